Context: an optimization exercise on an open-source flow, tuned for small area. The choices shown serve that exercise and are no tape-out recipe.
Function was checked by simulation only, so behaviour that the tests miss may differ from the original.
The runs stand in the order in which they began. Some may have run side by side, so a run need not build on the results above it, and the first need not be the original design.
The series may have gaps, and a smaller design here may also do less where the tests do not look.
Power is estimated from default activity; no workload was simulated.

<file path="design/flow/run.sh">
#!/bin/bash
# synth_recipe.tcl (not shown) runs the flow's synth.tcl, then flattens the netlist and writes it again
# the make line also repeats each setting of config.mk as NAME=value (left out here)
make -C /OpenROAD-flow-scripts/flow DESIGN_CONFIG=/design/flow/config.mk WORK_HOME=/design/flow/orfs CLKGATE_MAP_FILE= SYNTH_SCRIPT=/design/flow/synth_recipe.tcl finish
</file>
<file path="design/flow/config.mk">
export PLATFORM = sky130hd
export DESIGN_NAME = Game
export DESIGN_NICKNAME = Game
export VERILOG_FILES = /design/flow/design.v
export SDC_FILE = /design/flow/constraint.sdc
export NUM_CORES = 4
export LEC_CHECK = 0
export CAP_MARGIN = 20
export CORE_MARGIN = 2
export CORE_UTILIZATION = 40
export SLEW_MARGIN = 20
</file>
<file path="design/flow/constraint.sdc">
create_clock -name core_clock -period 11.0 [get_ports {clk}]
set_input_delay 2.2000 -clock core_clock [delete_from_list [all_inputs] [get_ports {clk}]]
set_output_delay 2.2000 -clock core_clock [all_outputs]
set_load 0.01 [all_outputs]
</file>
<file path="design/flow/design.v">
module IP_PS2_keyboard(clk,rst,ps2_clk,ps2_dat,ps2_code,ps2_done);
	input clk,rst,ps2_clk,ps2_dat;
	output reg[7:0] ps2_code; 
	output reg ps2_done;
	reg[7:0] PS2C_r; 
	wire PS2Cf;
	assign PS2Cf=(!rst)? 1'b1 : &PS2C_r;
	always @(posedge clk) 
		PS2C_r <= {ps2_clk,PS2C_r[7:1]};
	reg PS2Cf_d;
	always @(posedge clk or negedge rst)
		if(!rst) PS2Cf_d <= 1'b1;
		else PS2Cf_d <= PS2Cf;
	wire PS2Cf_fall = PS2Cf_d & ~PS2Cf;
	wire PS2Cf_rise = ~PS2Cf_d & PS2Cf;
	reg[10:0] register;
	always @(posedge clk or negedge rst) begin
		if(!rst) register<=11'h7ff;
		else if(PS2Cf_fall) register<={ps2_dat,register[10:1]};
	end
	reg[3:0] cnt;
	always @(posedge clk or negedge rst) begin
		if(!rst) cnt<=0;
		else if(PS2Cf_fall) begin
			if(cnt==10) cnt<=0; 
			else cnt<=cnt+4'd1;
		end
	end
	always @(posedge clk or negedge rst) begin
		if(!rst) begin 
			ps2_code<=8'h00;
			ps2_done<=0;
		end
		else if(PS2Cf_rise) begin
			if(cnt==10) begin
				if((register[9:2]!=8'hff)&(register[9:2]!=8'he0)&(register[9:2]!=8'hf0)) begin
					ps2_code<=register[9:2];
					ps2_done<=1;
				end				
			end
			else begin
				ps2_done<=0;
			end
		end
	end
endmodule
module ps2_deal_Model(clk,rst,ps2_done,ps2,P_up,P_down,P_left,P_right);
	input clk;
	input rst;
	input ps2_done;
	input [7:0]ps2;
	output reg P_up,P_down,P_left,P_right;
	always @(posedge clk or negedge rst)
		if(!rst)
			begin
				P_up <= 0; 
				P_down <= 0;
				P_left <= 0;
				P_right <= 0;
			end
		else if(ps2_done)
			case(ps2)
				8'h6b : P_left <= 1; 
				8'h72 : P_down <= 1;
				8'h74 : P_right <= 1;
				8'h75 : P_up <= 1;
				default: ;
			endcase
		else 
			begin
				P_up <= 0; 
				P_down <= 0;
				P_left <= 0;
				P_right <= 0;
			end
endmodule
module Game_control(clk,rst,P_up,P_down,P_left,P_right,vga_xpos,vga_ypos,vga_red,vga_green,vga_blue,the_end);
	input clk;
	input rst;
	input P_up,P_down,P_left,P_right;
	input [10:0]vga_xpos;
	input [9:0]vga_ypos;
	output vga_red;
	output vga_blue;
	output vga_green;
	output reg the_end;
	parameter DIV=2045;
	integer i,j;
	reg move,temp;
	always @(posedge clk or negedge rst)
		if(!rst)
			begin i <= 0; j <= 0; move <= 1'b0; temp <= 1'b0; end
		else if(i==DIV)
			begin i <= 1'b0; move <= ~move; end
		else if(j==DIV)
			begin j <= 1'b0; temp <= ~temp; end
		else
			begin i <= i + 1'b1; j <= j + 1'b1; end
	wire tick = (i!=DIV) && (j==DIV) && !temp;
	reg [3:0]state;
	parameter left=4'b0001,right=4'b0010,down=4'b0100,up=4'b1000;
	always @(posedge clk or negedge rst)
		if(!rst)
			state <= 4'b0000;
		else if(P_left)
			state <= left;
		else if(P_right)
			state <= right;
		else if(P_down)
			state <= down;
		else if(P_up)
			state <= up;
	parameter N=4;
	reg [11:0]m[2**N-1:0];
	reg [11:0]n[2**N-1:0];
	reg hit; 
	reg[N-1:0] hit_cnt;
	always @(negedge rst, posedge clk)
		if(!rst) begin 
			hit_cnt <= 1'b1;
			hit <= 1'b0;
		end
		else begin
			if(hit_cnt >= a) hit_cnt <= 1'b1;
			else begin
				hit_cnt <= hit_cnt + 1'b1;
				hit <= hit | ((m[0] == m[hit_cnt]) && (n[0] == n[hit_cnt]));
			end
		end
	wire wrap = (m[0] > 600) || (m[0] < 40) || (n[0] > 420) || (n[0] < 60);
	always @(posedge clk or negedge rst) begin
		if(!rst)
		begin m[0]<=200; n[0]<=200; the_end<=1'b0; end
		else if(tick) begin
			if(m[0] > 600)
				m[0] <= 40;
			else if(m[0] < 40)
				m[0] <= 600;
			else if( n[0] > 420)
				n[0] <= 60;
			else if( n[0] < 60)
				n[0] <= 420;
			else if(hit)
				begin m[0]<=0; n[0]<=0;the_end<=1'b1;end
			else
				begin
					case(state)
						left : m[0] <= m[0] - 12'd10;
						right : m[0] <= m[0] + 12'd10;
						down : n[0] <= n[0] + 12'd10;
						up: n[0] <= n[0] - 12'd10;
						default : m[0] <= m[0]+12'd10 ;
					endcase
				end
		end
	end
	integer long_cnt;
	always @(posedge clk)
		if(tick && !wrap && !hit)
			for(long_cnt=0; long_cnt<(2**N-1); long_cnt=long_cnt+1) begin
				m[long_cnt+1] <= m[long_cnt];
				n[long_cnt+1] <= n[long_cnt];
			end
	integer o,p,o_temp,p_temp;	
	always @(negedge rst,posedge clk)
		if(!rst) begin
				p <= 300; 
				o <= 300; 
				o_temp <= 100;
				p_temp <= 80;
		end
		else if(change)
			begin 
				p <= p_temp;
				o <= o_temp;
			end
		else if(o_temp > 400)
			o_temp <= 100;
		else if(o_temp <100)
			o_temp <= 400;
		else if(p_temp > 400)
			p_temp <= 80;
		else if(p_temp < 80)
			p_temp <= 400;
		else
			begin
				o_temp <= o_temp + 10;
				p_temp <= p_temp + 10;
			end
	reg change;
	always @(negedge rst, posedge clk)
		if(!rst) change <= 1'b0;   
		else 
		if(o==m[0] && p==n[0])
			change <= 1'b1;
		else
			change <= 1'b0;
	integer a;
	always @(negedge rst, posedge clk)
		if(!rst) a<=1'b0;    
		else if(!change && (o==m[0] && p==n[0])) begin
			if(a==2**N-1)    
				a <= 1'b0;
			else
				a <= a + 1'b1;
		end
	reg s_all;   
	integer dsp_cnt;
	always @(*) begin
		s_all = 0;
		for(dsp_cnt=0; dsp_cnt<2**N-1; dsp_cnt=dsp_cnt+1)
			if(dsp_cnt < a)
				s_all = s_all | s[dsp_cnt];
	end
	wire h;
	assign h = ((vga_xpos > m[0] ) && (vga_xpos < m[0] + 10) && (vga_ypos > n[0] ) && (vga_ypos < n[0] + 10) );
	reg s[2**N-2:0];
	integer s_cnt;
	always @(*) begin
		for(s_cnt=0; s_cnt<(2**N-1); s_cnt=s_cnt+1)
			s[s_cnt] = ((vga_xpos > m[s_cnt+1] ) && (vga_xpos < m[s_cnt+1] + 10) && (vga_ypos > n[s_cnt+1] ) && (vga_ypos < n[s_cnt+1] + 10) );
	end
	wire h_vaild = ((vga_xpos > 40 ) && (vga_xpos < 600 ) && (vga_ypos > 60	) && (vga_ypos < 420) ); 
	assign vga_green = h_vaild ? h : 1'b0;
	assign vga_blue = s_all;
	assign vga_red = ((vga_xpos > o ) && (vga_xpos < o + 10) && (vga_ypos > p	) && (vga_ypos < p + 10) );
endmodule
module Game_backgroud(vga_xpos,vga_ypos,vga_green);
	input [10:0]vga_xpos;
	input [9:0]vga_ypos;
	output vga_green;
	wire k1 , k2 , k3 , k4 ,k_all;
	assign k1 = ((vga_xpos > 30 ) && (vga_xpos < 40 ) && (vga_ypos > 50 ) && (vga_ypos < 440 ) );
	assign k2 = ((vga_xpos > 610 ) && (vga_xpos < 620 ) && (vga_ypos > 50 ) && (vga_ypos < 440 ) );
	assign k3 = ((vga_xpos > 30 ) && (vga_xpos <620 ) && (vga_ypos > 50 ) && (vga_ypos < 60 ) );
	assign k4 = ((vga_xpos > 30 ) && (vga_xpos < 620 ) && (vga_ypos > 430 ) && (vga_ypos < 440 ) );
	assign k_all = k1 | k2 | k3 | k4;
	wire d1,d2,d3,d4,d_all;
	assign d1 = ((vga_xpos > 40 ) && (vga_xpos < 50 ) && (vga_ypos > 20 ) && (vga_ypos < 40 ) );
	assign d2 = ((vga_xpos > 70 ) && (vga_xpos < 80 ) && (vga_ypos > 0 ) && (vga_ypos < 40 ) );
	assign d3 = ((vga_xpos > 40 ) && (vga_xpos <80 ) && (vga_ypos > 20 ) && (vga_ypos < 25 ) );
	assign d4 = ((vga_xpos > 40 ) && (vga_xpos < 80 ) && (vga_ypos > 35 ) && (vga_ypos < 40 ) );
	assign d_all = d1 | d2 | d3 | d4;
	wire l1,l2,l_all;
	assign l1 = ((vga_xpos > 200 ) && (vga_xpos < 210 ) && (vga_ypos > 0 ) && (vga_ypos < 40 ) );
	assign l2 = ((vga_xpos >200) && (vga_xpos < 230 ) && (vga_ypos > 35 ) && (vga_ypos < 40 ) );
	assign l_all = l1 | l2 ; 	
	wire h1,h2,h3,h_all;
	assign h1 = ((vga_xpos > 350 ) && (vga_xpos <360 ) && (vga_ypos > 0 ) && (vga_ypos < 40 ) );
	assign h2 = ((vga_xpos > 380 ) && (vga_xpos < 390 ) && (vga_ypos > 0 ) && (vga_ypos < 40 ) );
	assign h3 = ((vga_xpos > 350 ) && (vga_xpos < 390 ) && (vga_ypos > 18 ) && (vga_ypos < 23 ) );	
	assign h_all = h1 | h2 | h3 ;
	assign vga_green = k_all | d_all | l_all | h_all ;
endmodule
module merge(the_end,vga_b_green,vga_c_red,vga_c_green,vga_c_blue,vga_t_green,vga_red,vga_blue,vga_green);	
	input the_end;
	input vga_b_green;
	input vga_c_red;
	input vga_c_blue;
	input vga_c_green;
	input vga_t_green;
	output vga_red;
	output vga_blue;
	output vga_green;
	assign vga_red =  the_end ? 1'b0 : vga_c_red ;
	assign vga_blue = the_end ? 1'b0 : vga_c_blue;
	assign vga_green = the_end ? vga_t_green : (vga_b_green | vga_c_green);
endmodule
module The_End(vga_xpos,vga_ypos,vga_green);
	input [10:0] vga_xpos;
	input [9:0] vga_ypos;
	output vga_green;
	wire letter_t_1, letter_t_2,letter_t_all;
	assign letter_t_1  = ((vga_xpos > 60 ) && (vga_xpos < 120 ) && (vga_ypos > 200 ) && (vga_ypos < 205 ) );
	assign letter_t_2  = ((vga_xpos > 90 ) && (vga_xpos < 95 ) && (vga_ypos > 200 ) && (vga_ypos < 300 ) );
	assign letter_t_all = letter_t_1 | letter_t_2 ;
	wire letter_h_1, letter_h_2, letter_h_3,letter_h_all;
	assign letter_h_1  = ((vga_xpos > 160 ) && (vga_xpos < 165 ) && (vga_ypos > 200 ) && (vga_ypos < 300 ) );
	assign letter_h_2  = ((vga_xpos > 160 ) && (vga_xpos < 220 ) && (vga_ypos > 250 ) && (vga_ypos < 255 ) );
	assign letter_h_3  = ((vga_xpos > 215 ) && (vga_xpos < 220 ) && (vga_ypos > 250 ) && (vga_ypos < 300 ) );
	assign letter_h_all = letter_h_1 | letter_h_2 | letter_h_3;
	wire letter_e1_1, letter_e1_2,letter_e1_3, letter_e1_4, letter_e1_5 ,letter_e1_all;
	assign letter_e1_1  = ((vga_xpos > 260 ) && (vga_xpos < 320 ) && (vga_ypos > 220 ) && (vga_ypos < 225 ) );
	assign letter_e1_2  = ((vga_xpos > 260 ) && (vga_xpos < 265 ) && (vga_ypos > 220 ) && (vga_ypos < 300 ) );
	assign letter_e1_3  = ((vga_xpos > 260 ) && (vga_xpos < 320 ) && (vga_ypos > 250 ) && (vga_ypos < 255 ) );
	assign letter_e1_4  = ((vga_xpos > 260 ) && (vga_xpos < 320 ) && (vga_ypos > 295 ) && (vga_ypos < 300 ) );
	assign letter_e1_5  = ((vga_xpos > 315 ) && (vga_xpos < 320 ) && (vga_ypos > 220 ) && (vga_ypos < 255 ) );
	assign letter_e1_all = letter_e1_1 | letter_e1_2 | letter_e1_3 | letter_e1_4 | letter_e1_5;
	wire letter_e2_1, letter_e2_2,letter_e2_3, letter_e2_4 ,letter_e2_all;
	assign letter_e2_1  = ((vga_xpos > 360 ) && (vga_xpos < 420 ) && (vga_ypos > 200 ) && (vga_ypos < 205 ) );
	assign letter_e2_2  = ((vga_xpos > 360 ) && (vga_xpos < 365 ) && (vga_ypos > 200 ) && (vga_ypos < 300 ) );
	assign letter_e2_3  = ((vga_xpos > 360 ) && (vga_xpos < 410 ) && (vga_ypos > 250 ) && (vga_ypos < 255 ) );
	assign letter_e2_4  = ((vga_xpos > 360 ) && (vga_xpos < 420 ) && (vga_ypos > 295 ) && (vga_ypos < 300 ) );
	assign letter_e2_all = letter_e2_1 | letter_e2_2 | letter_e2_3 | letter_e2_4;	
	wire letter_n_1, letter_n_2, letter_n_3,letter_n_all;
	assign letter_n_1  = ((vga_xpos > 460 ) && (vga_xpos < 465 ) && (vga_ypos > 230 ) && (vga_ypos < 300 ) );
	assign letter_n_2  = ((vga_xpos > 460 ) && (vga_xpos < 520 ) && (vga_ypos > 230 ) && (vga_ypos < 235 ) );
	assign letter_n_3  = ((vga_xpos > 515 ) && (vga_xpos < 520 ) && (vga_ypos > 230 ) && (vga_ypos < 300 ) );
	assign letter_n_all = letter_n_1 | letter_n_2 | letter_n_3;	
	wire letter_d_1, letter_d_2,letter_d_3,letter_d_4,letter_d_all;
	assign letter_d_1  = ((vga_xpos > 560 ) && (vga_xpos < 565 ) && (vga_ypos > 250 ) && (vga_ypos < 300 ) );
	assign letter_d_2  = ((vga_xpos > 560 ) && (vga_xpos < 620 ) && (vga_ypos > 250 ) && (vga_ypos < 255 ) );
	assign letter_d_3  = ((vga_xpos > 560 ) && (vga_xpos < 620 ) && (vga_ypos > 295 ) && (vga_ypos < 300 ) );
	assign letter_d_4  = ((vga_xpos > 615 ) && (vga_xpos < 620 ) && (vga_ypos > 200 ) && (vga_ypos < 300 ) );
	assign letter_d_all = letter_d_1 | letter_d_2 | letter_d_3 | letter_d_4;
	assign vga_green = letter_t_all | letter_h_all | letter_e1_all | letter_e2_all | letter_n_all | letter_d_all; 
endmodule
module Game_Main_Model(clk,rst,P_up,P_down,P_left,P_right,vga_xpos,vga_ypos,vga_red,vga_blue,vga_green);
	input clk;
	input rst;
	input P_up,P_down,P_left,P_right;
	input [10:0]vga_xpos;
	input [9:0]vga_ypos;
	output vga_red;
	output vga_blue;
	output vga_green;
	wire [10:0]vga_xpos;
	wire [9:0]vga_ypos;
	wire vga_b_red,vga_b_blue,vga_b_green,vga_c_red,vga_c_blue,vga_c_green,vga_t_green,vga_f_blue,vga_red,vga_blue,vga_green;
	wire [200:0]s,m,n;
	wire s_all;
	wire [31:0]a;
	wire the_end;
	Game_control U1
					(.clk(clk),
					.rst(rst),
					.P_up(P_up),					
					.P_down(P_down),
					.P_left(P_left),
					.P_right(P_right),
					.vga_xpos(vga_xpos),
					.vga_ypos(vga_ypos),
					.vga_red(vga_c_red),
					.vga_blue(vga_c_blue),
					.vga_green(vga_c_green),
					.the_end(the_end));
	Game_backgroud U2
					(.vga_xpos(vga_xpos),
					.vga_ypos(vga_ypos),
					.vga_green(vga_b_green));
	merge U3
				(.the_end(the_end),
				.vga_b_green(vga_b_green),
				.vga_c_red(vga_c_red),
				.vga_c_blue(vga_c_blue),
				.vga_c_green(vga_c_green),
				.vga_t_green(vga_t_green),
				.vga_red(vga_red),
				.vga_blue(vga_blue),
				.vga_green(vga_green));	
	The_End U4
				(.vga_xpos(vga_xpos),
				.vga_ypos(vga_ypos),
				.vga_green(vga_t_green));					
endmodule
module IP_VGA_640X480(clk,rst,rgb_sig,vga_rgb,vga_hs,vga_vs,vga_xypos);
	input clk;
	input rst;
	input[2:0] rgb_sig;
	output[2:0] vga_rgb;
	output vga_hs, vga_vs;
	output[20:0] vga_xypos;
	parameter H_CNT_MAX=10'd800; 
	parameter H_HS=10'd96;
	parameter H_BP=10'd48;
	parameter H_DISP=10'd640;
	parameter H_FP=10'd16;
	parameter H_Left=H_HS+H_BP;
	parameter H_Right=H_HS+H_BP+H_DISP;
	parameter V_CNT_MAX=10'd521;
	parameter V_HS=10'd2;
	parameter V_BP=10'd29;
	parameter V_DISP=10'd480;
	parameter V_FP=10'd10;
	parameter V_Left=V_HS+V_BP;
	parameter V_Right=V_HS+V_BP+V_DISP;	
	reg clk_25M;
	always@(posedge clk or negedge rst)
		if(!rst) clk_25M<=0;
		else clk_25M<=~clk_25M;
	reg[9:0] h_cnt,v_cnt;
	always@(posedge clk or negedge rst) begin
		if(!rst) begin
			h_cnt<=0;
			v_cnt<=0;
		end
		else if(!clk_25M) begin
			if(h_cnt==(H_CNT_MAX-1)) begin
				h_cnt<=0;
				if(v_cnt==(V_CNT_MAX-1)) v_cnt<=0;
				else v_cnt<=v_cnt+10'd1;
			end
			else h_cnt<=h_cnt+10'd1;
		end
	end
	wire[10:0]vga_xpos;
	wire[9:0]vga_ypos;
	assign vga_xypos={vga_xpos,vga_ypos};
	assign vga_xpos = h_cnt - H_Left;
	assign vga_ypos = v_cnt - V_Left;
	assign vga_hs=(h_cnt<H_HS)? 1'b0: 1'b1;
	assign vga_vs=(v_cnt<V_HS)? 1'b0: 1'b1;
	wire disp_valid;
	assign disp_valid=((h_cnt>=H_Left)&&(h_cnt<H_Right)&& (v_cnt>=V_Left)&&(v_cnt<V_Right)) ? 1'b1:1'b0;
	assign vga_rgb = disp_valid ? rgb_sig : 3'b000;
endmodule
module Game
	(
		input clk,
		input rst,
		input ps2_clk,
		input ps2_dat,
        output vga_hs,
        output vga_vs,
		output[2:0] vga_rgb
	);
	wire P_up,P_down,P_left,P_right,ps2_done,vga_red,vga_blue,vga_green;
	wire[2:0] vga_color;
	wire [7:0]ps2;
	wire [7:0]ps2_code;
	wire [10:0]vga_xpos;
	wire [9:0]vga_ypos;
	wire [20:0]vga_zuobiao;
	assign vga_color={vga_red,vga_green,vga_blue};
	assign {vga_xpos,vga_ypos}=vga_zuobiao;
	IP_PS2_keyboard U0(.clk(clk),
	                .rst(rst),
	                .ps2_clk(ps2_clk),
	                .ps2_dat(ps2_dat),
	                .ps2_done(ps2_done),
	                .ps2_code(ps2));
	ps2_deal_Model U1
				(.clk(clk),
				.rst(rst),
				.ps2_done(ps2_done),
				.ps2(ps2),
				.P_up(P_up),
				.P_down(P_down),
				.P_left(P_left),
				.P_right(P_right));
	Game_Main_Model U2
				(.clk(clk),
				.rst(rst),
				.P_up(P_up),
				.P_down(P_down),
				.P_left(P_left),
				.P_right(P_right),
				.vga_xpos(vga_xpos),
                .vga_ypos(vga_ypos),
				.vga_red(vga_red),
				.vga_blue(vga_blue),
				.vga_green(vga_green));
	IP_VGA_640X480 U3(.clk(clk),
	                   .rst(rst),
	                   .rgb_sig(vga_color), 
	                   .vga_rgb(vga_rgb),														
	                   .vga_hs(vga_hs),
	                   .vga_vs(vga_vs),
	                   .vga_xypos(vga_zuobiao));
endmodule
</file>
==> impl_metrics.env, run 1 <==
export IMPL_hold_ws_ns=0.350
export IMPL_synth_edf_count=330
export IMPL_ys_types=85
export IMPL_ant_nets=0
export IMPL_synth_ff_type="edfxtp_1"
export IMPL_die_area_um2=128000
export IMPL_nets=6065
export IMPL_synth_area_um2=50200
export IMPL_worst_pin_slew_ns=1.11
export IMPL_fp_dieW_um=358
export IMPL_area_growth_pct=9.38
export IMPL_yosys_area_share_adder=0.185
export IMPL_layout_min_cycle_time_ns=9.14
export IMPL_skew_ns=0.0261
export IMPL_drive_above_1_share=0.0617
export IMPL_core_um2=125000
export IMPL_drv_slew=0
export IMPL_crit_fanout=40
export IMPL_avgSynthCellArea_um2=9.45
export IMPL_grt_usage=0.258
export IMPL_overflow=0
export IMPL_yosys_area_share_simple=0.162
export IMPL_clk_pin_slew_ns=0.06
export IMPL_start_util=0.402
export IMPL_worst_slack_ns=1.86
export IMPL_clk_latency_ns=0.70
export IMPL_holdBufCountCts=0
export IMPL_clockRootBuffer="clkbuf_16"
export IMPL_syn_nets=6063
export IMPL_yosys_area_top_type="edfxtp_1"
export IMPL_h_tree_depth=3
export IMPL_period_share=0.831
export IMPL_rsz0062_at_grt="false"
export IMPL_wl_per_cell_um=23.9
export IMPL_synth_area_leaders="edfxtp_1, ha_1, dfrtp_1"
export IMPL_drtIter0Drc=4347
export IMPL_cts_tree="built"
export IMPL_cts_resized_gates=0
export IMPL_ys_top_cells_by_count="ha_1, inv_1, xnor2_1"
export IMPL_cts_sinks=640
export IMPL_synthArstFlopShare=0.472
export IMPL_synth_top_family_by_area="adder cells"
export IMPL_drc=0
export IMPL_port_buffers=8
export IMPL_post_place_ws_ns=2.70
export IMPL_grt_pass1_vias=41500
export IMPL_dp_hpwl_um=124000
export IMPL_fmax_mhz=109
export IMPL_clockBufferDepth=3
export IMPL_grt_pass1_wl_um=253000
export IMPL_yosysSeqAreaShare=0.352
export IMPL_final_core_util=0.439
export IMPL_status="complete, no violations"
export IMPL_syn_inst=5316
export IMPL_cap_violations=0
export IMPL_cp_data_arrival_time_ns=6.94
export IMPL_antenna_found_initial=3
export IMPL_crit_required_ns=8.80
export IMPL_wirelength_um=168000
export IMPL_min_path_type="reg2reg"
export IMPL_via_count=42700
export IMPL_yosysMostFrequentCell="ha_1"
export IMPL_setup_tns_ns=0
export IMPL_nFillCells=12000
export IMPL_synth_compound_area_frac=0.161
export IMPL_post_cts_buffers=0
export IMPL_path_class="reg2out"
export IMPL_crit_path_start_kind="register"
export IMPL_io_pins=9
export IMPL_synth_xor_area_frac=0.0762
export IMPL_place_congestion=1.00
export IMPL_final_hold_viol_count=0
export IMPL_synth_mux_area_frac=0.0209
export IMPL_grt_max_degree=150
export IMPL_first_pass_iters=9
export IMPL_setup_violations=0
export IMPL_synth_top_cell_area_share=0.197
export IMPL_slew_limit_headroom=0.253
export IMPL_via_per_inst=6.08
export IMPL_end_kind="output port"
export IMPL_cts_made_buffers=75
export IMPL_dieHeight_um=358
export IMPL_ys_warn_count=7
export IMPL_fp_row_count=130
export IMPL_ys_ff_latch=640
per-stage QoR:
stage | std cells | cell area (µm²)
after CTS | 7027 | 54900
final | 7028 | 54900
after detailed placement | 6891 | 52400
after global placement | 6891 | 52400
after global routing | 7027 | 54900
after floorplan | 5316 | 50200
area by class of cell:
cell class / count / area, µm² / share of cell area
diodes: 1 / 2.50 / 0.0000455
clock buffers: 93 / 1980 / 0.0361
clock inverters: 43 / 591 / 0.0107
inverters: 438 / 1640 / 0.0299
multi-input cells: 4095 / 30400 / 0.554
flip-flops and latches: 640 / 17700 / 0.322
well taps: 1650 / 2060 / 0.0376
repair buffers: 68 / 548 / 0.00997
state kept, by name (all words and copies together) (netlist names), 4 cells and up:
signal / flops
U2.U1.m: 176
U2.U1.n: 176
U2.U1.a: 32
U2.U1.i: 32
U2.U1.j: 32
U2.U1.o: 31
U2.U1.o_temp: 31
U2.U1.p: 31
U2.U1.p_temp: 31
U3.h_cnt: 10
U3.v_cnt: 10
U0.register: 9
U0.PS2C_r: 8
U0.ps2_code: 8
U0.cnt: 4
U2.U1.hit_cnt: 4
U2.U1.state: 4
cell usage in the layout (no fill, tap or decap), drive strengths merged, types with 98 or more instances in the layout:
master / n
o21ai: 341
nand3: 159
nor4: 98
edfxtp: 330
xnor2: 347
nand2: 313
dfrtp: 272
inv: 440
nand4: 171
nor2: 344
a21oi: 245
nor3: 156
ha: 741
worst paths after layout:
check / from / to / slack (ns) / cells past startpoint
setup / recovery: U3.h_cnt[4]$_DFFE_PN0N_ / vga_rgb[1] / 1.86 / 15
hold / removal: U0.PS2C_r[2]$_DFF_P_ / U0.PS2C_r[1]$_DFF_P_ / 0.35 / 0
setup reg to reg: U2.U1.n[0][1]$_DFFE_PN0P_ / U2.U1.n[13][5]$_DFFE_PP_ / 6.43 / 8
hold reg to reg: U0.PS2C_r[2]$_DFF_P_ / U0.PS2C_r[1]$_DFF_P_ / 0.35 / 0
max in group asynchronous: rst / U2.U1.o[22]$_DFFE_PN0P_ / 7.26 / 3
min in group asynchronous: rst / U0.cnt[2]$_DFFE_PN0P_ / 1.53 / 1
kinds of logic (layout without fill, tap and decap cells):
| family | after synthesis | after routing |
|---|---|---|
| muxes | 96 | 96 |
| adders and majority gates | 743 | 743 |
| buffers and inverters | 581 | 642 |
| other | 0 | 1 |
| and+or+nand+nor | 1586 | 1586 |
| xor gates and xnor gates | 437 | 437 |
| DFF | 640 | 640 |
| AOI/OAI and AO/OA | 1233 | 1233 |
worst max-delay path, stage by stage (launching register included):
cell and delay, ns:
dfrtp_1 0.91, inv_2 0.07, buf_4 0.39, ha_1 0.80, inv_2 0.51, ha_1 0.47
nand4_1 0.12, a211oi_1 0.22, o221ai_1 0.17, a2111o_1 0.43, a2111oi_0 0.54, nand4_1 0.15
o32ai_1 0.33, o41ai_1 0.15, a41oi_1 0.35, clkdlybuf4s50_1 0.62
per-layer routing:
| layer | vias to the layer above | global-route usage | routed length [µm] |
|---|---|---|---|
| met1 | 20900 | 0.337 | 70900 |
| met4 | 4 | 0.117 | 8190 |
| met3 | 416 | 0.0539 | 13400 |
| li1 | 19700 | - | - |
| met2 | 1690 | 0.409 | 75800 |
| met5 | - | 0 | 22 |
Power of run 1 is not shown: the default activity estimate is doubtful for this run.
==> run 2: changes to the inputs <==
==> design/flow/design.v (replaced) <==
module IP_PS2_keyboard(clk,rst,ps2_clk,ps2_dat,key,key_stb);
	input clk,rst,ps2_clk,ps2_dat;
	output reg [1:0] key;
	output key_stb;
	reg [3:0] fc;
	always @(posedge clk or negedge rst)
		if(!rst) fc <= 4'd9;
		else if(ps2_clk) begin
			if(fc==4'd10) fc <= 4'd1;
			else if(fc[3]) fc <= 4'd9;
			else fc <= fc + 4'd1;
		end
		else begin
			if(fc==4'd8 || fc==4'd9) fc <= 4'd10;
			else fc <= 4'd0;
		end
	wire rise = (fc==4'd8);
	wire fall = (fc==4'd10);
	reg [3:0] bc;
	always @(posedge clk or negedge rst)
		if(!rst) bc <= 4'd0;
		else if(fall) bc <= (bc==4'd10) ? 4'd0 : bc + 4'd1;
	reg ok;
	reg e;
	always @(*)
		case(bc)
			4'd3: e = ~key[0];
			4'd4: e = key[1] & key[0];
			4'd5: e = ~(key[1] & key[0]);
			4'd6: e = 1'b1;
			4'd7: e = 1'b1;
			default: e = 1'b0;
		endcase
	always @(posedge clk)
		if(fall) begin
			if(bc==4'd1) begin key[1] <= ps2_dat; ok <= 1'b1; end
			if(bc==4'd2) key[0] <= ps2_dat;
			if(bc>=4'd3 && bc<=4'd8) ok <= ok & (ps2_dat == e);
		end
	reg d1,d2;
	always @(posedge clk or negedge rst)
		if(!rst) begin d1 <= 1'b0; d2 <= 1'b0; end
		else begin d1 <= rise && (bc==4'd10); d2 <= d1; end
	assign key_stb = d2 & ok;
endmodule
module ps2_deal_Model(clk,rst,key,key_stb,dir);
	input clk;
	input rst;
	input [1:0] key;
	input key_stb;
	output reg [1:0] dir;
	always @(posedge clk or negedge rst)
		if(!rst) dir <= 2'b00;
		else if(key_stb) dir <= key;
endmodule
module Game_control(clk,rst,dir,cx,sx,cy,sy,vis,vga_red,vga_green,vga_blue,the_end);
	input clk;
	input rst;
	input [1:0] dir;
	input [6:0] cx;
	input [3:0] sx;
	input [5:0] cy;
	input [3:0] sy;
	input vis;
	output vga_red;
	output vga_blue;
	output vga_green;
	output reg the_end;
	reg [10:0] lfsr;
	reg temp;
	wire lfsr_top = &lfsr;
	always @(posedge clk or negedge rst)
		if(!rst) begin lfsr <= 11'h7fe; temp <= 1'b0; end
		else begin
			lfsr <= {lfsr[9:0], lfsr[10]^lfsr[8]};
			if(lfsr_top) temp <= ~temp;
		end
	wire tick = lfsr_top & ~temp;
	reg [5:0] hx, hy;
	reg hit;
	wire wx_hi = (hx==6'd51);    
	wire wx_lo = (hx==6'd57);    
	wire wy_hi = (hy==6'd43);
	wire wy_lo = (hy==6'd5);
	wire wrap = wx_hi | wx_lo | wy_hi | wy_lo;
	always @(posedge clk or negedge rst)
		if(!rst) begin hx <= 6'd10; hy <= 6'd20; the_end <= 1'b0; end
		else if(tick) begin
			if(wx_hi) hx <= 6'd58;
			else if(wx_lo) hx <= 6'd50;
			else if(wy_hi) hy <= 6'd6;
			else if(wy_lo) hy <= 6'd42;
			else if(hit) the_end <= 1'b1;
			else case(dir)
				2'b11: hx <= hx - 6'd1;
				2'b01: hy <= hy + 6'd1;
				2'b10: hy <= hy - 6'd1;
				default: hx <= hx + 6'd1;
			endcase
		end
	reg [5:0] bx[1:15];
	reg [5:0] by[1:15];
	integer k;
	always @(posedge clk)
		if(tick && !wrap && !hit) begin
			bx[1] <= hx; by[1] <= hy;
			for(k=2; k<=15; k=k+1) begin
				bx[k] <= bx[k-1]; by[k] <= by[k-1];
			end
		end
	reg [4:0] fx, ot;
	reg [5:0] fy, pt;
	reg change;
	reg [3:0] a;
	wire eat = (hx=={1'b0,fx}) && (hy==fy);
	always @(posedge clk or negedge rst)
		if(!rst) begin
			fx <= 5'd20; fy <= 6'd30; ot <= 5'd0; pt <= 6'd8;
			change <= 1'b0; a <= 4'd0;
		end
		else begin
			change <= eat;
			if(eat && !change) a <= a + 4'd1;
			if(change) begin fx <= ot; fy <= pt; end
			else if(ot==5'd31) ot <= 5'd0;
			else if(pt==6'd41) pt <= 6'd8;
			else begin ot <= ot + 5'd1; pt <= pt + 6'd1; end
		end
	wire [5:0] qx = vis ? cx[5:0] : hx;
	wire [5:0] qy = vis ? cy : hy;
	reg [15:1] e;
	reg any, pe;
	reg [3:0] hc;
	always @(*) begin
		any = 1'b0;
		pe = 1'b0;
		for(k=1; k<=15; k=k+1) begin
			e[k] = (qx==bx[k]) && (qy==by[k]);
			if(vis ? (k <= a) : (k < a)) any = any | e[k];
			if(hc == k) pe = pe | e[k];
		end
	end
	reg pend;
	wire wrapinc = eat && !change && (a==4'd15);
	always @(posedge clk or negedge rst)
		if(!rst) begin hc <= 4'd1; pend <= 1'b0; hit <= 1'b0; end
		else begin
			if(!vis) begin
				if((any && !wrapinc) || (pend && pe)) hit <= 1'b1;
			end
			if(wrapinc) pend <= (hc!=4'd15);
			else if(!vis) pend <= 1'b0;
			if(!(wrapinc && hc!=4'd15) && !pend)
				hc <= (hc >= a) ? 4'd1 : hc + 4'd1;
		end
	wire sub_ok = (sx!=4'd0) && (sy!=4'd0);
	wire hin = !(hx==6'd50 || hx==6'd51 || hx==6'd57) && !(hy==6'd5 || hy==6'd42 || hy==6'd43);
	assign vga_green = sub_ok && hin && (cx[5:0]==hx) && (cy==hy);
	assign vga_blue = sub_ok && any;
	assign vga_red = sub_ok && (cx[5:0]=={1'b0,fx}) && (cy==fy);
endmodule
module Game_backgroud(cx,sx,cy,sy,vga_green);
	input [6:0] cx;
	input [3:0] sx;
	input [5:0] cy;
	input [3:0] sy;
	output vga_green;
	assign vga_green =
		(((cx > 7'd57) || ((cx == 7'd57) && (sx > 4'd0))) && (cx < 7'd58) && ((cy > 7'd5) || ((cy == 7'd5) && (sy > 4'd0))) && (cy < 7'd44)) |
		(((cx > 7'd115) || ((cx == 7'd115) && (sx > 4'd0))) && (cx < 7'd116) && ((cy > 7'd5) || ((cy == 7'd5) && (sy > 4'd0))) && (cy < 7'd44)) |
		(((cx > 7'd57) || ((cx == 7'd57) && (sx > 4'd0))) && (cx < 7'd116) && ((cy > 7'd5) || ((cy == 7'd5) && (sy > 4'd0))) && (cy < 7'd6)) |
		(((cx > 7'd57) || ((cx == 7'd57) && (sx > 4'd0))) && (cx < 7'd116) && ((cy > 7'd43) || ((cy == 7'd43) && (sy > 4'd0))) && (cy < 7'd44)) |
		(((cx > 7'd58) || ((cx == 7'd58) && (sx > 4'd0))) && (cx < 7'd59) && ((cy > 7'd2) || ((cy == 7'd2) && (sy > 4'd0))) && (cy < 7'd4)) |
		(((cx > 7'd61) || ((cx == 7'd61) && (sx > 4'd0))) && (cx < 7'd62) && ((cy > 7'd0) || ((cy == 7'd0) && (sy > 4'd0))) && (cy < 7'd4)) |
		(((cx > 7'd58) || ((cx == 7'd58) && (sx > 4'd0))) && (cx < 7'd62) && ((cy > 7'd2) || ((cy == 7'd2) && (sy > 4'd0))) && ((cy < 7'd2) || ((cy == 7'd2) && (sy < 4'd5)))) |
		(((cx > 7'd58) || ((cx == 7'd58) && (sx > 4'd0))) && (cx < 7'd62) && ((cy > 7'd3) || ((cy == 7'd3) && (sy > 4'd5))) && (cy < 7'd4)) |
		(((cx > 7'd74) || ((cx == 7'd74) && (sx > 4'd0))) && (cx < 7'd75) && ((cy > 7'd0) || ((cy == 7'd0) && (sy > 4'd0))) && (cy < 7'd4)) |
		(((cx > 7'd74) || ((cx == 7'd74) && (sx > 4'd0))) && (cx < 7'd77) && ((cy > 7'd3) || ((cy == 7'd3) && (sy > 4'd5))) && (cy < 7'd4)) |
		(((cx > 7'd89) || ((cx == 7'd89) && (sx > 4'd0))) && (cx < 7'd90) && ((cy > 7'd0) || ((cy == 7'd0) && (sy > 4'd0))) && (cy < 7'd4)) |
		(((cx > 7'd92) || ((cx == 7'd92) && (sx > 4'd0))) && (cx < 7'd93) && ((cy > 7'd0) || ((cy == 7'd0) && (sy > 4'd0))) && (cy < 7'd4)) |
		(((cx > 7'd89) || ((cx == 7'd89) && (sx > 4'd0))) && (cx < 7'd93) && ((cy > 7'd1) || ((cy == 7'd1) && (sy > 4'd8))) && ((cy < 7'd2) || ((cy == 7'd2) && (sy < 4'd3))));
endmodule
module merge(the_end,vga_b_green,vga_c_red,vga_c_green,vga_c_blue,vga_t_green,vga_red,vga_blue,vga_green);
	input the_end;
	input vga_b_green;
	input vga_c_red;
	input vga_c_blue;
	input vga_c_green;
	input vga_t_green;
	output vga_red;
	output vga_blue;
	output vga_green;
	assign vga_red =  the_end ? 1'b0 : vga_c_red ;
	assign vga_blue = the_end ? 1'b0 : vga_c_blue;
	assign vga_green = the_end ? vga_t_green : (vga_b_green | vga_c_green);
endmodule
module The_End(cx,sx,cy,sy,vga_green);
	input [6:0] cx;
	input [3:0] sx;
	input [5:0] cy;
	input [3:0] sy;
	output vga_green;
	assign vga_green =
		(((cx > 7'd60) || ((cx == 7'd60) && (sx > 4'd0))) && (cx < 7'd66) && ((cy > 7'd20) || ((cy == 7'd20) && (sy > 4'd0))) && ((cy < 7'd20) || ((cy == 7'd20) && (sy < 4'd5)))) |
		(((cx > 7'd63) || ((cx == 7'd63) && (sx > 4'd0))) && ((cx < 7'd63) || ((cx == 7'd63) && (sx < 4'd5))) && ((cy > 7'd20) || ((cy == 7'd20) && (sy > 4'd0))) && (cy < 7'd30)) |
		(((cx > 7'd70) || ((cx == 7'd70) && (sx > 4'd0))) && ((cx < 7'd70) || ((cx == 7'd70) && (sx < 4'd5))) && ((cy > 7'd20) || ((cy == 7'd20) && (sy > 4'd0))) && (cy < 7'd30)) |
		(((cx > 7'd70) || ((cx == 7'd70) && (sx > 4'd0))) && (cx < 7'd76) && ((cy > 7'd25) || ((cy == 7'd25) && (sy > 4'd0))) && ((cy < 7'd25) || ((cy == 7'd25) && (sy < 4'd5)))) |
		(((cx > 7'd75) || ((cx == 7'd75) && (sx > 4'd5))) && (cx < 7'd76) && ((cy > 7'd25) || ((cy == 7'd25) && (sy > 4'd0))) && (cy < 7'd30)) |
		(((cx > 7'd80) || ((cx == 7'd80) && (sx > 4'd0))) && (cx < 7'd86) && ((cy > 7'd22) || ((cy == 7'd22) && (sy > 4'd0))) && ((cy < 7'd22) || ((cy == 7'd22) && (sy < 4'd5)))) |
		(((cx > 7'd80) || ((cx == 7'd80) && (sx > 4'd0))) && ((cx < 7'd80) || ((cx == 7'd80) && (sx < 4'd5))) && ((cy > 7'd22) || ((cy == 7'd22) && (sy > 4'd0))) && (cy < 7'd30)) |
		(((cx > 7'd80) || ((cx == 7'd80) && (sx > 4'd0))) && (cx < 7'd86) && ((cy > 7'd25) || ((cy == 7'd25) && (sy > 4'd0))) && ((cy < 7'd25) || ((cy == 7'd25) && (sy < 4'd5)))) |
		(((cx > 7'd80) || ((cx == 7'd80) && (sx > 4'd0))) && (cx < 7'd86) && ((cy > 7'd29) || ((cy == 7'd29) && (sy > 4'd5))) && (cy < 7'd30)) |
		(((cx > 7'd85) || ((cx == 7'd85) && (sx > 4'd5))) && (cx < 7'd86) && ((cy > 7'd22) || ((cy == 7'd22) && (sy > 4'd0))) && ((cy < 7'd25) || ((cy == 7'd25) && (sy < 4'd5)))) |
		(((cx > 7'd90) || ((cx == 7'd90) && (sx > 4'd0))) && (cx < 7'd96) && ((cy > 7'd20) || ((cy == 7'd20) && (sy > 4'd0))) && ((cy < 7'd20) || ((cy == 7'd20) && (sy < 4'd5)))) |
		(((cx > 7'd90) || ((cx == 7'd90) && (sx > 4'd0))) && ((cx < 7'd90) || ((cx == 7'd90) && (sx < 4'd5))) && ((cy > 7'd20) || ((cy == 7'd20) && (sy > 4'd0))) && (cy < 7'd30)) |
		(((cx > 7'd90) || ((cx == 7'd90) && (sx > 4'd0))) && (cx < 7'd95) && ((cy > 7'd25) || ((cy == 7'd25) && (sy > 4'd0))) && ((cy < 7'd25) || ((cy == 7'd25) && (sy < 4'd5)))) |
		(((cx > 7'd90) || ((cx == 7'd90) && (sx > 4'd0))) && (cx < 7'd96) && ((cy > 7'd29) || ((cy == 7'd29) && (sy > 4'd5))) && (cy < 7'd30)) |
		(((cx > 7'd100) || ((cx == 7'd100) && (sx > 4'd0))) && ((cx < 7'd100) || ((cx == 7'd100) && (sx < 4'd5))) && ((cy > 7'd23) || ((cy == 7'd23) && (sy > 4'd0))) && (cy < 7'd30)) |
		(((cx > 7'd100) || ((cx == 7'd100) && (sx > 4'd0))) && (cx < 7'd106) && ((cy > 7'd23) || ((cy == 7'd23) && (sy > 4'd0))) && ((cy < 7'd23) || ((cy == 7'd23) && (sy < 4'd5)))) |
		(((cx > 7'd105) || ((cx == 7'd105) && (sx > 4'd5))) && (cx < 7'd106) && ((cy > 7'd23) || ((cy == 7'd23) && (sy > 4'd0))) && (cy < 7'd30)) |
		(((cx > 7'd110) || ((cx == 7'd110) && (sx > 4'd0))) && ((cx < 7'd110) || ((cx == 7'd110) && (sx < 4'd5))) && ((cy > 7'd25) || ((cy == 7'd25) && (sy > 4'd0))) && (cy < 7'd30)) |
		(((cx > 7'd110) || ((cx == 7'd110) && (sx > 4'd0))) && (cx < 7'd116) && ((cy > 7'd25) || ((cy == 7'd25) && (sy > 4'd0))) && ((cy < 7'd25) || ((cy == 7'd25) && (sy < 4'd5)))) |
		(((cx > 7'd110) || ((cx == 7'd110) && (sx > 4'd0))) && (cx < 7'd116) && ((cy > 7'd29) || ((cy == 7'd29) && (sy > 4'd5))) && (cy < 7'd30)) |
		(((cx > 7'd115) || ((cx == 7'd115) && (sx > 4'd5))) && (cx < 7'd116) && ((cy > 7'd20) || ((cy == 7'd20) && (sy > 4'd0))) && (cy < 7'd30));
endmodule
module Game_Main_Model(clk,rst,dir,cx,sx,cy,sy,vis,vga_red,vga_blue,vga_green);
	input clk;
	input rst;
	input [1:0] dir;
	input [6:0] cx;
	input [3:0] sx;
	input [5:0] cy;
	input [3:0] sy;
	input vis;
	output vga_red;
	output vga_blue;
	output vga_green;
	wire vga_b_green,vga_c_red,vga_c_blue,vga_c_green,vga_t_green;
	wire the_end;
	Game_control U1(.clk(clk),.rst(rst),.dir(dir),.cx(cx),.sx(sx),.cy(cy),.sy(sy),.vis(vis),
		.vga_red(vga_c_red),.vga_green(vga_c_green),.vga_blue(vga_c_blue),.the_end(the_end));
	Game_backgroud U2(.cx(cx),.sx(sx),.cy(cy),.sy(sy),.vga_green(vga_b_green));
	merge U3(.the_end(the_end),.vga_b_green(vga_b_green),.vga_c_red(vga_c_red),
		.vga_c_blue(vga_c_blue),.vga_c_green(vga_c_green),.vga_t_green(vga_t_green),
		.vga_red(vga_red),.vga_blue(vga_blue),.vga_green(vga_green));
	The_End U4(.cx(cx),.sx(sx),.cy(cy),.sy(sy),.vga_green(vga_t_green));
endmodule
module IP_VGA_640X480(clk,rst,rgb_sig,vga_rgb,vga_hs,vga_vs,cx,sx,cy,sy,vis);
	input clk;
	input rst;
	input[2:0] rgb_sig;
	output[2:0] vga_rgb;
	output vga_hs, vga_vs;
	output reg [6:0] cx;
	output reg [3:0] sx;
	output reg [5:0] cy;
	output reg [3:0] sy;
	output vis;
	reg clk_25M;
	always@(posedge clk or negedge rst)
		if(!rst) clk_25M<=0;
		else clk_25M<=~clk_25M;
	wire h_end = (cx==7'd119) && (sx==4'd5);
	wire v_end = (cy==6'd48) && (sy==4'd9);
	always@(posedge clk or negedge rst) begin
		if(!rst) begin
			cx<=7'd39; sx<=4'd6;
			cy<=6'd60; sy<=4'd9;
		end
		else if(!clk_25M) begin
			if(h_end) begin
				cx<=7'd39; sx<=4'd6;
				if(v_end) begin cy<=6'd60; sy<=4'd9; end
				else if(sy==4'd9) begin sy<=4'd0; cy<=cy+6'd1; end
				else sy<=sy+4'd1;
			end
			else if(sx==4'd9) begin sx<=4'd0; cx<=cx+7'd1; end
			else sx<=sx+4'd1;
		end
	end
	assign vga_hs = !((cx < 7'd49) || ((cx==7'd49) && (sx < 4'd2)));
	assign vga_vs = !(((cy==6'd60) && (sy==4'd9)) || ((cy==6'd61) && (sy==4'd0)));
	assign vis = (cx >= 7'd54) && (cx <= 7'd117) && (cy < 6'd48);
	assign vga_rgb = vis ? rgb_sig : 3'b000;
endmodule
module Game
	(
		input clk,
		input rst,
		input ps2_clk,
		input ps2_dat,
        output vga_hs,
        output vga_vs,
		output[2:0] vga_rgb
	);
	wire key_stb,vis,vga_red,vga_blue,vga_green;
	wire [1:0] key, dir;
	wire [6:0] cx;
	wire [3:0] sx, sy;
	wire [5:0] cy;
	IP_PS2_keyboard U0(.clk(clk),.rst(rst),.ps2_clk(ps2_clk),.ps2_dat(ps2_dat),
		.key(key),.key_stb(key_stb));
	ps2_deal_Model U1(.clk(clk),.rst(rst),.key(key),.key_stb(key_stb),.dir(dir));
	Game_Main_Model U2(.clk(clk),.rst(rst),.dir(dir),.cx(cx),.sx(sx),.cy(cy),.sy(sy),.vis(vis),
		.vga_red(vga_red),.vga_blue(vga_blue),.vga_green(vga_green));
	IP_VGA_640X480 U3(.clk(clk),.rst(rst),.rgb_sig({vga_red,vga_green,vga_blue}),
		.vga_rgb(vga_rgb),.vga_hs(vga_hs),.vga_vs(vga_vs),.cx(cx),.sx(sx),.cy(cy),.sy(sy),.vis(vis));
endmodule
==> impl_metrics.env, run 2 <==
export IMPL_synth_edf_count=183
export IMPL_grt_usage=0.244
export IMPL_synth_compound_area_frac=0.168
export IMPL_final_cell_mix="edfxtp_1, xor2_1, xnor2_1"
export IMPL_cts_made_buffers=31
export IMPL_yosys_area_top_type="edfxtp_1"
export IMPL_clk_pin_slew_ns=0.06
export IMPL_crit_path_start_kind="register"
export IMPL_clockBufferDepth=3
export IMPL_grt_max_degree=176
export IMPL_area_growth_pct=9.69
export IMPL_fmax_mhz=120
export IMPL_rsz0062_at_grt="false"
export IMPL_setup_violations=0
export IMPL_hold_ws_ns=0.359
export IMPL_h_tree_depth=1
export IMPL_fp_dieW_um=208
export IMPL_yosys_area_share_simple=0.129
export IMPL_end_kind="output port"
export IMPL_core_um2=40800
export IMPL_path_class="reg2out"
export IMPL_dp_hpwl_um=36800
export IMPL_synth_mux_area_frac=0.0258
export IMPL_drive_above_1_share=0.114
export IMPL_fp_row_count=74
export IMPL_dieHeight_um=208
export IMPL_cp_data_arrival_time_ns=6.15
export IMPL_crit_required_ns=8.80
export IMPL_period_share=0.759
export IMPL_drc=0
export IMPL_layout_commonest_cell="edfxtp_1"
export IMPL_cts_tree="built"
export IMPL_avgSynthCellArea_um2=10.7
export IMPL_skew_ns=0.0327
export IMPL_via_count=13100
export IMPL_yosysSeqAreaShare=0.473
export IMPL_crit_fanout=26
export IMPL_synth_xor_area_frac=0.132
export IMPL_min_path_type="reg2reg"
export IMPL_drtIter0Drc=1816
export IMPL_io_pins=9
export IMPL_place_congestion=0.949
export IMPL_final_hold_viol_count=0
export IMPL_wirelength_um=53500
export IMPL_ys_ff_latch=275
export IMPL_worst_pin_slew_ns=1.18
export IMPL_ys_top_cells_by_count="edfxtp_1, xor2_1, xnor2_1"
export IMPL_via_per_inst=6.31
export IMPL_clk_latency_ns=0.60
export IMPL_synth_ff_type="edfxtp_1"
export IMPL_layout_min_cycle_time_ns=8.35
export IMPL_clockRootBuffer="clkbuf_16"
export IMPL_start_util=0.406
export IMPL_synth_area_um2=16600
export IMPL_nets=1566
export IMPL_largestRegisters="U2.U1.bx: 90 flops, U2.U1.by: 90 flops, U2.U1.lfsr: 11 flops"
export IMPL_holdBufCountCts=0
export IMPL_syn_inst=1554
export IMPL_overflow=0
export IMPL_cts_sinks=275
export IMPL_status="complete, no violations"
export IMPL_setup_tns_ns=0
export IMPL_synth_top_cell_area_share=0.331
export IMPL_drv_slew=0
export IMPL_slew_limit_headroom=0.208
export IMPL_syn_nets=1596
export IMPL_yosys_area_share_adder=0.0296
export IMPL_cts_resized_gates=0
export IMPL_yosysMostFrequentCell="edfxtp_1"
export IMPL_ys_types=99
export IMPL_ant_nets=0
export IMPL_grt_pass1_wl_um=81100
export IMPL_synth_top_family_by_area="compound AO/OA/AOI/OAI gates"
export IMPL_port_buffers=8
export IMPL_antenna_found_initial=0
export IMPL_first_pass_iters=6
export IMPL_synthArstFlopShare=0.335
export IMPL_grt_pass1_vias=12700
export IMPL_cap_violations=0
export IMPL_die_area_um2=43100
export IMPL_ys_warn_count=6
export IMPL_synth_area_leaders="edfxtp_1, dfrtp_1, xor2_1"
export IMPL_wl_per_cell_um=25.7
export IMPL_post_cts_buffers=0
[run 2: per-stage QoR]
step / util / setup WS [ns] / instances / instance area, µm²
2_1_floorplan: - / 1.50 / 1554 / 16600
3_3_place_gp: 0.419 / 3.55 / 2023 / 17100
3_5_place_dp: 0.419 / 3.39 / 2023 / 17100
4_1_cts: 0.445 / 2.74 / 2081 / 18200
5_1_grt: 0.445 / 2.41 / 2081 / 18200
6_report: 0.445 / 2.65 / 2082 / 18200
[run 2: area by class of cell]
type | instances | area [µm²]
antenna | 1 | 2.50
clock buffer | 37 | 851
clock inverter | 21 | 224
fill | 3758 | 22600
inverter | 72 | 270
multi-input combinational | 1110 | 8040
sequential | 275 | 7840
tap | 532 | 666
timing repair buffer | 34 | 285
[run 2: logic make-up (layout without fill, tap and decap cells)]
family / Yosys count / in the layout
and+or+nand+nor: 415 / 415
xor gates and xnor gates: 249 / 249
muxes: 40 / 40
DFF: 275 / 275
adders and majority gates: 38 / 38
AOI/OAI and AO/OA: 368 / 368
buffers and inverters: 169 / 164
other: 0 / 1
[run 2: final timing paths]
kind	cells after the start	end	startpoint	slack (ns)
max	13	vga_rgb[0]	U3.cx[5]$_DFFE_PN1P_	2.65
min	0	U0.d2$_DFF_PN0_	U0.d1$_DFF_PN0_	0.36
max reg2reg	12	U2.U1.hit$_DFFE_PN0P_	U3.cx[5]$_DFFE_PN1P_	6.16
min reg2reg	0	U0.d2$_DFF_PN0_	U0.d1$_DFF_PN0_	0.36
max in group asynchronous	2	U2.U1.hc[2]$_DFFE_PN0P_	rst	8.24
min in group asynchronous	1	U2.U1.pt[2]$_DFFE_PN0P_	rst	1.56
[run 2: routing by layer]
metal	track usage	share of wire
met5	0	0
met2	0.372	0.44
met3	0.0422	0.093
met4	0.103	0.046
met1	0.343	0.42
[run 2: worst max-delay path, stage by stage (launching register included)]
cell	delay (ns)
dfstp_2	0.51
buf_4	0.41
nand3_1	0.59
o21ai_4	0.89
buf_4	0.43
mux2i_1	0.44
o22ai_1	0.15
a211o_1	0.32
or3_1	0.38
nand4_1	0.11
o21a_1	0.17
nor2_2	0.06
a2111oi_2	0.46
clkdlybuf4s50_1	0.62
Power of run 2 is not shown: the default activity estimate is doubtful for this run.
==> run 3: changes to the inputs <==
--- a/design/flow/config.mk
+++ b/design/flow/config.mk
@@ -9,3 +9,4 @@
 export CORE_MARGIN = 2
-export CORE_UTILIZATION = 40
+export CORE_UTILIZATION = 60
 export SLEW_MARGIN = 20
+export SYNTH_HIERARCHICAL = 1
==> impl_metrics.env, run 3 <==
export IMPL_nFillCells=1873
export IMPL_post_cts_buffers=0
export IMPL_synth_ff_type="edfxtp_1"
export IMPL_clockRootBuffer="clkbuf_16"
export IMPL_placed_area_um2=15100
export IMPL_start_util=0.613
export IMPL_fmax_mhz=121
export IMPL_finalInstanceArea_um2=16000
export IMPL_fp_dieW_um=162
export IMPL_core_um2=24400
export IMPL_end_kind="output port"
export IMPL_dieHeight_um=162
export IMPL_cts_sinks=275
export IMPL_cp_data_arrival_time_ns=6.04
export IMPL_diodes=0
export IMPL_place_congestion=0.921
export IMPL_synth_top_cell_area_share=0.368
export IMPL_skew_ns=0.0162
export IMPL_yosysMostFrequentCell="xnor2_1"
export IMPL_layout_commonest_cell="xnor2_1"
export IMPL_worst_pin_slew_ns=1.03
export IMPL_avgSynthCellArea_um2=12.1
export IMPL_clockBufferDepth=3
export IMPL_ff2ff_path_depth=15
export IMPL_r2r_end="U2.U1.hit$_DFFE_PN0P_"
export IMPL_r2r_start="U3.cx[1]$_DFFE_PN1P_"
export IMPL_cts_tree="built"
export IMPL_wirelength_um=32600
export IMPL_overflow=0
export IMPL_ys_types=101
export IMPL_drc=0
export IMPL_die_area_um2=26200
export IMPL_yosysSeqAreaShare=0.525
export IMPL_crit_fanout=32
export IMPL_yosys_area_top_type="edfxtp_1"
export IMPL_synthArstFlopShare=0.335
export IMPL_clk_latency_ns=0.57
export IMPL_setup_tns_ns=0
export IMPL_grt_pass1_wl_um=51700
export IMPL_via_per_inst=6.00
export IMPL_setup_violations=0
export IMPL_antenna_found_initial=0
export IMPL_drtIter0Drc=919
export IMPL_cts_made_buffers=29
export IMPL_holdBufCountCts=0
export IMPL_crit_required_ns=8.80
export IMPL_min_path_type="reg2reg"
export IMPL_cts_resized_gates=0
export IMPL_grt_max_degree=82
export IMPL_synth_edf_count=183
export IMPL_multiInputGateArea_um2=6560
export IMPL_whs_path_depth=0
export IMPL_h_tree_depth=1
export IMPL_clk_pin_slew_ns=0.06
export IMPL_nets=1279
export IMPL_drive_above_1_share=0.125
export IMPL_slew_limit_headroom=0.314
export IMPL_ys_top_cells_by_count="xnor2_1, edfxtp_1, nand2_1"
export IMPL_crit_path_start_kind="register"
export IMPL_largestRegisters="U2.U1.bx: 90 flops, U2.U1.by: 90 flops, U2.U1.lfsr: 11 flops"
export IMPL_ant_nets=0
export IMPL_drv_slew=0
export IMPL_synth_area_leaders="edfxtp_1, xnor2_1, dfrtp_1"
export IMPL_whs_endpoint="U0.d2$_DFF_PN0_"
export IMPL_path_class="reg2out"
export IMPL_r2r_setup_slack_ns=6.26
export IMPL_port_buffers=8
export IMPL_layout_min_cycle_time_ns=8.24
export IMPL_ys_ff_latch=275
export IMPL_wl_per_cell_um=20.6
export IMPL_ys_warn_count=12
export IMPL_grt_usage=0.253
export IMPL_first_pass_iters=5
export IMPL_regArea_um2=7840
export IMPL_rsz0062_at_grt="false"
export IMPL_syn_nets=1279
export IMPL_dp_hpwl_um=22000
export IMPL_grt_pass1_vias=9265
export IMPL_period_share=0.749
export IMPL_cap_violations=0
export IMPL_final_hold_viol_count=0
export IMPL_syn_inst=1235
export IMPL_synth_area_um2=14900
export IMPL_area_growth_pct=7.12
export IMPL_via_count=9494
export IMPL_final_cell_mix="xnor2_1, edfxtp_1, nand2_1"
export IMPL_io_pins=9
export IMPL_fp_row_count=57
export IMPL_status="complete, no violations"
export IMPL_hold_path_startpoint="U0.d1$_DFF_PN0_"
[run 3: through the flow]
stage / setup slack (ns) / cells / util / hold WS, ns
6_report: 2.76 / 1582 / 0.656 / 0.348
3_5_place_dp: 3.36 / 1528 / 0.621 / 0.337
4_1_cts: 2.76 / 1582 / 0.656 / 0.351
3_3_place_gp: 3.42 / 1528 / 0.621 / 0.336
5_1_grt: 2.32 / 1582 / 0.656 / 0.361
2_1_floorplan: 4.68 / 1235 / - / 0.331
[run 3: area by class of cell]
cell class | count | share of cell area
Sequential cell | 275 | 0.490
Clock inverter | 7 | 0.00344
Inverter | 55 | 0.0129
Multi-Input combinational cell | 859 | 0.410
Clock buffer | 47 | 0.0508
Tap cell | 324 | 0.0253
Timing Repair Buffer | 15 | 0.00813
[run 3: critical path, stage by stage (launching register included)]
cell             delay (ns)
dfstp_2                0.90
ha_1                   0.24
o21ai_0                0.07
a21oi_1                0.18
o221ai_1               0.19
inv_1                  0.10
buf_4                  0.42
mux2i_4                0.90
xnor2_1                0.15
nor4_1                 0.47
nand3_1                0.20
o22ai_1                0.17
a22oi_1                0.11
a31oi_2                0.23
nor4b_2                0.10
nor3_1                 0.13
nor2b_1                0.15
inv_1                  0.05
nor2_1                 0.14
clkdlybuf4s50_1        0.57
[run 3: layer usage]
metal / routed length (µm) / global-route usage
met1: 14600 / 0.356
met4: 994 / 0.0720
met2: 15500 / 0.416
met3: 1530 / 0.0317
met5: 0 / 0
[run 3: per-module statistics from Yosys (local to each module, per instance), excerpt]
module           flops+latches  times used  cells inside
Game_backgroud               0           1            68
The_End                      0           1           105
IP_VGA_640X480              22           1           147
IP_PS2_keyboard             13           1            75
merge                        0           1             5
Game_control               238           1           831
ps2_deal_Model               2           1             4
[run 3: worst max path at each step]
stage | slack, ns | endpoint | from | cells past startpoint
after floorplan | 4.68 | U2.U1.hx[5]$_DFFE_PN0P_ | U2.U1.hx[3]$_DFFE_PN1P_ | 8
after global placement | 3.42 | vga_rgb[0] | U3.cx[1]$_DFFE_PN1P_ | 19
after detailed placement | 3.36 | vga_rgb[0] | U3.cx[1]$_DFFE_PN1P_ | 19
after CTS | 2.76 | vga_rgb[0] | U3.cx[1]$_DFFE_PN1P_ | 19
after global routing | 2.32 | vga_rgb[0] | U3.cx[0]$_DFFE_PN1P_ | 19
final | 2.76 | vga_rgb[0] | U3.cx[1]$_DFFE_PN1P_ | 19
[run 3: cells by family after synthesis]
logic type / count (synthesis) / share of synthesized area
muxes: 37 / 0.0370
and+or+nand+nor: 345 / 0.133
AOI/OAI and AO/OA: 194 / 0.0919
adders and majority gates: 40 / 0.0345
DFF: 275 / 0.525
xor gates and xnor gates: 243 / 0.142
buffers and inverters: 101 / 0.0368
Power of run 3 is not shown: the default activity estimate is doubtful for this run.
==> run 4: changes to the inputs <==
--- a/design/flow/design.v
+++ b/design/flow/design.v
@@ -55,3 +55,3 @@
 endmodule
-module Game_control(clk,rst,dir,cx,sx,cy,sy,vis,vga_red,vga_green,vga_blue,the_end);
+module Game_control(clk,rst,dir,cx,sx,cy,sy,bnd,vga_red,vga_green,vga_blue,the_end);
 	input clk;
@@ -63,3 +63,3 @@
 	input [3:0] sy;
-	input vis;
+	input bnd;
 	output vga_red;
@@ -80,4 +80,5 @@
 	reg hit;
-	wire wx_hi = (hx==6'd51);    
-	wire wx_lo = (hx==6'd57);    
+	wire [5:0] hxp1 = hx + 6'd1;
+	wire wx_hi = (hx==6'd50);    
+	wire wx_lo = (hx==6'd56);    
 	wire wy_hi = (hy==6'd43);
@@ -86,6 +87,6 @@
 	always @(posedge clk or negedge rst)
-		if(!rst) begin hx <= 6'd10; hy <= 6'd20; the_end <= 1'b0; end
+		if(!rst) begin hx <= 6'd9; hy <= 6'd20; the_end <= 1'b0; end
 		else if(tick) begin
-			if(wx_hi) hx <= 6'd58;
-			else if(wx_lo) hx <= 6'd50;
+			if(wx_hi) hx <= 6'd57;
+			else if(wx_lo) hx <= 6'd49;
 			else if(wy_hi) hy <= 6'd6;
@@ -97,16 +98,7 @@
 				2'b10: hy <= hy - 6'd1;
-				default: hx <= hx + 6'd1;
+				default: hx <= hxp1;
 			endcase
 		end
-	reg [5:0] bx[1:15];
-	reg [5:0] by[1:15];
-	integer k;
-	always @(posedge clk)
-		if(tick && !wrap && !hit) begin
-			bx[1] <= hx; by[1] <= hy;
-			for(k=2; k<=15; k=k+1) begin
-				bx[k] <= bx[k-1]; by[k] <= by[k-1];
-			end
-		end
-	reg [4:0] fx, ot;
+	wire shift = tick && !wrap && !hit;
+	reg [4:0] fx1, ot;
 	reg [5:0] fy, pt;
@@ -114,6 +106,6 @@
 	reg [3:0] a;
-	wire eat = (hx=={1'b0,fx}) && (hy==fy);
+	wire eat = (hxp1=={1'b0,fx1}) && (hy==fy);
 	always @(posedge clk or negedge rst)
 		if(!rst) begin
-			fx <= 5'd20; fy <= 6'd30; ot <= 5'd0; pt <= 6'd8;
+			fx1 <= 5'd20; fy <= 6'd30; ot <= 5'd0; pt <= 6'd8;
 			change <= 1'b0; a <= 4'd0;
@@ -123,3 +115,3 @@
 			if(eat && !change) a <= a + 4'd1;
-			if(change) begin fx <= ot; fy <= pt; end
+			if(change) begin fx1 <= ot; fy <= pt; end
 			else if(ot==5'd31) ot <= 5'd0;
@@ -128,16 +120,59 @@
 		end
-	wire [5:0] qx = vis ? cx[5:0] : hx;
-	wire [5:0] qy = vis ? cy : hy;
-	reg [15:1] e;
-	reg any, pe;
-	reg [3:0] hc;
+	reg [31:0] rv;
+	reg [3:0] R;
+	reg pf, sk;
+	reg [1:0] pd;
+	wire [3:0] Rn = R + 4'd1 + {3'd0,shift};
+	wire [1:0] d = (pf && R==4'd1) ? pd : rv[1:0];
+	always @(posedge clk)
+		rv <= {(shift && R==4'd0) ? dir : d, rv[31:2]};
+	always @(posedge clk or negedge rst)
+		if(!rst) begin R <= 4'd0; pf <= 1'b0; sk <= 1'b0; end
+		else begin
+			R <= Rn;
+			sk <= shift && (R==4'd15);
+			if(shift && R!=4'd0) pf <= 1'b1;
+			else if(R==4'd1) pf <= 1'b0;
+		end
+	always @(posedge clk)
+		if(shift) pd <= dir;
+	reg [5:0] ax, ay;
+	wire anchor = (R==4'd0) || (shift && R==4'd15);
+	reg [5:0] px, py;
 	always @(*) begin
-		any = 1'b0;
-		pe = 1'b0;
-		for(k=1; k<=15; k=k+1) begin
-			e[k] = (qx==bx[k]) && (qy==by[k]);
-			if(vis ? (k <= a) : (k < a)) any = any | e[k];
-			if(hc == k) pe = pe | e[k];
+		px = ax; py = ay;
+		if(anchor) begin px = hx; py = hy; end
+		else if(!sk) case(d)
+			2'b11: px = (ax==6'd49) ? 6'd57 : ax + 6'd1;
+			2'b00: px = (ax==6'd57) ? 6'd49 : ax - 6'd1;
+			2'b01: py = (ay==6'd6) ? 6'd42 : ay - 6'd1;
+			2'b10: py = (ay==6'd42) ? 6'd6 : ay + 6'd1;
+		endcase
+	end
+	always @(posedge clk) begin ax <= px; ay <= py; end
+	wire colm = (cx < 7'd53) || (cx > 7'd116);
+	wire [5:0] qx = colm ? hx : cx[5:0];
+	wire [5:0] qy = colm ? hy : cy;
+	wire match = ({px,py} == {qx,qy});
+	reg [3:0] nmi, cmi;
+	reg nm0, cm0;
+	wire take = match && (R!=4'd0) && ((nmi==4'd0) || (R < nmi));
+	wire [3:0] mmi = take ? R : nmi;
+	wire mm0 = nm0 | (match && (R==4'd0));
+	wire [3:0] smmi = mm0 ? 4'd1 : (mmi==4'd0) ? 4'd0 : mmi + 4'd1;
+	wire [3:0] scmi = cm0 ? 4'd1 : (cmi==4'd0) ? 4'd0 : cmi + 4'd1;
+	always @(posedge clk) begin
+		if(bnd) begin
+			cmi <= shift ? smmi : mmi;
+			cm0 <= shift ? 1'b0 : mm0;
+			nmi <= 4'd0;
+			nm0 <= 1'b0;
+		end
+		else begin
+			if(shift) begin cmi <= scmi; cm0 <= 1'b0; end
+			nmi <= shift ? smmi : mmi;
+			nm0 <= shift ? 1'b0 : mm0;
 		end
 	end
+	reg [3:0] hc;
 	reg pend;
@@ -147,7 +182,6 @@
 		else begin
-			if(!vis) begin
-				if((any && !wrapinc) || (pend && pe)) hit <= 1'b1;
-			end
+			if(colm && match && (((R!=4'd0) && (R < a) && !wrapinc) || (pend && (R==hc))))
+				hit <= 1'b1;
 			if(wrapinc) pend <= (hc!=4'd15);
-			else if(!vis) pend <= 1'b0;
+			else if(colm && (R==hc)) pend <= 1'b0;
 			if(!(wrapinc && hc!=4'd15) && !pend)
@@ -156,6 +190,6 @@
 	wire sub_ok = (sx!=4'd0) && (sy!=4'd0);
-	wire hin = !(hx==6'd50 || hx==6'd51 || hx==6'd57) && !(hy==6'd5 || hy==6'd42 || hy==6'd43);
-	assign vga_green = sub_ok && hin && (cx[5:0]==hx) && (cy==hy);
-	assign vga_blue = sub_ok && any;
-	assign vga_red = sub_ok && (cx[5:0]=={1'b0,fx}) && (cy==fy);
+	wire hin = !(hx==6'd49 || hx==6'd50 || hx==6'd56) && !(hy==6'd5 || hy==6'd42 || hy==6'd43);
+	assign vga_green = sub_ok && hin && (cx[5:0]==hxp1) && (cy==hy);
+	assign vga_blue = sub_ok && (cmi!=4'd0) && (cmi <= a);
+	assign vga_red = sub_ok && (cx[5:0]=={1'b0,fx1}) && (cy==fy);
 endmodule
@@ -225,3 +259,3 @@
 endmodule
-module Game_Main_Model(clk,rst,dir,cx,sx,cy,sy,vis,vga_red,vga_blue,vga_green);
+module Game_Main_Model(clk,rst,dir,cx,sx,cy,sy,vis,bnd,vga_red,vga_blue,vga_green);
 	input clk;
@@ -234,2 +268,3 @@
 	input vis;
+	input bnd;
 	output vga_red;
@@ -239,3 +274,3 @@
 	wire the_end;
-	Game_control U1(.clk(clk),.rst(rst),.dir(dir),.cx(cx),.sx(sx),.cy(cy),.sy(sy),.vis(vis),
+	Game_control U1(.clk(clk),.rst(rst),.dir(dir),.cx(cx),.sx(sx),.cy(cy),.sy(sy),.bnd(bnd),
 		.vga_red(vga_c_red),.vga_green(vga_c_green),.vga_blue(vga_c_blue),.the_end(the_end));
@@ -247,3 +282,3 @@
 endmodule
-module IP_VGA_640X480(clk,rst,rgb_sig,vga_rgb,vga_hs,vga_vs,cx,sx,cy,sy,vis);
+module IP_VGA_640X480(clk,rst,rgb_sig,vga_rgb,vga_hs,vga_vs,cx,sx,cy,sy,vis,bnd);
 	input clk;
@@ -258,2 +293,3 @@
 	output vis;
+	output bnd;
 	reg clk_25M;
@@ -282,2 +318,3 @@
 	assign vga_vs = !(((cy==6'd60) && (sy==4'd9)) || ((cy==6'd61) && (sy==4'd0)));
+	assign bnd = !clk_25M && (sx==4'd9);
 	assign vis = (cx >= 7'd54) && (cx <= 7'd117) && (cy < 6'd48);
@@ -295,3 +332,3 @@
 	);
-	wire key_stb,vis,vga_red,vga_blue,vga_green;
+	wire key_stb,vis,bnd,vga_red,vga_blue,vga_green;
 	wire [1:0] key, dir;
@@ -303,6 +340,6 @@
 	ps2_deal_Model U1(.clk(clk),.rst(rst),.key(key),.key_stb(key_stb),.dir(dir));
-	Game_Main_Model U2(.clk(clk),.rst(rst),.dir(dir),.cx(cx),.sx(sx),.cy(cy),.sy(sy),.vis(vis),
+	Game_Main_Model U2(.clk(clk),.rst(rst),.dir(dir),.cx(cx),.sx(sx),.cy(cy),.sy(sy),.vis(vis),.bnd(bnd),
 		.vga_red(vga_red),.vga_blue(vga_blue),.vga_green(vga_green));
 	IP_VGA_640X480 U3(.clk(clk),.rst(rst),.rgb_sig({vga_red,vga_green,vga_blue}),
-		.vga_rgb(vga_rgb),.vga_hs(vga_hs),.vga_vs(vga_vs),.cx(cx),.sx(sx),.cy(cy),.sy(sy),.vis(vis));
+		.vga_rgb(vga_rgb),.vga_hs(vga_hs),.vga_vs(vga_vs),.cx(cx),.sx(sx),.cy(cy),.sy(sy),.vis(vis),.bnd(bnd));
 endmodule
--- a/design/flow/config.mk
+++ b/design/flow/config.mk
@@ -11,2 +11 @@
 export SLEW_MARGIN = 20
-export SYNTH_HIERARCHICAL = 1
==> impl_metrics.env, run 4 <==
export IMPL_ys_ff_latch=157
export IMPL_cp_data_arrival_time_ns=4.92
export IMPL_post_cts_buffers=0
export IMPL_peakVddDrop_mv=0.0965
export IMPL_synth_top_cell_area_share=0.150
export IMPL_largestRegisters="U2.U1.rv: 32 flops, U2.U1.lfsr: 11 flops, U3.cx: 7 flops"
export IMPL_clk_pin_slew_ns=0.07
export IMPL_grt_max_degree=67
export IMPL_ys_warn_count=4
export IMPL_yosysMostFrequentCell="nand2_1"
export IMPL_fmax_mhz=141
export IMPL_fp_dieW_um=135
export IMPL_ys_types=96
export IMPL_power_density_nw_per_um2=110
export IMPL_start_util=0.607
export IMPL_cts_made_buffers=17
export IMPL_via_count=8812
export IMPL_overflow=0
export IMPL_largest_register="U2.U1.rv"
export IMPL_multiInputGateArea_um2=6030
export IMPL_skew_ns=0.0105
export IMPL_drv_slew=0
export IMPL_yosysSeqAreaShare=0.365
export IMPL_synth_area_leaders="dfrtp_1, dfxtp_1, dfstp_2"
export IMPL_yosys_area_top_type="dfrtp_1"
export IMPL_core_um2=17100
export IMPL_cap_violations=0
export IMPL_grt_pass1_wl_um=41700
export IMPL_period_share=0.647
export IMPL_dieHeight_um=135
export IMPL_crit_path_start_kind="register"
export IMPL_min_path_type="reg2reg"
export IMPL_antenna_found_initial=0
export IMPL_layout_min_cycle_time_ns=7.12
export IMPL_largest_reg_flops=32
export IMPL_whs_endpoint="U2.U1.rv[20]$_DFF_P_"
export IMPL_regArea_um2=3780
export IMPL_r2r_end="U2.U1.cmi[2]$_DFFE_PP_"
export IMPL_cts_resized_gates=0
export IMPL_p_leak_nw=4.57
export IMPL_dp_hpwl_um=18000
export IMPL_final_hold_viol_count=0
export IMPL_path_class="reg2out"
export IMPL_drc=0
export IMPL_avgSynthCellArea_um2=8.67
export IMPL_gr_usage_met1=0.406
export IMPL_area_growth_pct=6.57
export IMPL_synthArstFlopShare=0.624
export IMPL_cts_sinks=157
export IMPL_setup_violations=0
export IMPL_crit_fanout=24
export IMPL_status="complete, no violations"
export IMPL_ys_top_cells_by_count="nand2_1, nor2_1, o21ai_0"
export IMPL_h_tree_depth=4
export IMPL_setup_tns_ns=0
export IMPL_nets=1220
export IMPL_grt_pass1_vias=8012
export IMPL_via_per_inst=6.31
export IMPL_place_congestion=0.972
export IMPL_ff2ff_path_depth=20
export IMPL_post_place_ws_ns=4.46
export IMPL_ant_nets=0
export IMPL_layout_commonest_cell="nand2_1"
export IMPL_clockRootBuffer="clkbuf_16"
export IMPL_drtIter0Drc=867
export IMPL_synth_area_um2=10400
export IMPL_hold_path_startpoint="U2.U1.rv[22]$_DFF_P_"
export IMPL_port_buffers=8
export IMPL_worst_pin_slew_ns=0.978
export IMPL_finalInstanceArea_um2=11000
export IMPL_syn_nets=1256
export IMPL_syn_inst=1194
export IMPL_clk_latency_ns=0.44
export IMPL_slew_limit_headroom=0.343
export IMPL_grt_usage=0.285
export IMPL_wl_per_cell_um=18.2
export IMPL_use_met3=0.0576
export IMPL_synth_ff_type="dfrtp_1"
export IMPL_drive_above_1_share=0.110
export IMPL_first_pass_iters=6
export IMPL_io_pins=9
export IMPL_placed_area_um2=10400
export IMPL_diodes=0
export IMPL_rsz0062_at_grt="false"
export IMPL_whs_path_depth=0
export IMPL_clockBufferDepth=2
export IMPL_cts_tree="built"
export IMPL_fp_row_count=48
export IMPL_crit_required_ns=8.80
export IMPL_die_area_um2=18300
export IMPL_nFillCells=1438
export IMPL_wirelength_um=25400
export IMPL_r2r_setup_slack_ns=5.05
export IMPL_synth_edf_count=10
export IMPL_r2r_start="U2.U1.R[1]$_DFF_PN0_"
export IMPL_end_kind="output port"
export IMPL_holdBufCountCts=0
export IMPL_final_cell_mix="nand2_1, nor2_1, o21ai_0"
export IMPL_worst_slack_ns=3.88
export IMPL_busiest_layer="met2"
export IMPL_use_met2=0.442
-- run 4: final cells by class --
type                            count  area share
Clock buffer                       17      0.0385
Clock inverter                     15      0.0169
Inverter                           54      0.0185
Multi-Input combinational cell    913       0.546
Sequential cell                   157       0.342
Tap cell                          225      0.0255
Timing Repair Buffer               15      0.0118
-- run 4: cells by family after synthesis --
kind of cell / count (synthesis) / share of synthesized area
AOI/OAI and AO/OA: 301 / 0.189
xor gates and xnor gates: 78 / 0.0660
muxes: 28 / 0.0298
DFF: 157 / 0.365
adders and majority gates: 58 / 0.0708
and+or+nand+nor: 448 / 0.226
buffers and inverters: 124 / 0.0528
-- run 4: metal layers --
metal  up-vias  wire length (µm)
li1       4218                 -
met1      4175             11800
met2       367             11300
met3        52              1730
met4         0               537
met5         -                 0
-- run 4: critical path, stage by stage (launching register included) --
cell and delay, ns:
dfrtp_1 0.90, nor2_1 0.24, or4_4 0.48, and2_1 0.42, nor2_1 0.32, nand2_1 0.11, or3_1 0.34, o21ai_0 0.18
o21ai_0 0.09, o21ai_0 0.11, nand2_1 0.07, a31o_2 0.20, a311oi_1 0.38, clkdlybuf4s50_1 0.62
-- run 4: worst max-delay path by stage --
stage                         start    endpoint  slack [ns]  depth (start not counted)
6_report       U3.cx[3]$_DFFE_PN0P_  vga_rgb[1]        3.88                         13
2_1_floorplan  U3.cx[5]$_DFFE_PN1P_  vga_rgb[1]        5.69                         15
3_5_place_dp   U3.cx[3]$_DFFE_PN0P_  vga_rgb[1]        4.46                         13
5_1_grt        U3.cx[3]$_DFFE_PN0P_  vga_rgb[1]        3.50                         13
4_1_cts        U3.cx[3]$_DFFE_PN0P_  vga_rgb[1]        3.96                         13
3_3_place_gp   U3.cx[3]$_DFFE_PN0P_  vga_rgb[1]        4.53                         13
-- run 4: metrics by stage --
stage                     total power, W  std cells   util  hold slack [ns]
after floorplan                 0.000611       1194      -            0.310
after global placement          0.000621       1364  0.611            0.310
after detailed placement        0.000622       1364  0.611            0.313
after CTS                        0.00122       1396  0.647            0.331
after global routing             0.00125       1396  0.647            0.331
final                            0.00121       1396  0.647            0.328
-- run 4: report_power, final --
part / switching [W] / total, W / internal [W]
Sequential: 0.00000734 / 0.000590 / 0.000583
Combinational: 0.0000122 / 0.0000197 / 0.00000749
Clock: 0.000290 / 0.000601 / 0.000312
==> run 5: changes to the inputs <==
==> design/flow/flow/run.sh (new file) <==
#!/bin/bash
# Layout flow: the standard synthesis, then the combinational logic is
# mapped again for area (flip-flops kept as they are: same instances, names
# and cell types), then the standard layout from floorplan to finish.
set -euo pipefail
W=$PWD
R=$W/orfs/results/$FLOW_PLATFORM/Game/base
L=$W/orfs/logs/$FLOW_PLATFORM/Game/base
bash standard.sh $R/1_2_yosys.v > std_synth.log 2>&1
cp $R/1_2_yosys.v $W/1_2_yosys.std.v
bash flow/remap.sh $W/1_2_yosys.std.v $W/1_2_yosys.remap.v $L/1_2_yosys.log $W/flow/abc_area.script > remap.log 2>&1
cp $W/1_2_yosys.remap.v $R/1_2_yosys.v
bash standard.sh > std_flow.log 2>&1
==> design/flow/flow/abc_area.script (new file) <==
strash
dc2
dch
map -a
strash
dc2
dch
map -a
strash
dch
map -a
topo
==> design/flow/flow/remap.sh (new file) <==
#!/bin/bash
# remap.sh IN.v OUT.v YOSYSLOG ABCSCRIPT: maps the combinational logic of a
# mapped netlist again for area; the flip-flops (their instances, names and
# cell types) are kept as they are.
set -euo pipefail
IN=$1; OUT=$2; YLOG=$3; ABCS=$4
LIB=$FLOW_HOME/platforms/sky130hd/lib/sky130_fd_sc_hd__tt_025C_1v80.lib
DU=$(grep -o -- "-dont_use [A-Za-z0-9_]*" "$YLOG" | sort -u | tr '\n' ' ')
SEQ=$(python3 - "$LIB" <<'P'
import re, sys
t = open(sys.argv[1]).read()
cells = re.split(r'\n\s*cell\s*\(\s*"?', t)[1:]
print(' '.join(re.match(r'(\w+)', c).group(1) for c in cells
      if re.search(r'\b(ff|latch|statetable|ff_bank)\s*\(', c) or 'clock_gating' in c))
P
)
cat > remap.ys <<Y
read_liberty -ignore_miss_func $LIB
blackbox $SEQ
read_verilog $IN
hierarchy -top Game
flatten
opt_clean -purge
abc -script $ABCS -liberty $LIB $DU
opt_clean -purge
hilomap -singleton -hicell sky130_fd_sc_hd__conb_1 HI -locell sky130_fd_sc_hd__conb_1 LO
splitnets
opt_clean -purge
tee -o remap_stat.txt stat -liberty $LIB
write_verilog -noattr -nohex -nodec $OUT
Y
YS=${YOSYS_EXE:-$(command -v yosys || echo $FLOW_HOME/../tools/install/yosys/bin/yosys)}
"$YS" -s remap.ys
==> design/flow/standard.sh (new file) <==
#!/bin/bash
# synth_recipe.tcl (not shown) runs the flow's synth.tcl, then flattens the netlist and writes it again
# the make line also repeats each setting of config.mk as NAME=value (left out here)
make -C /OpenROAD-flow-scripts/flow DESIGN_CONFIG=/design/flow/config.mk WORK_HOME=/design/flow/orfs CLKGATE_MAP_FILE= SYNTH_SCRIPT=/design/flow/synth_recipe.tcl "${@:-finish}"
removed: design/flow/run.sh
==> impl_metrics.env, run 5 <==
export IMPL_start_util=0.609
export IMPL_setup_tns_ns=0
export IMPL_fmax_mhz=161
export IMPL_via_count=8504
export IMPL_cp_data_arrival_time_ns=6.37
export IMPL_drive_above_1_share=0.0616
export IMPL_via_per_inst=5.93
export IMPL_dieHeight_um=125
export IMPL_first_pass_iters=6
export IMPL_syn_nets=1210
export IMPL_setup_violations=0
export IMPL_cts_resized_gates=0
export IMPL_r2r_end="U2.U1.cmi[2]$_DFFE_PP_"
export IMPL_period_share=0.564
export IMPL_dp_hpwl_um=17600
export IMPL_worst_slack_ns=4.79
export IMPL_cts_tree="built"
export IMPL_setup_worst_path_start="U2.U1.hx[4]$_DFFE_PN0P_"
export IMPL_post_cts_buffers=0
export IMPL_fp_row_count=44
export IMPL_power_density_nw_per_um2=126
export IMPL_status="complete, no violations"
export IMPL_drc=0
export IMPL_largestRegisters="U2.U1.rv: 32 flops, U2.U1.lfsr: 11 flops, U3.cx: 7 flops"
export IMPL_holdBufCountCts=0
export IMPL_synth_area_um2=8780
export IMPL_r2r_setup_slack_ns=4.79
export IMPL_clockBufferDepth=2
export IMPL_path_class="reg2reg"
export IMPL_die_area_um2=15600
export IMPL_nFillCells=1242
export IMPL_whs_endpoint="U2.U1.rv[29]$_DFF_P_"
export IMPL_nets=1242
export IMPL_largest_reg_flops=32
export IMPL_cts_sinks=157
export IMPL_drv_slew=0
export IMPL_cts_made_buffers=17
export IMPL_syn_inst=1206
export IMPL_port_buffers=8
export IMPL_layout_commonest_cell="nor2_1"
export IMPL_area_growth_pct=10.9
export IMPL_wl_per_cell_um=16.4
export IMPL_crit_required_ns=11.16
export IMPL_final_hold_viol_count=0
export IMPL_crit_path_start_kind="register"
export IMPL_r2r_start="U2.U1.hx[4]$_DFFE_PN0P_"
export IMPL_overflow=0
export IMPL_clk_latency_ns=0.43
export IMPL_crit_fanout=29
export IMPL_slew_limit_headroom=0.481
export IMPL_largest_register="U2.U1.rv"
export IMPL_post_place_ws_ns=4.95
export IMPL_grt_usage=0.311
export IMPL_hold_ws_ns=0.322
export IMPL_clockRootBuffer="clkbuf_16"
export IMPL_grt_pass1_wl_um=39600
export IMPL_core_um2=14400
export IMPL_peakVddDrop_mv=0.115
export IMPL_ys_warn_count=4
export IMPL_wirelength_um=23500
export IMPL_p_leak_nw=3.78
export IMPL_cp_slowest_cell="dfrtp_1"
export IMPL_place_congestion=1.01
export IMPL_max_stage_delay_ns=0.51
export IMPL_end_kind="register"
export IMPL_h_tree_depth=4
export IMPL_grt_max_degree=58
export IMPL_cap_violations=0
export IMPL_layout_min_cycle_time_ns=6.21
export IMPL_grt_pass1_vias=7868
export IMPL_ff2ff_path_depth=29
export IMPL_whs_path_depth=0
export IMPL_hold_path_startpoint="U2.U1.rv[31]$_DFF_P_"
export IMPL_rsz0062_at_grt="false"
export IMPL_skew_ns=0.0133
export IMPL_fp_dieW_um=125
export IMPL_avgSynthCellArea_um2=7.28
export IMPL_antenna_found_initial=0
export IMPL_clk_pin_slew_ns=0.06
export IMPL_io_pins=9
export IMPL_drtIter0Drc=906
export IMPL_diodes=0
export IMPL_ant_nets=0
export IMPL_worst_pin_slew_ns=0.772
export IMPL_final_cell_mix="nor2_1, clkinv_1, nand2_1"
export IMPL_min_path_type="reg2reg"
==> run 5: critical path: cells and delay by family (launching register included) <==
| family | cells | cell delay (ns) |
|---|---|---|
| buffers and inverters | 7 | 1.41 |
| AND/OR/NAND/NOR | 11 | 1.60 |
| flip-flops | 1 | 0.51 |
| AO/OA/AOI/OAI | 11 | 2.42 |
==> run 5: worst max path at each step <==
stage                              to  slack, ns  depth (start not counted)
2_1_floorplan  U2.U1.cmi[2]$_DFFE_PP_       5.39                         27
3_3_place_gp   U2.U1.cmi[2]$_DFFE_PP_       5.15                         29
3_5_place_dp   U2.U1.cmi[2]$_DFFE_PP_       4.95                         29
4_1_cts        U2.U1.cmi[2]$_DFFE_PP_       4.94                         29
5_1_grt        U2.U1.cmi[2]$_DFFE_PP_       4.11                         31
6_report       U2.U1.cmi[2]$_DFFE_PP_       4.79                         29
==> run 5: routing by layer <==
layer  global-route usage  vias up  share of wire
li1                     -     4187              -
met1                0.461     3893           0.46
met2                0.454      367           0.42
met3               0.0732       57          0.090
met4                0.101        0          0.024
met5                    0        -              0
==> run 5: where the power goes <==
group	switching (W)	total [W]	internal (W)
logic	0.0000177	0.0000245	0.00000685
registers	0.00000509	0.000590	0.000584
clock network	0.000252	0.000614	0.000362
total	0.000275	0.00123	0.000953
==> run 5: layout make-up <==
| class | count | area (µm²) | share of cell area |
|---|---|---|---|
| Clock buffer | 18 | 429 | 0.0441 |
| Tap cell | 184 | 230 | 0.0236 |
| Inverter | 211 | 792 | 0.0813 |
| Timing Repair Buffer | 13 | 115 | 0.0118 |
| Sequential cell | 157 | 3780 | 0.388 |
| Multi-Input combinational cell | 838 | 4210 | 0.432 |
| Clock inverter | 14 | 181 | 0.0186 |
==> run 5: per-stage QoR <==
step	utilization	instances	power [W]	area, µm²
6_report	0.675	1435	0.00123	9740
3_3_place_gp	0.633	1403	0.000625	9130
5_1_grt	0.675	1435	0.00127	9740
4_1_cts	0.675	1435	0.00124	9740
2_1_floorplan	-	1206	0.000613	8780
3_5_place_dp	0.633	1403	0.000625	9130
==> run 6: changes to the inputs <==
--- a/design/flow/design.v
+++ b/design/flow/design.v
@@ -70,7 +70,7 @@
 	reg temp;
-	wire lfsr_top = &lfsr;
+	wire lfsr_top = (lfsr==11'h400);
 	always @(posedge clk or negedge rst)
-		if(!rst) begin lfsr <= 11'h7fe; temp <= 1'b0; end
+		if(!rst) begin lfsr <= 11'h000; temp <= 1'b0; end
 		else begin
-			lfsr <= {lfsr[9:0], lfsr[10]^lfsr[8]};
+			lfsr <= {lfsr[9:0], ~(lfsr[10]^lfsr[8])};
 			if(lfsr_top) temp <= ~temp;
@@ -94,8 +94,4 @@
 			else if(hit) the_end <= 1'b1;
-			else case(dir)
-				2'b11: hx <= hx - 6'd1;
-				2'b01: hy <= hy + 6'd1;
-				2'b10: hy <= hy - 6'd1;
-				default: hx <= hxp1;
-			endcase
+			else if(dir[0] ^ dir[1]) hy <= hy + {{5{dir[1]}},1'b1};
+			else hx <= hx + {{5{dir[1]}},1'b1};
 		end
@@ -141,2 +137,7 @@
 	reg [5:0] px, py;
+	wire xs = (d==2'b11) || (d==2'b00);
+	wire xdn = (d==2'b00);
+	wire ydn = (d==2'b01);
+	wire [5:0] xa = ax + {{5{xdn}},1'b1};
+	wire [5:0] ya = ay + {{5{ydn}},1'b1};
 	always @(*) begin
@@ -144,8 +145,6 @@
 		if(anchor) begin px = hx; py = hy; end
-		else if(!sk) case(d)
-			2'b11: px = (ax==6'd49) ? 6'd57 : ax + 6'd1;
-			2'b00: px = (ax==6'd57) ? 6'd49 : ax - 6'd1;
-			2'b01: py = (ay==6'd6) ? 6'd42 : ay - 6'd1;
-			2'b10: py = (ay==6'd42) ? 6'd6 : ay + 6'd1;
-		endcase
+		else if(!sk) begin
+			if(xs) px = (!xdn && ax==6'd49) ? 6'd57 : (xdn && ax==6'd57) ? 6'd49 : xa;
+			else py = (ydn && ay==6'd6) ? 6'd42 : (!ydn && ay==6'd42) ? 6'd6 : ya;
+		end
 	end
@@ -157,3 +156,3 @@
 	reg [3:0] nmi, cmi;
-	reg nm0, cm0;
+	reg nm0;
 	wire take = match && (R!=4'd0) && ((nmi==4'd0) || (R < nmi));
@@ -162,3 +161,4 @@
 	wire [3:0] smmi = mm0 ? 4'd1 : (mmi==4'd0) ? 4'd0 : mmi + 4'd1;
-	wire [3:0] scmi = cm0 ? 4'd1 : (cmi==4'd0) ? 4'd0 : cmi + 4'd1;
+	wire hcmp = (cx[5:0]==hxp1) && (cy==hy);
+	wire [3:0] scmi = hcmp ? 4'd1 : (cmi==4'd0) ? 4'd0 : cmi + 4'd1;
 	always @(posedge clk) begin
@@ -166,3 +166,2 @@
 			cmi <= shift ? smmi : mmi;
-			cm0 <= shift ? 1'b0 : mm0;
 			nmi <= 4'd0;
@@ -171,3 +170,3 @@
 		else begin
-			if(shift) begin cmi <= scmi; cm0 <= 1'b0; end
+			if(shift) cmi <= scmi;
 			nmi <= shift ? smmi : mmi;
--- a/design/flow/flow/run.sh
+++ b/design/flow/flow/run.sh
@@ -12,2 +12,4 @@
 cp $W/1_2_yosys.remap.v $R/1_2_yosys.v
-bash standard.sh > std_flow.log 2>&1
+# clock tree: clkbuf_8 buffers and no dummy loads (the default tree uses
+# clkbuf_16 and adds dummy loads for balance)
+bash standard.sh "CTS_ARGS=-sink_clustering_enable -repair_clock_nets -dont_use_dummy_load -buf_list sky130_fd_sc_hd__clkbuf_8" finish > std_flow.log 2>&1
==> impl_metrics.env, run 6 <==
export IMPL_status="complete, no violations"
export IMPL_antenna_found_initial=0
export IMPL_rsz0062_at_grt="false"
export IMPL_largest_reg_flops=32
export IMPL_start_util=0.615
export IMPL_via_per_inst=5.91
export IMPL_cts_tree="built"
export IMPL_cp_data_arrival_time_ns=4.27
export IMPL_ant_nets=0
export IMPL_wirelength_um=22900
export IMPL_fp_row_count=43
export IMPL_setup_tns_ns=0
export IMPL_overflow=0
export IMPL_clk_pin_slew_ns=0.10
export IMPL_placed_area_um2=8890
export IMPL_p_total_w=0.000926
export IMPL_first_pass_iters=7
export IMPL_layout_commonest_cell="nor2_1"
export IMPL_avgSynthCellArea_um2=7.36
export IMPL_core_um2=13900
export IMPL_largestRegisters="U2.U1.rv: 32 flops, U2.U1.lfsr: 11 flops, U3.cx: 7 flops"
export IMPL_slew_limit_headroom=0.274
export IMPL_grt_pass1_vias=7481
export IMPL_power_density_nw_per_um2=101
export IMPL_drv_slew=0
export IMPL_min_path_type="reg2reg"
export IMPL_largest_register="U2.U1.rv"
export IMPL_finalInstanceArea_um2=9130
export IMPL_cts_made_buffers=17
export IMPL_cts_resized_gates=0
export IMPL_holdBufCountCts=0
export IMPL_final_hold_viol_count=0
export IMPL_grt_usage=0.312
export IMPL_area_growth_pct=6.53
export IMPL_grt_pass1_wl_um=36700
export IMPL_fp_dieW_um=124
export IMPL_via_count=8115
export IMPL_wl_per_cell_um=16.7
export IMPL_post_cts_buffers=0
export IMPL_end_kind="output port"
export IMPL_io_pins=9
export IMPL_nets=1199
export IMPL_cts_sinks=156
export IMPL_path_class="reg2out"
export IMPL_dp_hpwl_um=17500
export IMPL_syn_nets=1169
export IMPL_crit_fanout=7
export IMPL_grt_max_degree=55
export IMPL_clockBufferDepth=2
export IMPL_crit_path_start_kind="register"
export IMPL_drive_above_1_share=0.0444
export IMPL_port_buffers=8
export IMPL_skew_ns=0.0296
export IMPL_h_tree_depth=4
export IMPL_place_congestion=1.03
export IMPL_drtIter0Drc=694
export IMPL_setup_violations=0
export IMPL_period_share=0.589
export IMPL_clk_latency_ns=0.47
export IMPL_drc=0
export IMPL_dieHeight_um=124
export IMPL_clockRootBuffer="clkbuf_8"
export IMPL_p_leak_nw=3.54
export IMPL_layout_min_cycle_time_ns=6.47
export IMPL_crit_required_ns=8.80
export IMPL_r2r_setup_slack_ns=4.98
export IMPL_syn_inst=1165
export IMPL_worst_pin_slew_ns=1.08
export IMPL_fmax_mhz=154
export IMPL_ys_warn_count=4
export IMPL_die_area_um2=15300
export IMPL_peakVddDrop_mv=0.117
export IMPL_cap_violations=0
export IMPL_final_cell_mix="nor2_1, clkinv_1, nand2_1"
export IMPL_synth_area_um2=8570
export IMPL_diodes=0
[run 6: final timing paths]
| check | startpoint | to | depth (start not counted) |
|---|---|---|---|
| setup / recovery | U2.U1.hx[0]$_DFFE_PN1P_ | vga_rgb[1] | 14 |
| hold / removal | U2.U1.rv[25]$_DFF_P_ | U2.U1.rv[23]$_DFF_P_ | 0 |
| setup reg to reg | U2.U1.hy[3]$_DFFE_PN0P_ | U2.U1.cmi[2]$_DFFE_PP_ | 30 |
| hold reg to reg | U2.U1.rv[25]$_DFF_P_ | U2.U1.rv[23]$_DFF_P_ | 0 |
| max in group asynchronous | rst | U3.cx[6]$_DFFE_PN0P_ | 2 |
| min in group asynchronous | rst | U0.fc[1]$_DFF_PN0_ | 1 |
[run 6: area by class of cell]
type,count,area (µm²)
inverter,194,728
tap,180,225
fill,1285,4810
sequential,156,3740
multi-input combinational,815,4110
clock buffer,17,234
timing repair buffer,11,100
[run 6: stage by stage]
| stage | utilization | worst slack [ns] | instances | hold WS (ns) |
|---|---|---|---|---|
| floorplan | - | 5.88 | 1165 | 0.310 |
| global placement | 0.638 | 5.09 | 1356 | 0.310 |
| detailed placement | 0.638 | 5.11 | 1356 | 0.313 |
| CTS | 0.655 | 4.61 | 1373 | 0.304 |
| global route | 0.655 | 4.25 | 1373 | 0.312 |
| finish | 0.655 | 4.53 | 1373 | 0.306 |
[run 6: critical path, stage by stage (launching register included)]
cell and delay (ns):
dfstp_2 0.64, clkinv_1 0.19, nor2_1 0.30, clkinv_1 0.14, nor2_1 0.15, clkinv_1 0.19
nor3_1 0.38, xor2_1 0.43, clkinv_1 0.22, o2111ai_1 0.25, nor2_1 0.06, nand4_1 0.12
nand4_1 0.12, o311a_2 0.14, clkdlybuf4s50_1 0.50
[run 6: report_power, final]
group / switching [W] / leakage (nW) / internal [W]
clock network: 0.000184 / 0.122 / 0.000136
logic: 0.0000158 / 1.72 / 0.00000643
registers: 0.00000367 / 1.70 / 0.000580
[run 6: routing by layer]
metal	routed length [µm]	up-vias	track usage
met5	0	-	0
met4	699	0	0.119
met3	1730	60	0.0600
met2	10100	348	0.476
met1	10400	3666	0.439
li1	-	4041	-
==> run 7: changes to the inputs <==
==> design/flow/flow/abc_area.script (replaced) <==
strash
dc2
dch
map -a
strash
dc2
dch
map -a
strash
dc2
dch
map -a
strash
dch
amap
topo
--- a/design/flow/flow/remap.sh
+++ b/design/flow/flow/remap.sh
@@ -32,2 +32,6 @@
 YS=${YOSYS_EXE:-$(command -v yosys || echo $FLOW_HOME/../tools/install/yosys/bin/yosys)}
-"$YS" -s remap.ys
+# keep the standard netlist if the mapping failed or lost logic
+if ! "$YS" -s remap.ys; then cp "$IN" "$OUT"; exit 0; fi
+NI=$(grep -c "sky130_fd_sc_hd__" "$IN" || true)
+NO=$(grep -c "sky130_fd_sc_hd__" "$OUT" || true)
+if [ "$NO" -lt $((NI / 2)) ]; then echo "remap lost logic ($NO of $NI cells): kept the standard netlist"; cp "$IN" "$OUT"; fi
==> impl_metrics.env, run 7 <==
export IMPL_crit_required_ns=8.80
export IMPL_min_path_type="reg2reg"
export IMPL_setup_tns_ns=0
export IMPL_multiInputGateArea_um2=3870
export IMPL_grt_usage=0.322
export IMPL_largest_register="U2.U1.rv"
export IMPL_hold_ws_ns=0.321
export IMPL_overflow=0
export IMPL_status="complete, no violations"
export IMPL_nets=1063
export IMPL_crit_path_start_kind="register"
export IMPL_first_pass_iters=9
export IMPL_setup_violations=0
export IMPL_via_count=7909
export IMPL_ant_nets=0
export IMPL_clk_pin_slew_ns=0.07
export IMPL_cts_sinks=156
export IMPL_die_area_um2=14500
export IMPL_drv_slew=0
export IMPL_layout_min_cycle_time_ns=6.98
export IMPL_clockBufferDepth=2
export IMPL_syn_nets=1032
export IMPL_end_kind="output port"
export IMPL_largestRegisters="U2.U1.rv: 32 flops, U2.U1.lfsr: 11 flops, U3.cx: 7 flops"
export IMPL_h_tree_depth=4
export IMPL_p_total_w=0.000925
export IMPL_fmax_mhz=143
export IMPL_diodes=0
export IMPL_crit_fanout=8
export IMPL_drive_above_1_share=0.0454
export IMPL_largest_reg_flops=32
export IMPL_p_leak_nw=3.19
export IMPL_drc=0
export IMPL_post_cts_buffers=0
export IMPL_dieHeight_um=121
export IMPL_wirelength_um=22600
export IMPL_dp_hpwl_um=16600
export IMPL_grt_pass1_wl_um=36800
export IMPL_synth_area_um2=8160
export IMPL_holdBufCountCts=0
export IMPL_clk_latency_ns=0.46
export IMPL_ys_warn_count=4
export IMPL_fp_dieW_um=121
export IMPL_antenna_found_initial=0
export IMPL_place_congestion=1.04
export IMPL_path_class="reg2out"
export IMPL_via_per_inst=6.41
export IMPL_grt_max_degree=65
export IMPL_cts_resized_gates=0
export IMPL_syn_inst=1028
export IMPL_clockRootBuffer="clkbuf_8"
export IMPL_fp_row_count=42
export IMPL_io_pins=9
export IMPL_nFillCells=1176
export IMPL_final_cell_mix="nor2_1, clkinv_1, nand2_1"
export IMPL_port_buffers=8
export IMPL_start_util=0.616
export IMPL_drtIter0Drc=980
export IMPL_cp_data_arrival_time_ns=4.78
export IMPL_wl_per_cell_um=18.3
export IMPL_grt_pass1_vias=7221
export IMPL_area_growth_pct=6.89
export IMPL_cts_made_buffers=17
export IMPL_power_density_nw_per_um2=106
export IMPL_core_um2=13200
export IMPL_cap_violations=0
export IMPL_worst_pin_slew_ns=0.814
export IMPL_layout_commonest_cell="nor2_1"
export IMPL_regArea_um2=3740
export IMPL_final_hold_viol_count=0
export IMPL_slew_limit_headroom=0.457
export IMPL_period_share=0.634
export IMPL_rsz0062_at_grt="false"
export IMPL_cts_tree="built"
export IMPL_skew_ns=0.0270
export IMPL_avgSynthCellArea_um2=7.93
export IMPL_peakVddDrop_mv=0.0761
==> run 7: power breakdown <==
part           leakage [nW]  switching, W  internal, W
clock network         0.122      0.000187     0.000136
logic                  1.37     0.0000138   0.00000552
registers              1.70    0.00000395     0.000579
==> run 7: layout make-up <==
class                   count  area share
clock buffers              17      0.0268
repair buffers             12      0.0123
multi-input cells         725       0.444
well taps                 176      0.0253
inverters                 147      0.0633
flip-flops and latches    156       0.429
==> run 7: metal layers <==
metal / vias up / GRT usage / wire [µm]
met1: 3606 / 0.457 / 9890
met5: - / 0 / 0
met2: 415 / 0.480 / 9810
met3: 82 / 0.0684 / 1990
met4: 0 / 0.136 / 862
li1: 3806 / - / -
==> run 7: metrics by stage <==
step	setup slack, ns	instance area, µm²	util	cells
6_report	4.02	8720	0.658	1233
3_5_place_dp	4.54	8480	0.641	1216
3_3_place_gp	4.68	8480	0.641	1216
4_1_cts	4.15	8720	0.658	1233
2_1_floorplan	5.22	8160	-	1028
5_1_grt	3.62	8720	0.658	1233
==> run 7: path summary, 6_finish.rpt <==
| kind | cells past startpoint | slack, ns | endpoint | from |
|---|---|---|---|---|
| setup / recovery | 17 | 4.02 | vga_rgb[1] | U2.U1.hx[0]$_DFFE_PN1P_ |
| hold / removal | 0 | 0.32 | U2.U1.rv[13]$_DFF_P_ | U2.U1.rv[15]$_DFF_P_ |
| setup reg to reg | 28 | 4.45 | U2.U1.cmi[2]$_DFFE_PP_ | U2.U1.hx[3]$_DFFE_PN1P_ |
| hold reg to reg | 0 | 0.32 | U2.U1.rv[13]$_DFF_P_ | U2.U1.rv[15]$_DFF_P_ |
| max in group asynchronous | 2 | 8.14 | U2.U1.hx[2]$_DFFE_PN0P_ | rst |
| min in group asynchronous | 1 | 1.67 | U0.bc[3]$_DFFE_PN0P_ | rst |
==> run 7: worst max-delay path, cell delays in order, from the launching register on <==
cell	delay (ns)
dfstp_2	0.61
clkinv_1	0.24
nor2_1	0.35
clkinv_1	0.14
nor2_1	0.19
clkinv_1	0.11
nor2_1	0.23
clkinv_1	0.16
nor2_1	0.16
clkinv_1	0.14
o22ai_1	0.21
clkinv_1	0.13
a21oi_1	0.16
o2111ai_1	0.16
o41ai_1	0.45
nor3_1	0.14
nor3_1	0.19
clkdlybuf4s50_1	0.57
==> run 8: changes to the inputs <==
--- a/design/flow/flow/run.sh
+++ b/design/flow/flow/run.sh
@@ -2,3 +2,3 @@
 # Layout flow: the standard synthesis, then the combinational logic is
-# mapped again for area (flip-flops kept as they are: same instances, names
+# mapped again for area with a few ABC scripts, smallest kept (flip-flops kept as they are: same instances, names
 # and cell types), then the standard layout from floorplan to finish.
@@ -10,3 +10,3 @@
 cp $R/1_2_yosys.v $W/1_2_yosys.std.v
-bash flow/remap.sh $W/1_2_yosys.std.v $W/1_2_yosys.remap.v $L/1_2_yosys.log $W/flow/abc_area.script > remap.log 2>&1
+bash flow/search.sh $W/1_2_yosys.std.v $W/1_2_yosys.remap.v $L/1_2_yosys.log > remap.log 2>&1
 cp $W/1_2_yosys.remap.v $R/1_2_yosys.v
==> design/flow/flow/abc_b1.script (new file) <==
strash
dc2
dch
map -a
strash
dc2
dch
map -a
strash
dc2
dch
map -a
strash
dch
map -a
topo
==> design/flow/flow/abc_b6.script (new file) <==
strash
dc2
dch
map -a
strash
dc2
dch
map -a
strash
dc2
dch
map -a
strash
dch
amap
topo
==> design/flow/flow/abc_b8.script (new file) <==
strash
dc2
dch
amap
strash
dc2
dch
amap
strash
dc2
dch
amap
topo
==> design/flow/flow/abc_c1.script (new file) <==
strash
dc2
dch
map -a
strash
dc2
dch
map -a
strash
dc2
dch
map -a
strash
dc2
dch
map -a
strash
dc2
dch
map -a
strash
dch
amap
topo
==> design/flow/flow/search.sh (new file) <==
#!/bin/bash
# search.sh IN.v OUT.v YOSYSLOG: maps the logic again with each ABC script
# in flow/abc_*.script, for a few rounds, and keeps the smallest netlist.
set -euo pipefail
IN=$1; OUT=$2; YLOG=$3
FL=$(cd "$(dirname "$0")" && pwd)
cur=$IN
area() { grep "Chip area" "$1" | awk '{print $NF}'; }
best=""
for round in 1 2 3; do
  rbest=""; rarea=""
  for s in "$FL"/abc_*.script; do
    n=$(basename "$s" .script)
    d=remap_r${round}_$n; mkdir -p $d
    ( cd $d && bash "$FL/remap.sh" "$cur" "$PWD/out.v" "$YLOG" "$s" > remap.log 2>&1 ) || continue
    [ -f $d/remap_stat.txt ] || continue
    a=$(area $d/remap_stat.txt)
    echo "round $round $n: $a"
    if [ -z "$rarea" ] || python3 -c "import sys; sys.exit(0 if $a < $rarea else 1)"; then rarea=$a; rbest=$PWD/$d/out.v; fi
  done
  [ -n "$rbest" ] || break
  if [ -n "$best" ] && ! python3 -c "import sys; sys.exit(0 if $rarea < $barea else 1)"; then break; fi
  best=$rbest; barea=$rarea; cur=$rbest
  echo "round $round best: $barea ($best)"
done
if [ -n "$best" ]; then cp "$best" "$OUT"; else cp "$IN" "$OUT"; fi
removed: design/flow/flow/abc_area.script
==> impl_metrics.env, run 8 <==
export IMPL_status="complete, no violations"
export IMPL_end_kind="output port"
export IMPL_holdBufCountCts=0
export IMPL_multiInputGateArea_um2=3770
export IMPL_fmax_mhz=146
export IMPL_via_count=7820
export IMPL_place_congestion=1.05
export IMPL_rsz0062_at_grt="false"
export IMPL_peakVddDrop_mv=0.102
export IMPL_final_hold_viol_count=0
export IMPL_cts_sinks=156
export IMPL_clk_pin_slew_ns=0.09
export IMPL_grt_pass1_vias=6887
export IMPL_largest_register="U2.U1.rv"
export IMPL_min_path_type="reg2reg"
export IMPL_cts_tree="built"
export IMPL_period_share=0.621
export IMPL_hold_ws_ns=0.319
export IMPL_regArea_um2=3740
export IMPL_wirelength_um=22100
export IMPL_die_area_um2=14400
export IMPL_worst_slack_ns=4.17
export IMPL_synth_area_um2=8070
export IMPL_dieHeight_um=120
export IMPL_avgSynthCellArea_um2=7.91
export IMPL_diodes=0
export IMPL_overflow=0
export IMPL_drv_slew=0
export IMPL_nets=1054
export IMPL_crit_fanout=15
export IMPL_io_pins=9
export IMPL_cp_data_arrival_time_ns=4.63
export IMPL_grt_pass1_wl_um=35500
export IMPL_final_core_util=0.654
export IMPL_ys_warn_count=4
export IMPL_fp_row_count=42
export IMPL_clockRootBuffer="clkbuf_8"
export IMPL_crit_path_start_kind="register"
export IMPL_dp_hpwl_um=16400
export IMPL_first_pass_iters=6
export IMPL_crit_required_ns=8.80
export IMPL_cap_violations=0
export IMPL_fp_dieW_um=120
export IMPL_largest_reg_flops=32
export IMPL_area_growth_pct=6.90
export IMPL_grt_max_degree=68
export IMPL_antenna_found_initial=0
export IMPL_start_util=0.612
export IMPL_drive_above_1_share=0.0458
export IMPL_setup_violations=0
export IMPL_slew_limit_headroom=0.454
export IMPL_grt_usage=0.315
export IMPL_worst_pin_slew_ns=0.798
export IMPL_final_cell_mix="nor2_1, clkinv_1, o22ai_1"
export IMPL_largestRegisters="U2.U1.rv: 32 flops, U2.U1.lfsr: 11 flops, U3.cx: 7 flops"
export IMPL_post_cts_buffers=0
export IMPL_setup_tns_ns=0
export IMPL_cts_made_buffers=17
export IMPL_port_buffers=8
export IMPL_path_class="reg2out"
export IMPL_nFillCells=1134
export IMPL_post_place_ws_ns=4.13
export IMPL_drtIter0Drc=1050
export IMPL_skew_ns=0.0244
export IMPL_ant_nets=0
export IMPL_cts_resized_gates=0
export IMPL_wl_per_cell_um=18.1
export IMPL_syn_inst=1020
export IMPL_clockBufferDepth=2
export IMPL_via_per_inst=6.39
export IMPL_power_density_nw_per_um2=106
export IMPL_p_leak_nw=3.22
export IMPL_core_um2=13200
export IMPL_h_tree_depth=4
export IMPL_drc=0
export IMPL_clk_latency_ns=0.46
export IMPL_layout_commonest_cell="nor2_1"
export IMPL_layout_min_cycle_time_ns=6.83
export IMPL_syn_nets=1024
## run 8: cell types whose count changed in the layout (fill, tap and decap cells not counted), sizes merged, moves of 4 or more
cell / previous run / this run
a211oi: 9 / 14
a311oi: 0 / 4
a31oi: 12 / 17
clkinv: 147 / 152
nand2: 83 / 77
nor2: 195 / 205
nor3: 42 / 36
nor4: 20 / 14
o21a: 10 / 16
o22a: 8 / 2
o22ai: 74 / 78
or2: 13 / 4
or3: 8 / 4
## run 8: where the power goes
| group | total, W | internal (W) | switching [W] |
|---|---|---|---|
| clock | 0.000317 | 0.000136 | 0.000181 |
| combinational | 0.0000187 | 0.00000527 | 0.0000134 |
| sequential | 0.000583 | 0.000579 | 0.00000385 |
## run 8: through the flow
stage               power [W]  cells  instance area [µm²]
finish               0.000918   1224                 8630
global route         0.000948   1224                 8630
CTS                  0.000923   1224                 8630
detailed placement   0.000613   1207                 8390
global placement     0.000613   1207                 8390
floorplan            0.000602   1020                 8070
## run 8: layout make-up
type | count | share of cell area
clock buffer | 17 | 0.0271
sequential | 156 | 0.433
multi-input combinational | 712 | 0.437
inverter | 152 | 0.0661
timing repair buffer | 11 | 0.0116
tap | 176 | 0.0255
## run 8: routing by layer
metal  track usage  routed length, µm
met1         0.481              10100
met2         0.434               8960
met3        0.0803               2400
met4         0.107                622
met5             0                  0
## run 8: final timing paths
kind	start	endpoint	slack, ns	cells after the start
max	U3.cx[3]$_DFFE_PN0P_	vga_rgb[1]	4.17	10
min	U2.U1.rv[20]$_DFF_P_	U2.U1.rv[18]$_DFF_P_	0.32	0
max reg2reg	U2.U1.hy[4]$_DFFE_PN1P_	U2.U1.cmi[2]$_DFFE_PP_	4.43	26
min reg2reg	U2.U1.rv[20]$_DFF_P_	U2.U1.rv[18]$_DFF_P_	0.32	0
max in group asynchronous	rst	U2.U1.the_end$_DFFE_PN0P_	8.14	2
min in group asynchronous	rst	U3.cy[1]$_DFFE_PN0P_	1.69	1
## run 8: critical path, cell delays in order, from the launching register on
cell and delay (ns):
dfrtp_1 0.63, clkinv_1 0.59, o22ai_1 0.45, a311oi_1 0.14, a2111o_1 0.41, or4_1 0.57
o41ai_1 0.48, nor3_1 0.11, nor2_1 0.13, o21a_1 0.15, clkdlybuf4s50_1 0.53
==> run 9: changes to the inputs <==
--- a/design/flow/flow/run.sh
+++ b/design/flow/flow/run.sh
@@ -14,2 +14,3 @@
 # clkbuf_16 and adds dummy loads for balance)
-bash standard.sh "CTS_ARGS=-sink_clustering_enable -repair_clock_nets -dont_use_dummy_load -buf_list sky130_fd_sc_hd__clkbuf_8" finish > std_flow.log 2>&1
+# ports: buffered with buf_1 (the default picks a larger delay buffer)
+bash standard.sh "BUFFER_PORTS_ARGS=-inputs -outputs -buffer_cell sky130_fd_sc_hd__buf_1" "CTS_ARGS=-sink_clustering_enable -repair_clock_nets -dont_use_dummy_load -buf_list sky130_fd_sc_hd__clkbuf_8" finish > std_flow.log 2>&1
==> impl_metrics.env, run 9 <==
export IMPL_status="complete, no violations"
export IMPL_critical_path_buf_inv_count=4
export IMPL_overflow=0
export IMPL_met3_length_um=2290
export IMPL_die_area_um2=14400
export IMPL_fp_row_count=42
export IMPL_min_path_type="reg2reg"
export IMPL_port_buffers=8
export IMPL_r2r_start="U2.U1.hy[2]$_DFFE_PN1P_"
export IMPL_h_tree_depth=4
export IMPL_clockBufferDepth=2
export IMPL_synth_area_um2=8070
export IMPL_cp_slowest_cell="clkinv_1"
export IMPL_final_hold_viol_count=0
export IMPL_worst_slack_ns=4.28
export IMPL_nets=1054
export IMPL_post_place_ws_ns=3.99
export IMPL_layout_min_cycle_time_ns=6.72
export IMPL_setup_tns_ns=0
export IMPL_fp_dieW_um=120
export IMPL_cts_sinks=156
export IMPL_via_per_inst=6.35
export IMPL_hold_path_startpoint="U2.U1.rv[26]$_DFF_P_"
export IMPL_avgSynthCellArea_um2=7.91
export IMPL_syn_nets=1024
export IMPL_largestRegisters="U2.U1.rv: 32 flops, U2.U1.lfsr: 11 flops, U3.cx: 7 flops"
export IMPL_cts_made_buffers=17
export IMPL_grt_pass1_vias=7097
export IMPL_regArea_um2=3740
export IMPL_seqPwrFrac=0.634
export IMPL_wl_per_cell_um=18.1
export IMPL_highest_layer="met4"
export IMPL_period_share=0.611
export IMPL_place_congestion=1.00
export IMPL_cts_resized_gates=0
export IMPL_cts_tree="built"
export IMPL_grt_max_degree=54
export IMPL_diodes=0
export IMPL_nFillCells=1158
export IMPL_drtIter0Drc=917
export IMPL_pwr_share_clk=0.346
export IMPL_p_leak_nw=3.20
export IMPL_io_pins=9
export IMPL_worst_pin_slew_ns=1.02
export IMPL_grt_pass1_wl_um=36900
export IMPL_met2_length_um=9130
export IMPL_clk_pin_slew_ns=0.09
export IMPL_r2r_end="U2.U1.cmi[2]$_DFFE_PP_"
export IMPL_skew_ns=0.0343
export IMPL_internal_power_w=0.000720
export IMPL_ant_nets=0
export IMPL_holdBufCountCts=0
export IMPL_drv_slew=0
export IMPL_dieHeight_um=120
export IMPL_antenna_found_initial=0
export IMPL_fmax_mhz=149
export IMPL_clk_latency_ns=0.46
export IMPL_drt_met1_wl_um=10200
export IMPL_ff2ff_path_depth=25
export IMPL_wirelength_um=22200
export IMPL_swShare=0.217
export IMPL_post_cts_buffers=0
export IMPL_crit_path_start_kind="register"
export IMPL_peakVddDrop_mv=0.100
export IMPL_syn_inst=1020
export IMPL_r2r_setup_slack_ns=4.28
export IMPL_dp_hpwl_um=16500
export IMPL_end_kind="register"
export IMPL_multiInputGateArea_um2=3770
export IMPL_layout_commonest_cell="nor2_1"
export IMPL_whs_endpoint="U2.U1.rv[24]$_DFF_P_"
export IMPL_drc=0
export IMPL_final_cell_mix="nor2_1, clkinv_1, o22ai_1"
export IMPL_path_class="reg2reg"
export IMPL_largest_register="U2.U1.rv"
export IMPL_area_growth_pct=6.36
export IMPL_cap_violations=0
export IMPL_cp_data_arrival_time_ns=6.89
export IMPL_p_total_w=0.000920
export IMPL_power_density_nw_per_um2=107
export IMPL_core_um2=13200
export IMPL_clockRootBuffer="clkbuf_8"
export IMPL_largest_reg_flops=32
export IMPL_start_util=0.612
export IMPL_crit_fanout=19
export IMPL_p_sw_w=0.000200
export IMPL_whs_path_depth=0
export IMPL_ys_warn_count=4
export IMPL_grt_usage=0.324
export IMPL_drive_above_1_share=0.0458
export IMPL_max_stage_delay_ns=0.61
export IMPL_slew_limit_headroom=0.313
export IMPL_combPwrFrac=0.021
export IMPL_first_pass_iters=5
export IMPL_crit_required_ns=11.17
export IMPL_path_common_cell="nor2_1"
export IMPL_rsz0062_at_grt="false"
export IMPL_crit_family="simple AND/OR/NAND/NOR gates"
export IMPL_via_count=7775
export IMPL_setup_violations=0
==> run 9: how the worst max path moves through the flow <==
stage                            startpoint                      to  slack, ns  depth (start not counted)
floorplan           U2.U1.hy[2]$_DFFE_PN1P_  U2.U1.cmi[2]$_DFFE_PP_       5.37                         25
global placement    U2.U1.hy[2]$_DFFE_PN1P_  U2.U1.cmi[2]$_DFFE_PP_       4.25                         25
detailed placement  U2.U1.hy[2]$_DFFE_PN1P_  U2.U1.cmi[2]$_DFFE_PP_       3.99                         25
CTS                 U2.U1.hy[2]$_DFFE_PN1P_  U2.U1.cmi[2]$_DFFE_PP_       3.97                         25
global route        U2.U1.lfsr[8]$_DFF_PN0_  U2.U1.cmi[2]$_DFFE_PP_       3.55                         26
finish              U2.U1.hy[2]$_DFFE_PN1P_  U2.U1.cmi[2]$_DFFE_PP_       4.28                         25
==> run 9: layout make-up <==
| class | instances | area share |
|---|---|---|
| timing repair buffer | 11 | 0.00656 |
| clock buffer | 17 | 0.0273 |
| inverter | 152 | 0.0665 |
| multi-input combinational | 712 | 0.439 |
| sequential | 156 | 0.435 |
| tap | 176 | 0.0257 |
==> run 9: metrics by stage <==
stage,instances,util,area [µm²],hold WS (ns)
3_5_place_dp,1207,0.633,8350,0.313
3_3_place_gp,1207,0.633,8350,0.311
5_1_grt,1224,0.651,8580,0.319
6_report,1224,0.651,8580,0.311
4_1_cts,1224,0.651,8580,0.316
2_1_floorplan,1020,-,8070,0.310
==> run 9: layer usage <==
layer,track usage,vias to the layer above
met3,0.0784,54
met2,0.455,419
met5,0,-
li1,-,3769
met1,0.487,3533
met4,0.113,0
==> run 9: power by group through the flow <==
stage          Sequential, W  Combinational, W  Clock [W]
2_1_floorplan       0.000593        0.00000917          0
3_3_place_gp        0.000594         0.0000187          0
3_5_place_dp        0.000594         0.0000192          0
4_1_cts             0.000583         0.0000193   0.000325
5_1_grt             0.000583         0.0000222   0.000344
6_report            0.000583         0.0000190   0.000318

==> afterwards: timing with drivers on the ports <==
Ports are ideal in the flow. The routed layouts listed here were re-timed in OpenROAD.
Step 1, drivers: a clkbuf_16 drives clk and a buf_2 each remaining input, both assumed.
Step 2, shift: input delay + t, output delay - t, t = (earliest + latest rising clock arrival at the registers) / 2. This alone moves slack from input paths to output paths.
Three values: ideal ports, drivers, drivers and shift; two values: the first two.
| run | t, ns | slack for setup (ns) | worst register clock-pin slew, ns |
|---|---|---|---|
| run 1 | 0.760 | 1.855 / 1.785 / 2.545 | 0.07 / 0.07 |
| run 2 | 0.637 | 2.652 / 2.599 / 3.235 | 0.07 / 0.07 |
| run 3 | 0.607 | 2.761 / 2.714 / 3.321 | 0.07 / 0.07 |
| run 4 | 0.482 | 3.885 / 3.838 / 4.320 | 0.08 / 0.08 |
| run 5 | 0.469 | 4.791 / 4.791 / 4.791 | 0.07 / 0.07 |
| run 6 | 0.488 | 4.526 / 4.487 / 4.975 | 0.10 / 0.10 |
| run 7 | 0.490 | 4.021 / 3.979 / 4.447 | 0.09 / 0.09 |
| run 8 | 0.481 | 4.172 / 4.134 / 4.432 | 0.09 / 0.09 |
| run 9 | 0.479 | 4.275 / 4.275 / 4.275 | 0.09 / 0.09 |
After both steps setup and hold are still met in every run listed.
